This design comes from an exercise in tuning for small area and a short achievable clock period on the open sky130 flow, not from production work.
Where RTL was checked, it was by simulation tests only, not by an equivalence proof against the original.
The runs stand in the order in which they began. Some may have run side by side, so a run need not build on the results above it, and the first need not be the original design.
The series may have gaps, and a smaller design here may also do less where the tests do not look.
The RTL of runs 2 and 3 was laid out without a check of its function.
Power is estimated from default activity; no workload was simulated.

--- flow/constraint.sdc ---
create_clock -name core_clock -period 12.0 [get_ports {clk}]
set_input_delay 2.4000 -clock core_clock [delete_from_list [all_inputs] [get_ports {clk}]]
set_output_delay 2.4000 -clock core_clock [all_outputs]
set_load 0.01 [all_outputs]
--- flow/design.v ---
module core (
   input wire clk,
   input wire rst,
   input wire en,
   input [3:0] pLength,
   input [239:0] prog,
   input [3:0] wready,
   input rreadyL,
   input rreadyR,
   input rreadyU,
   input rreadyD,
   input signed [10:0] left,
   input signed [10:0] right,
   input signed [10:0] up,
   input signed [10:0] down,
   output reg signed [10:0] out,
   output reg [3:0] write,
   output reg readL,
   output reg readR,
   output reg readU,
   output reg readD,
   output logic [3:0] pc,
   output reg signed [10:0] acc,
   output reg signed [10:0] bak
   );
   reg [2:0] last;
   reg [3:0] lastwrite;
   reg [3:0] pcReg;
   wire [15:0] instr = prog[16*pc +: 16];
   always_comb
      if(((write | lastwrite) & wready) != 0)
         if(pcReg == pLength-1)
            pc = 0;
         else
            pc = pcReg+1;
      else
         pc = pcReg;
   always_ff @(posedge clk or posedge rst) begin
      if (rst) begin
         pcReg <= 0;
         acc <= 0;
         bak <= 0;
         last <= 3'd0;
         lastwrite <= 0;
         out <= 0;
         write <= 0;
         readL <= 0;
         readR <= 0;
         readU <= 0;
         readD <= 0;
      end
      else if(en && (pLength != 0)) begin
         readL <= 0;
         readR <= 0;
         readU <= 0;
         readD <= 0;
         if(((write | lastwrite) != 0) && (((write | lastwrite) & wready) == 0)) begin
            if(write != 0) begin
               if(instr[13:11] == 3'd2) begin
                  case(write)
                     4'b0001: last <= 3'd4;
                     4'b0010: last <= 3'd5;
                     4'b0100: last <= 3'd6;
                     4'b1000: last <= 3'd7;
                  endcase
               end
               lastwrite <= write;
               write <= 0;
            end
            else begin
               if(instr[13:11] == 3'd2) begin
                  case(lastwrite)
                     4'b0001: write <= 4'b0010;
                     4'b0010: write <= 4'b1000;
                     4'b0100: write <= 4'b0001;
                     4'b1000: write <= 4'b0100;
                  endcase
               end
               else begin
                  write <= lastwrite;
               end
               lastwrite <= 0;
            end
         end
         else begin
            write <= 0;
            lastwrite <= 0;
            if(pc == pLength-1)
               pcReg <= 0;
            else
               pcReg <= pc+1;
            if(!instr[14]) begin  
               if(signed'(instr[10:0]) > 11'sd999) begin
                  if(instr[10:0] == 11'd1000) begin
                     if(instr[13:11] == 3'd1)
                        acc <= 0;
                     else if((instr[13:11] != 3'd0) && ((instr[13:11] != 3'd3) || (last != 3'd0))) begin
                        out <= 0;
                        pcReg <= pc;
                        if(instr[13:11] == 3'd2)
                           write[2] <= 1;  
                        else if(instr[13:11] == 3'd3)
                           write[last[1:0]] <= 1;
                        else
                           write[instr[12:11]] <= 1;
                     end
                  end
                  else if(instr[10:0] == 11'd1001) begin  
                     if((instr[13:11] != 3'd1) && (instr[13:11] != 3'd0) && ((instr[13:11] != 3'd3) || (last != 3'd0))) begin
                        out <= acc;
                        pcReg <= pc;
                        if(instr[13:11] == 3'd2)
                           write[2] <= 1;  
                        else if(instr[13:11] == 3'd3)
                           write[last[1:0]] <= 1;
                        else
                           write[instr[12:11]] <= 1;
                     end
                  end
                  else if((instr[10:0] == 11'd1004) || ((instr[10:0] == 11'd1002) && rreadyL) || ((instr[10:0] == 11'd1003) && (last == 3'd4))) begin  
                     if(rreadyL) begin
                        readL <= 1;
                        if(instr[10:0] == 11'd1002)
                            last <= 3'd4;
                        if(instr[13:11] == 3'd1)
                           acc <= left;
                        else if((instr[13:11] != 3'd0) && ((instr[13:11] != 3'd3) || (last != 3'd0))) begin
                           out <= left;
                           pcReg <= pc;
                           if(instr[13:11] == 3'd2)
                              write[2] <= 1;  
                           else if(instr[13:11] == 3'd3)
                              write[last[1:0]] <= 1;
                           else
                              write[instr[12:11]] <= 1;
                        end
                     end
                     else begin
                        pcReg <= pc;
                     end
                  end
                  else if((instr[10:0] == 11'd1005) || ((instr[10:0] == 11'd1002) && rreadyR) || ((instr[10:0] == 11'd1003) && (last == 3'd5))) begin  
                     if(rreadyR) begin
                        readR <= 1;
                        if(instr[10:0] == 11'd1002)
                            last <= 3'd5;
                        if(instr[13:11] == 3'd1)
                           acc <= right;
                        else if((instr[13:11] != 3'd0) && ((instr[13:11] != 3'd3) || (last != 3'd0))) begin
                           out <= right;
                           pcReg <= pc;
                           if(instr[13:11] == 3'd2)
                              write[2] <= 1;  
                           else if(instr[13:11] == 3'd3)
                              write[last[1:0]] <= 1;
                           else
                              write[instr[12:11]] <= 1;
                        end
                     end
                     else begin
                        pcReg <= pc;
                     end
                  end
                  else if((instr[10:0] == 11'd1006) || ((instr[10:0] == 11'd1002) && rreadyU) || ((instr[10:0] == 11'd1003) && (last == 3'd6))) begin  
                     if(rreadyU) begin
                        readU <= 1;
                        if(instr[10:0] == 11'd1002)
                            last <= 3'd6;
                        if(instr[13:11] == 3'd1)
                           acc <= up;
                        else if((instr[13:11] != 3'd0) && ((instr[13:11] != 3'd3) || (last != 3'd0))) begin
                           out <= up;
                           pcReg <= pc;
                           if(instr[13:11] == 3'd2)
                              write[2] <= 1;  
                           else if(instr[13:11] == 3'd3)
                              write[last[1:0]] <= 1;
                           else
                              write[instr[12:11]] <= 1;
                        end
                     end
                     else begin
                        pcReg <= pc;
                     end
                  end
                  else if((instr[10:0] == 11'd1007) || (instr[10:0] == 11'd1002) || ((instr[10:0] == 11'd1003) && (last == 3'd7))) begin  
                     if(rreadyD) begin
                        readD <= 1;
                        if(instr[10:0] == 11'd1002)
                            last <= 3'd7;
                        if(instr[13:11] == 3'd1)
                           acc <= down;
                        else if((instr[13:11] != 3'd0) && ((instr[13:11] != 3'd3) || (last != 3'd0))) begin
                           out <= down;
                           pcReg <= pc;
                           if(instr[13:11] == 3'd2)
                              write[2] <= 1;  
                           else if(instr[13:11] == 3'd3)
                              write[last[1:0]] <= 1;
                           else
                              write[instr[12:11]] <= 1;
                        end
                     end
                     else begin
                        pcReg <= pc;
                     end
                  end
               end
               else begin  
                  if(instr[13:11] == 3'd1)
                        acc <= signed'(instr[10:0]);
                     else if((instr[13:11] != 3'd0) && ((instr[13:11] != 3'd3) || (last != 3'd0))) begin
                        out <= signed'(instr[10:0]);
                        pcReg <= pc;
                        if(instr[13:11] == 3'd2)
                           write[2] <= 1;  
                        else if(instr[13:11] == 3'd3)
                           write[last[1:0]] <= 1;
                        else
                           write[instr[12:11]] <= 1;
                     end
               end
            end
            else begin
               case(instr[13:11])
                  3'b100:  
                     if(signed'(instr[10:0]) > 11'sd999) begin
                        if(instr[10:0] == 11'd1001 ) begin  
                           if((acc + acc) > 12'sd999) acc <= 11'sd999;
                           else if((acc + acc) < -12'sd999) acc <= -11'sd999;
                           else acc <= acc + acc;
                        end
                        else if((instr[10:0] == 11'd1004) || ((instr[10:0] == 11'd1002) && rreadyL) || ((instr[10:0] == 11'd1003) && (last == 3'd4))) begin  
                           if(rreadyL) begin
                              readL <= 1;
                              if((acc + left) > 12'sd999) acc <= 11'sd999;
                              else if((acc + left) < -12'sd999) acc <= -11'sd999;
                              else acc <= acc + left;
                              if(instr[10:0] == 11'd1002)
                                  last <= 3'd4;
                           end
                           else begin
                              pcReg <= pc;
                           end
                        end
                        else if((instr[10:0] == 11'd1005) || ((instr[10:0] == 11'd1002) && rreadyR) || ((instr[10:0] == 11'd1003) && (last == 3'd5))) begin  
                           if(rreadyR) begin
                              readR <= 1;
                              if((acc + right) > 12'sd999) acc <= 11'sd999;
                              else if((acc + right) < -12'sd999) acc <= -11'sd999;
                              else acc <= acc + right;
                              if(instr[10:0] == 11'd1002)
                                  last <= 3'd5;
                           end
                           else begin
                              pcReg <= pc;
                           end
                        end
                        else if((instr[10:0] == 11'd1006) || ((instr[10:0] == 11'd1002) && rreadyU) || ((instr[10:0] == 11'd1003) && (last == 3'd6))) begin  
                           if(rreadyU) begin
                              readU <= 1;
                              if((acc + up) > 12'sd999) acc <= 11'sd999;
                              else if((acc + up) < -12'sd999) acc <= -11'sd999;
                              else acc <= acc + up;
                              if(instr[10:0] == 11'd1002)
                                  last <= 3'd6;
                           end
                           else begin
                              pcReg <= pc;
                           end
                        end
                        else if((instr[10:0] == 11'd1007) || (instr[10:0] == 11'd1002) || ((instr[10:0] == 11'd1003) && (last == 3'd7))) begin  
                           if(rreadyD) begin
                              readD <= 1;
                              if((acc + down) > 12'sd999) acc <= 11'sd999;
                              else if((acc + down) < -12'sd999) acc <= -11'sd999;
                              else acc <= acc + down;
                              if(instr[10:0] == 11'd1002)
                                  last <= 3'd7;
                           end
                           else begin
                              pcReg <= pc;
                           end
                        end
                     end
                     else begin
                        if(acc + signed'(instr[10:0]) > 12'sd999) acc <= 11'sd999;
                        else if(acc + signed'(instr[10:0]) < -12'sd999) acc <= -11'sd999;
                        else acc <= acc + signed'(instr[10:0]);
                     end
                  3'b101:  
                     if(signed'(instr[10:0]) > 11'sd999) begin
                        if(instr[10:0] == 11'd1001 ) begin  
                           acc <= 0;
                        end
                        else if((instr[10:0] == 11'd1004) || ((instr[10:0] == 11'd1002) && rreadyL) || ((instr[10:0] == 11'd1003) && (last == 3'd4))) begin  
                           if(rreadyL) begin
                              readL <= 1;
                              if((acc - left) > 12'sd999) acc <= 11'sd999;
                              else if((acc - left) < -12'sd999) acc <= -11'sd999;
                              else acc <= acc - left;
                              if(instr[10:0] == 11'd1002)
                                  last <= 3'd4;
                           end
                           else begin
                              pcReg <= pc;
                           end
                        end
                        else if((instr[10:0] == 11'd1005) || ((instr[10:0] == 11'd1002) && rreadyR) || ((instr[10:0] == 11'd1003) && (last == 3'd5))) begin  
                           if(rreadyR) begin
                              readR <= 1;
                              if((acc - right) > 12'sd999) acc <= 11'sd999;
                              else if((acc - right) < -12'sd999) acc <= -11'sd999;
                              else acc <= acc - right;
                              if(instr[10:0] == 11'd1002)
                                  last <= 3'd5;
                           end
                           else begin
                              pcReg <= pc;
                           end
                        end
                        else if((instr[10:0] == 11'd1006) || ((instr[10:0] == 11'd1002) && rreadyU) || ((instr[10:0] == 11'd1003) && (last == 3'd6))) begin  
                           if(rreadyU) begin
                              readU <= 1;
                              if((acc - up) > 12'sd999) acc <= 11'sd999;
                              else if((acc - up) < -12'sd999) acc <= -11'sd999;
                              else acc <= acc - up;
                              if(instr[10:0] == 11'd1002)
                                  last <= 3'd6;
                           end
                           else begin
                              pcReg <= pc;
                           end
                        end
                        else if((instr[10:0] == 11'd1007) || (instr[10:0] == 11'd1002) || ((instr[10:0] == 11'd1003) && (last == 3'd7))) begin  
                           if(rreadyD) begin
                              readD <= 1;
                              if((acc - down) > 12'sd999) acc <= 11'sd999;
                              else if((acc - down) < -12'sd999) acc <= -11'sd999;
                              else acc <= acc - down;
                              if(instr[10:0] == 11'd1002)
                                  last <= 3'd7;
                           end
                           else begin
                              pcReg <= pc;
                           end
                        end
                     end
                     else begin
                        if(acc - signed'(instr[10:0]) > 12'sd999) acc <= 11'sd999;
                        else if(acc - signed'(instr[10:0]) < -12'sd999) acc <= -11'sd999;
                        else acc <= acc - signed'(instr[10:0]);
                     end
                  3'b110:  
                     if(signed'(instr[10:0]) > 11'sd999) begin
                        if(instr[10:0] == 11'd1000 ) begin  
                           pcReg <= 0;
                        end
                        else if(instr[10:0] == 11'd1001 ) begin  
                           if((signed'(5'(pc)) + acc) > signed'(5'(pLength-1))) pcReg <= pLength-1;
                           else if((signed'(5'(pc)) + acc) < 5'sd0) pcReg <= 0;
                           else pcReg <= signed'(5'(pc)) + acc;
                        end
                        else if((instr[10:0] == 11'd1004) || ((instr[10:0] == 11'd1002) && rreadyL) || ((instr[10:0] == 11'd1003) && (last == 3'd4))) begin  
                           if(rreadyL) begin
                              readL <= 1;
                              if((signed'(5'(pc)) + left) > signed'(5'(pLength-1))) pcReg <= pLength-1;
                              else if((signed'(5'(pc)) + left) < 5'sd0) pcReg <= 0;
                              else pcReg <= signed'(5'(pc)) + left;
                              if(instr[10:0] == 11'd1002)
                                  last <= 3'd4;
                           end
                           else begin
                              pcReg <= pc;
                           end
                        end
                        else if((instr[10:0] == 11'd1005) || ((instr[10:0] == 11'd1002) && rreadyR) || ((instr[10:0] == 11'd1003) && (last == 3'd5))) begin  
                           if(rreadyR) begin
                              readR <= 1;
                              if((signed'(5'(pc)) + right) > signed'(5'(pLength-1))) pcReg <= pLength-1;
                              else if((signed'(5'(pc)) + right) < 5'sd0) pcReg <= 0;
                              else pcReg <= signed'(5'(pc)) + right;
                              if(instr[10:0] == 11'd1002)
                                  last <= 3'd5;
                           end
                           else begin
                              pcReg <= pc;
                           end
                        end
                        else if((instr[10:0] == 11'd1006) || ((instr[10:0] == 11'd1002) && rreadyU) || ((instr[10:0] == 11'd1003) && (last == 3'd6))) begin  
                           if(rreadyU) begin
                              readU <= 1;
                              if((signed'(5'(pc)) + up) > signed'(5'(pLength-1))) pcReg <= pLength-1;
                              else if((signed'(5'(pc)) + up) < 5'sd0) pcReg <= 0;
                              else pcReg <= signed'(5'(pc)) + up;
                              if(instr[10:0] == 11'd1002)
                                  last <= 3'd6;
                           end
                           else begin
                              pcReg <= pc;
                           end
                        end
                        else if((instr[10:0] == 11'd1007) || (instr[10:0] == 11'd1002) || ((instr[10:0] == 11'd1003) && (last == 3'd7))) begin  
                           if(rreadyD) begin
                              readD <= 1;
                              if((signed'(5'(pc)) + down) > signed'(5'(pLength-1))) pcReg <= pLength-1;
                              else if((signed'(5'(pc)) + down) < 5'sd0) pcReg <= 0;
                              else pcReg <= signed'(5'(pc)) + down;
                              if(instr[10:0] == 11'd1002)
                                  last <= 3'd7;
                           end
                           else begin
                              pcReg <= pc;
                           end
                        end
                     end
                     else begin
                        if(signed'(5'(pc)) + signed'(instr[10:0]) > signed'(5'(pLength-1))) pcReg <= pLength-1;
                        else if(signed'(5'(pc)) + signed'(instr[10:0]) < 5'sd0) pcReg <= 0;
                        else pcReg <= signed'(5'(pc)) + signed'(instr[10:0]);
                     end
                  3'b111:
                     case(instr[10:4])
                        7'b1111010:  
                           pcReg <= instr[3:0];
                        7'b1111011:  
                           if(acc == 11'sb0) pcReg <= instr[3:0];
                        7'b1111100:  
                           if(acc != 11'sb0) pcReg <= instr[3:0];
                        7'b1111101:  
                           if(acc > 11'sb0) pcReg <= instr[3:0];
                        7'b1111110:  
                           if(acc < 11'sb0) pcReg <= instr[3:0];
                        7'b1111111:
                           case(instr[3:0])
                              4'b1100:  
                                 begin
                                    acc <= bak;
                                    bak <= acc;
                                 end
                              4'b1101:  
                                 bak <= acc;
                              4'b1110:  
                                acc <= -acc;
                              4'b1111:  
                                 ;
                           endcase
                     endcase
               endcase
            end
         end
      end
   end
endmodule
module stack (
   input wire clk,
   input wire rst,
   input wire en,
   input [3:0] wready,
   input rreadyL,
   input rreadyR,
   input rreadyU,
   input rreadyD,
   input signed [10:0] left,
   input signed [10:0] right,
   input signed [10:0] up,
   input signed [10:0] down,
   output reg signed [10:0] out,
   output reg [3:0] write,
   output reg readL,
   output reg readR,
   output reg readU,
   output reg readD
);
   reg [10:0] stack [0:14];
   reg [3:0] depth;
   reg [3:0] lastwrite;
   always_ff @(posedge clk or posedge rst) begin
      if (rst) begin
         out <= 0;
         write <= 0;
         readL <= 0;
         readR <= 0;
         readU <= 0;
         readD <= 0;
         depth <= 0;
         lastwrite <= 4'b0100;  
      end
      else if(en) begin
         readL <= 0;
         readR <= 0;
         readU <= 0;
         readD <= 0;
         if(depth != 0 && write == 0) begin
            if((wready & lastwrite) != 0) begin
               if(depth != 1)
                  out <= stack[depth-2];
               lastwrite <= 4'b0100;  
               depth <= depth-1;
            end 
            else begin
               case(lastwrite)
                  4'b0001: write <= 4'b0010;
                  4'b0010: write <= 4'b1000;
                  4'b0100: write <= 4'b0001;
                  4'b1000: write <= 4'b0100;
               endcase
               if(depth != 15) begin
                  if(rreadyL) begin
                     readL <= 1;
                     out <= left;
                     stack[depth] <= left;
                     depth <= depth + 1;
                  end
                  else if(rreadyR) begin
                     readR <= 1;
                     out <= right;
                     stack[depth] <= right;
                     depth <= depth + 1;
                  end
                  else if(rreadyU) begin
                     readU <= 1;
                     out <= up;
                     stack[depth] <= up;
                     depth <= depth + 1;
                  end
                  else if(rreadyD) begin
                     readD <= 1;
                     out <= down;
                     stack[depth] <= down;
                     depth <= depth + 1;
                  end
               end
            end
         end
         else begin
            if(write != 0) begin
               lastwrite <= write;
               write <= 0;
            end
            if(depth != 15) begin
               if(rreadyL) begin
                  readL <= 1;
                  out <= left;
                  stack[depth] <= left;
                  depth <= depth + 1;
               end
               else if(rreadyR) begin
                  readR <= 1;
                  out <= right;
                  stack[depth] <= right;
                  depth <= depth + 1;
               end
               else if(rreadyU) begin
                  readU <= 1;
                  out <= up;
                  stack[depth] <= up;
                  depth <= depth + 1;
               end
               else if(rreadyD) begin
                  readD <= 1;
                  out <= down;
                  stack[depth] <= down;
                  depth <= depth + 1;
               end
            end
         end
      end
   end
endmodule
module node (
   input stack,
   input wire clk,
   input wire rst,
   input [3:0] pLength,
   input [239:0] prog,
   input [3:0] wready,
   input rreadyL,
   input rreadyR,
   input rreadyU,
   input rreadyD,
   input signed [10:0] left,
   input signed [10:0] right,
   input signed [10:0] up,
   input signed [10:0] down,
   output logic signed [10:0] out,
   output logic [3:0] write,
   output logic readL,
   output logic readR,
   output logic readU,
   output logic readD,
   output logic [3:0] pc,
   output logic signed [10:0] acc,
   output logic signed [10:0] bak
);
   reg signed [10:0] outC;
   reg [3:0] writeC;
   reg readLC;
   reg readRC;
   reg readUC;
   reg readDC;
   reg [3:0] pcC;
   reg signed [10:0] accC;
   reg signed [10:0] bakC;
   core core0(.clk(clk), .rst(rst), .en(!stack), .pLength(pLength), .prog(prog), .wready(wready),
      .rreadyL(rreadyL), .rreadyR(rreadyR), .rreadyU(rreadyU), .rreadyD(rreadyD),
      .left(left), .right(right), .up(up), .down(down),
      .out(outC), .write(writeC), .readL(readLC), .readR(readRC), .readU(readUC),
      .readD(readDC), .pc(pcC), .acc(accC), .bak(bakC)
   );
   reg signed [10:0] outS;
   reg [3:0] writeS;
   reg readLS;
   reg readRS;
   reg readUS;
   reg readDS;
   stack stack0(.clk(clk), .rst(rst), .en(stack), .wready(wready),
      .rreadyL(rreadyL), .rreadyR(rreadyR), .rreadyU(rreadyU), .rreadyD(rreadyD),
      .left(left), .right(right), .up(up), .down(down),
      .out(outS), .write(writeS), .readL(readLS), .readR(readRS), .readU(readUS),
      .readD(readDS)
   );
   always_comb begin
      if(!stack) begin
         out = outC;
         write = writeC;
         readL = readLC;
         readR = readRC;
         readU = readUC;
         readD = readDC;
         pc = pcC;
         acc = accC;
         bak = bakC;
      end
      else begin
         out = outS;
         write = writeS;
         readL = readLS;
         readR = readRS;
         readU = readUS;
         readD = readDS;
         pc = 4'b0;
         acc = 11'b0;
         bak = 11'b0;
      end
   end
endmodule
module row
(
   input wire clk,
   input wire rst,
   input [15:0] pLength,
   input [959:0] prog,
   input [43:0] up,
   input [43:0] down,
   input [3:0] rreadyU,
   input [3:0] rreadyD,
   input [3:0] wreadyU,
   input [3:0] wreadyD,
   input [3:0] stack,
   output [3:0] writeU,
   output [3:0] writeD,
   output [43:0] out,
   output [3:0] readU,
   output [3:0] readD,
   output [43:0] acc
);
   wire [7:0] wreg;
   wire [7:0] rreg;
   assign rreg[0] = 1'b0;
   assign rreg[7] = 1'b0;
   node node0(.clk(clk), .rst(rst), .pLength(pLength[3:0]), .prog(prog[239:0]), .acc(acc[10:0]), .stack(stack[0]),
      .write({writeD[0], writeU[0], wreg[1:0]}), .wready({wreadyD[0], wreadyU[0], rreg[1:0]}), .out(out[10:0]),
      .rreadyR(wreg[2]), .readR(rreg[2]), .right(out[21:11]),
      .rreadyL(1'b0), .readL(), .left(11'd0),
      .rreadyU(rreadyU[0]), .readU(readU[0]), .up(up[10:0]),
      .rreadyD(rreadyD[0]), .readD(readD[0]), .down(down[10:0]),
      .pc(), .bak()
   );
   node node1(.clk(clk), .rst(rst), .pLength(pLength[7:4]), .prog(prog[479:240]), .acc(acc[21:11]), .stack(stack[1]),
      .write({writeD[1], writeU[1], wreg[3:2]}), .wready({wreadyD[1], wreadyU[1], rreg[3:2]}), .out(out[21:11]),
      .rreadyL(wreg[1]), .readL(rreg[1]), .left(out[10:0]),
      .rreadyR(wreg[4]), .readR(rreg[4]), .right(out[32:22]),
      .rreadyU(rreadyU[1]), .readU(readU[1]), .up(up[21:11]),
      .rreadyD(rreadyD[1]), .readD(readD[1]), .down(down[21:11]),
      .pc(), .bak()
   );
   node node2(.clk(clk), .rst(rst), .pLength(pLength[11:8]), .prog(prog[719:480]), .acc(acc[32:22]), .stack(stack[2]),
      .write({writeD[2], writeU[2], wreg[5:4]}), .wready({wreadyD[2], wreadyU[2], rreg[5:4]}), .out(out[32:22]),
      .rreadyL(wreg[3]), .readL(rreg[3]), .left(out[21:11]),
      .rreadyR(wreg[6]), .readR(rreg[6]), .right(out[43:33]),
      .rreadyU(rreadyU[2]), .readU(readU[2]), .up(up[32:22]),
      .rreadyD(rreadyD[2]), .readD(readD[2]), .down(down[32:22]),
      .pc(), .bak()
   );
   node node3(.clk(clk), .rst(rst), .pLength(pLength[15:12]), .prog(prog[959:720]), .acc(acc[43:33]), .stack(stack[3]),
      .write({writeD[3], writeU[3], wreg[7:6]}), .wready({wreadyD[3], wreadyU[3], rreg[7:6]}), .out(out[43:33]),
      .rreadyL(wreg[5]), .readL(rreg[5]), .left(out[32:22]),
      .rreadyR(1'b0), .readR(), .right(11'd0),
      .rreadyU(rreadyU[3]), .readU(readU[3]), .up(up[43:33]),
      .rreadyD(rreadyD[3]), .readD(readD[3]), .down(down[43:33]),
      .pc(), .bak()
   );
endmodule
--- flow/run.sh ---
#!/bin/bash
# synth_recipe.tcl (not shown) runs the flow's synth.tcl, then flattens the netlist and writes it again
# the make line also repeats each setting of config.mk as NAME=value (left out here)
make -C /OpenROAD-flow-scripts/flow DESIGN_CONFIG=/design/flow/config.mk WORK_HOME=/design/flow/orfs CLKGATE_MAP_FILE= SYNTH_SCRIPT=/design/flow/synth_recipe.tcl finish
--- flow/config.mk ---
export PLATFORM = sky130hd
export DESIGN_NAME = row
export DESIGN_NICKNAME = row
export VERILOG_FILES = /design/flow/design.v
export SDC_FILE = /design/flow/constraint.sdc
export NUM_CORES = 4
export LEC_CHECK = 0
export CAP_MARGIN = 20
export CORE_MARGIN = 2
export CORE_UTILIZATION = 35
export SLEW_MARGIN = 20
==> impl_metrics.tcl, run 1 <==
set metrics [dict create \
    postCtsSetupBuffers 0 \
    crit_arrival_ns 10.91 \
    syn-cell-area_sq_mm 0.102 \
    synth_most_common_cell "nand2_1" \
    rows 197 \
    synth_edf_count 660 \
    die_h_microns 543 \
    yosys-top-cells-count "nand2_1 (1122), a21oi_1 (962), nor2_1 (926)" \
    yosys_warnings 4 \
    totalNegativeSetupSlack_ns 0 \
    crit_slowest_cell "or4_1" \
    grt_first_pass_wirelength_microns 704000 \
    slew_violations 0 \
    critPathKind "in -> reg" \
    die_area_sq_mm 0.295 \
    slew_headroom 0.194 \
    gp_congestion 1.03 \
    synth_cells 12200 \
    worst_ep_required_time_ns 12.60 \
    routedWlPerCell_microns 28.8 \
    finalCriticalPeriod_ns 10.31 \
    gr-usage-all-layers 0.321 \
    start_util 0.352 \
    yosys.area.top_type "edfxtp_1" \
    coreArea_sq_mm 0.289 \
    layout-drive-gt1-share 0.0795 \
    synth_top_cell_area_share 0.195 \
    synth_cell_types 129 \
    async_reset_ff_frac 0.321 \
    status "finished clean" \
    ctsHoldBuffers 0 \
    drc 0 \
    ant_nets 0 \
    antenna_found_initial 50 \
    grt_overflow 0 \
    worstMarginPinSlew_ns 1.21 \
    fillers 29000 \
    yosys-top-cells-area "edfxtp_1 (19%), ha_1 (10%), dfrtp_1 (7.6%), a21oi_1 (4.7%), nand2_1 (4.1%)" \
    via_per_inst 6.22 \
    htree_levels 3 \
    cts_buffer_depth 3 \
    hpwl_microns 382000 \
    dr.pass1.iters 7 \
    post_cts_resize_count 0 \
    r2r_slack_ns 3.38 \
    cp_max_fo 11 \
    io_pins 1190 \
    slowest_delay_ns 0.84 \
    clkTransAtPathRegs_ns 0.07 \
    ys.flop_type "edfxtp_1" \
    avgSynthCellArea_sq_um 8.31 \
    maxCapViolCount 0 \
    final_nets 15200 \
    end_kind "flip-flop" \
    die_x_microns 543 \
    cts_made_buffers 107 \
    postLayoutSetupSlackWorst_ns 1.69 \
    ys_seq_area_frac 0.272 \
    grt_max_degree 157 \
    worstSkewPairLatency_ns 0.77 \
    hold_class "reg -> reg" \
    vias 107000 \
    area_growth_pct 20.5 \
    hold_violations 0 \
    cts_tree "done" \
    drtIter0Drc 12900 \
    ys_ff_latch 972 \
    ctsRootBufferMaster "clkbuf_16" \
    grt_pass1_vias 99600 \
    place_ws_ns 1.19 \
    period_share 0.859 \
    cp-start-kind "input port" \
    port_buffers 1129 \
    fin_skew_ns 0.0546 \
    syn_nets 14200 \
    routed_wl_microns 497000 \
    numClockSinks 972 \
    max_freq_mhz 97.0 \
    grt_setup_unrepaired "no" \
    setup_viol 0 \
]
metrics by stage:
step	instances	hold slack (ns)	util	instance area, sq um
6_report	17200	0.471	0.424	122000
3_3_place_gp	17000	0.454	0.411	119000
2_1_floorplan	12200	0.435	-	102000
4_1_cts	17200	0.472	0.424	122000
3_5_place_dp	17000	0.457	0.411	119000
5_1_grt	17200	0.498	0.424	122000
kinds of logic (layout without fill, tap and decap cells):
logic type / count (synthesis) / count (layout) / synth area share
flip-flops: 972 / 972 / 0.272
other: 0 / 21 / 0
adder cells (fa/ha/maj): 927 / 927 / 0.118
AND/OR/NAND/NOR: 3741 / 3741 / 0.177
XOR/XNOR: 537 / 537 / 0.0471
buffers and inverters: 1341 / 2448 / 0.0527
multiplexers: 413 / 413 / 0.0437
AO/OA/AOI/OAI: 4306 / 4306 / 0.290
final cells by class:
class	instances	area, sq um	share of cell area
antenna	21	52.6	0.000429
inverter	684	2570	0.0210
sequential	972	27600	0.226
timing repair buffer	1563	14500	0.119
clock inverter	70	754	0.00616
multi-input combinational	9924	69300	0.565
clock buffer	131	2840	0.0232
tap	3880	4850	0.0396
registers in the layout, summed over array words and instances, names as in the netlist, 11 cells and up:
| signal | cells |
|---|---|
| node0.core0.bak | 11 |
| node3.core0.acc | 11 |
| node2.core0.acc | 11 |
| node0.stack0.out | 11 |
| node3.core0.out | 11 |
| node2.stack0.stack | 165 |
| node1.core0.acc | 11 |
| node3.stack0.out | 11 |
| node1.core0.bak | 11 |
| node2.stack0.out | 11 |
| node0.core0.acc | 11 |
| node2.core0.out | 11 |
| node3.core0.bak | 11 |
| node2.core0.bak | 11 |
| node1.stack0.stack | 165 |
| node0.stack0.stack | 165 |
| node1.core0.out | 11 |
| node1.stack0.out | 11 |
| node3.stack0.stack | 165 |
| node0.core0.out | 11 |
worst max-delay path, delay by kind of cell:
kind | cells | cell delay (ns)
AOI/OAI and AO/OA | 14 | 3.12
and+or+nand+nor | 7 | 2.59
buffers and inverters | 6 | 2.03
adders and majority gates | 2 | 0.57
xor gates and xnor gates | 1 | 0.15
layout by cell type, fill, tap and decap left out, types with 58 or more instances in the layout:
| cell type | synthesis | layout |
|---|---|---|
| o21a_1 | 202 | 202 |
| ha_1 | 839 | 839 |
| a21boi_0 | 64 | 64 |
| nand3_1 | 314 | 314 |
| xor2_1 | 106 | 106 |
| nand2b_1 | 138 | 138 |
| nor2b_1 | 161 | 161 |
| o31ai_1 | 87 | 86 |
| nor4_1 | 111 | 109 |
| buf_4 | 38 | 426 |
| a22oi_1 | 285 | 285 |
| o22ai_1 | 94 | 94 |
| o221ai_1 | 105 | 105 |
| a221oi_1 | 142 | 142 |
| nor3_1 | 264 | 256 |
| mux2_2 | 167 | 167 |
| o21ai_0 | 803 | 796 |
| o211ai_1 | 174 | 174 |
| dfrtp_1 | 308 | 307 |
| clkdlybuf4s50_1 | 0 | 1123 |
| and3_1 | 128 | 128 |
| a211oi_1 | 143 | 143 |
| fa_1 | 58 | 58 |
| inv_1 | 655 | 652 |
| o21bai_1 | 66 | 66 |
| mux2i_1 | 234 | 210 |
| a21o_1 | 144 | 144 |
| and2_1 | 78 | 78 |
| clkbuf_16 | 0 | 108 |
| a31oi_1 | 154 | 151 |
| nor2_1 | 926 | 913 |
| or3_1 | 69 | 69 |
| edfxtp_1 | 660 | 660 |
| nand2_1 | 1122 | 1122 |
| a22o_1 | 105 | 105 |
| xnor2_1 | 423 | 419 |
| a21oi_1 | 962 | 956 |
| nand4_1 | 162 | 162 |
worst paths after layout:
kind,endpoint,from,depth (start not counted)
min reg2reg,node0.core0.readU,node0.core0.readU,2
max in group asynchronous,node0.core0.acc[4],rst,5
max reg2reg,node1.core0.acc[4],node2.core0.readL,28
max,node0.core0.acc[2],pLength[0],30
min,node0.core0.readU,node0.core0.readU,2
min in group asynchronous,node1.stack0.out[6],rst,3
metal layers:
layer | track usage | up-vias | share of wire
li1 | - | 48500 | -
met1 | 0.433 | 51900 | 0.42
met2 | 0.490 | 5783 | 0.43
met3 | 0.0739 | 1023 | 0.10
met4 | 0.132 | 38 | 0.048
met5 | 0.000493 | - | 0.00049
Power of run 1 is not shown: the default activity estimate is doubtful for this run.
==> run 2, diff against run 1 <==
==> flow/design.v (replaced) <==
module stack (
   input wire clk,
   input [13:0] we,
   input [10:0] d,
   input [3:0] depth,
   output [10:0] q      
);
   reg [10:0] mem [0:13];
   always_ff @(posedge clk) begin
      for (int i = 0; i < 14; i++)
         if (we[i]) mem[i] <= d;
   end
   assign q = mem[depth - 4'd2];
endmodule
module node (
   input wire clk,
   input wire rst,
   input wire stack,
   input [3:0] pLength,
   input [239:0] prog,
   input [3:0] wready,
   input [3:0] rready,
   input [10:0] left,
   input [10:0] right,
   input [10:0] up,
   input [10:0] down,
   output reg [10:0] out,
   output reg [3:0] write,
   output reg [3:0] read,
   output reg [10:0] acc
);
   reg [3:0] lw;
   reg [3:0] pc;         
   reg [10:0] bak;
   reg [2:0] last;       
   reg anyDst;           
   reg [3:0] depth;
   wire [10:0] memTop;
   wire [13:0] memWe;
   wire [1:0] anyDir = rready[0] ? 2'd0 : rready[1] ? 2'd1 : rready[2] ? 2'd2 : 2'd3;
   wire [15:0] instr = prog[16*pc +: 16];
   wire [2:0] dst = instr[13:11];
   wire [10:0] src = instr[10:0];
   wire [2:0] code = src[2:0];
   wire special = !src[10] && (&src[9:5]) && src[3];
   wire [1:0] sdir = code[2] ? code[1:0] : (code[0] ? last[1:0] : anyDir);
   wire [1:0] psel = stack ? anyDir : sdir;
   reg [10:0] pv;
   always_comb
      case (psel)
         2'd0: pv = left;
         2'd1: pv = right;
         2'd2: pv = up;
         2'd3: pv = down;
      endcase
   wire prdy = rready[psel];
   wire coreEn = !stack && (pLength != 4'd0);
   wire isMov = !instr[14];
   wire isAdd = instr[14:11] == 4'b1100;
   wire isSub = instr[14:11] == 4'b1101;
   wire isJro = instr[14:11] == 4'b1110;
   wire isMisc = instr[14:11] == 4'b1111;
   wire usesSrc = !isMisc;
   wire waiting = (write | lw) != 4'd0;
   wire ack = ((write | lw) & wready) != 4'd0;
   wire srcNone = special && code == 3'd3 && !last[2];
   wire srcPort = special && (code[2] || code[1]) && !srcNone;
   wire stall = usesSrc && srcPort && !prdy;
   reg [10:0] v;
   always_comb
      if (!special) v = src;
      else if (code == 3'd0) v = 11'd0;
      else if (code == 3'd1) v = acc;
      else v = pv;
   wire [11:0] opB = {v[10], v} ^ {12{isSub}};
   wire [11:0] sum = {acc[10], acc} + opB + {11'd0, isSub};
   wire over = !sum[11] && sum[10:0] > 11'd999;
   wire under = sum[11] && sum[10:0] < 11'd1049;
   wire [10:0] sat = over ? 11'd999 : under ? -11'sd999 : sum[10:0];
   wire [10:0] neg = -acc;
   wire [3:0] pLast = pLength - 4'd1;
   wire [4:0] t = {1'b0, pc} + {1'b0, v[3:0]};
   reg [3:0] jro;
   always_comb
      if (!v[10]) begin
         if (v[9:4] != 6'd0 || t > {1'b0, pLast}) jro = pLast;
         else jro = t[3:0];
      end
      else begin
         if (v[9:4] != 6'h3f || !t[4]) jro = 4'd0;
         else jro = t[3:0];
      end
   wire [3:0] inc = (pc == pLast) ? 4'd0 : pc + 4'd1;
   wire accZero = acc == 11'd0;
   reg jmpTaken;
   always_comb
      case (instr[6:4])
         3'b010: jmpTaken = 1'b1;
         3'b011: jmpTaken = accZero;
         3'b100: jmpTaken = !accZero;
         3'b101: jmpTaken = !acc[10] && !accZero;
         3'b110: jmpTaken = acc[10];
         default: jmpTaken = 1'b0;
      endcase
   wire movWrite = isMov && dst != 3'd1 && dst != 3'd0 && (dst != 3'd3 || last[2]);
   wire [1:0] wdir = dst[2] ? dst[1:0] : (dst[0] ? last[1:0] : 2'd2);
   reg [10:0] accC, bakC, outC;
   reg [3:0] pcC, writeC, lwC, readC;
   reg [2:0] lastC;
   reg anyDstC;
   always_comb begin
      accC = acc; bakC = bak; outC = out; pcC = pc; writeC = write; lwC = lw;
      readC = 4'd0; lastC = last; anyDstC = anyDst;
      if (waiting && !ack) begin
         if (write != 4'd0) begin
            if (anyDst) lastC = {1'b1, write[3] ? 2'd3 : write[2] ? 2'd2 : write[1] ? 2'd1 : 2'd0};
            lwC = write;
            writeC = 4'd0;
         end
         else begin
            writeC = anyDst ? {lw[1], lw[3], lw[0], lw[2]} : lw;
            lwC = 4'd0;
         end
      end
      else begin
         writeC = 4'd0;
         lwC = 4'd0;
         pcC = inc;
         anyDstC = dst == 3'd2;
         if (stall)
            pcC = pc;
         else if (!(usesSrc && srcNone)) begin
            if (usesSrc && srcPort) begin
               readC[sdir] = 1'b1;
               if (code == 3'd2) lastC = {1'b1, sdir};
            end
            if (isMov) begin
               if (dst == 3'd1) accC = v;
               else if (movWrite) begin
                  outC = v;
                  writeC[wdir] = 1'b1;
               end
            end
            else if (isAdd || isSub) accC = sat;
            else if (isJro) pcC = (special && code == 3'd0) ? 4'd0 : jro;
            else if (instr[6:4] == 3'b111) begin
               case (instr[1:0])
                  2'b00: begin accC = bak; bakC = acc; end
                  2'b01: bakC = acc;
                  2'b10: accC = neg;
                  2'b11: ;
               endcase
            end
            else if (jmpTaken) pcC = instr[3:0];
         end
      end
   end
   wire [3:0] stackLw = {lw[3], lw[2] | (lw == 4'd0), lw[1], lw[0]};
   wire pop = depth != 4'd0 && write == 4'd0 && (wready & stackLw) != 4'd0;
   wire push = depth != 4'd15 && rready != 4'd0 && !pop;
   reg [10:0] outS;
   reg [3:0] writeS, lwS, readS, depthS;
   always_comb begin
      outS = out; writeS = write; lwS = lw; readS = 4'd0; depthS = depth;
      if (depth != 4'd0 && write == 4'd0) begin
         if (pop) begin
            if (depth != 4'd1) outS = memTop;
            lwS = 4'd0;
            depthS = depth - 4'd1;
         end
         else
            writeS = {stackLw[1], stackLw[3], stackLw[0], stackLw[2]};
      end
      else if (write != 4'd0) begin
         lwS = write;
         writeS = 4'd0;
      end
      if (push) begin
         readS[anyDir] = 1'b1;
         outS = pv;
         depthS = depth + 4'd1;
      end
   end
   stack mem0(.clk(clk), .we(memWe), .d(out), .q(memTop), .depth(depth));
   assign memWe = (stack && push) ? (14'd1 << (depth - 4'd1)) & {14{depth != 4'd0}} : 14'd0;
   always_ff @(posedge clk or posedge rst) begin
      if (rst) begin
         out <= 11'd0;
         write <= 4'd0;
         read <= 4'd0;
         lw <= 4'd0;
         acc <= 11'd0;
         bak <= 11'd0;
         pc <= 4'd0;
         last <= 3'd0;
         anyDst <= 1'b0;
         depth <= 4'd0;
      end
      else if (stack) begin
         out <= outS;
         write <= writeS;
         read <= readS;
         lw <= lwS;
         depth <= depthS;
      end
      else if (coreEn) begin
         out <= outC;
         write <= writeC;
         read <= readC;
         lw <= lwC;
         acc <= accC;
         bak <= bakC;
         pc <= pcC;
         last <= lastC;
         anyDst <= anyDstC;
      end
   end
endmodule
module row
(
   input wire clk,
   input wire rst,
   input [15:0] pLength,
   input [959:0] prog,
   input [43:0] up,
   input [43:0] down,
   input [3:0] rreadyU,
   input [3:0] rreadyD,
   input [3:0] wreadyU,
   input [3:0] wreadyD,
   input [3:0] stack,
   output [3:0] writeU,
   output [3:0] writeD,
   output [43:0] out,
   output [3:0] readU,
   output [3:0] readD,
   output [43:0] acc
);
   wire [3:0] wr [0:3];
   wire [3:0] rd [0:3];
   genvar n;
   generate
      for (n = 0; n < 4; n++) begin : g
         wire rreadyL = (n == 0) ? 1'b0 : wr[(n == 0) ? 0 : n-1][1];
         wire rreadyR = (n == 3) ? 1'b0 : wr[(n == 3) ? 3 : n+1][0];
         wire wreadyL = (n == 0) ? 1'b0 : rd[(n == 0) ? 0 : n-1][1];
         wire wreadyR = (n == 3) ? 1'b0 : rd[(n == 3) ? 3 : n+1][0];
         wire [10:0] left = (n == 0) ? 11'd0 : out[11*((n == 0) ? 0 : n-1) +: 11];
         wire [10:0] right = (n == 3) ? 11'd0 : out[11*((n == 3) ? 3 : n+1) +: 11];
         node nd(.clk(clk), .rst(rst), .stack(stack[n]), .pLength(pLength[4*n +: 4]),
            .prog(prog[240*n +: 240]),
            .wready({wreadyD[n], wreadyU[n], wreadyR, wreadyL}),
            .rready({rreadyD[n], rreadyU[n], rreadyR, rreadyL}),
            .left(left), .right(right), .up(up[11*n +: 11]), .down(down[11*n +: 11]),
            .out(out[11*n +: 11]), .write(wr[n]), .read(rd[n]), .acc(acc[11*n +: 11]));
         assign writeU[n] = wr[n][2];
         assign writeD[n] = wr[n][3];
         assign readU[n] = rd[n][2];
         assign readD[n] = rd[n][3];
      end
   endgenerate
endmodule
--- a/flow/config.mk
+++ b/flow/config.mk
@@ -5,7 +5,7 @@
 export SDC_FILE = /design/flow/constraint.sdc
 export NUM_CORES = 4
 export LEC_CHECK = 0
-export CAP_MARGIN = 20
+export CAP_MARGIN = 30
 export CORE_MARGIN = 2
-export CORE_UTILIZATION = 35
+export CORE_UTILIZATION = 50
 export SLEW_MARGIN = 20
==> impl_metrics.tcl, run 2 <==
set metrics [dict create \
    status "finished clean" \
    rows 120 \
    ctsHoldBuffers 0 \
    end_kind "flip-flop" \
    period_share 0.785 \
    grt_first_pass_wirelength_microns 348000 \
    postCtsSetupBuffers 0 \
    worstMarginPinSlew_ns 1.08 \
    numClockSinks 842 \
    synth_cells 4918 \
    gp_congestion 1.08 \
    max_freq_mhz 106 \
    synth_most_common_cell "edfxtp_1" \
    grt_pass1_vias 47400 \
    ys_ff_latch 842 \
    layout_commonest_cell "clkdlybuf4s50_1" \
    clkTransAtPathRegs_ns 0.06 \
    drtIter0Drc 6484 \
    path_buf_inv 1 \
    ys.flop_type "edfxtp_1" \
    die_area_sq_mm 0.110 \
    ctsRootBufferMaster "clkbuf_16" \
    syn_nets 6139 \
    slew_violations 0 \
    io_pins 1190 \
    hold_class "reg -> reg" \
    async_reset_ff_frac 0.268 \
    worst_ep_required_time_ns 12.62 \
    critPathKind "in -> reg" \
    yosys-top-cells-count "edfxtp_1 (616), nand2_1 (404), nor2_1 (373)" \
    crit_arrival_ns 10.04 \
    routed_wl_microns 248000 \
    top_register "g.nd.mem0.mem" \
    start_util 0.502 \
    r2r_cells 26 \
    yosys-top-cells-area "edfxtp_1 (35%), dfrtp_1 (11%), mux4_2 (7.0%), mux2i_1 (3.4%), ha_1 (3.0%)" \
    slowest_delay_ns 0.69 \
    die_x_microns 331 \
    postLayoutCellArea_sq_mm 0.0694 \
    crit_family "compound AO/OA/AOI/OAI gates" \
    dr.pass1.iters 7 \
    grt_setup_unrepaired "no" \
    synth_cell_types 118 \
    port_buffers 1129 \
    ant_nets 0 \
    grt_overflow 0 \
    via_per_inst 6.66 \
    postLayoutSetupSlackWorst_ns 2.58 \
    gr-usage-all-layers 0.441 \
    drc 0 \
    maxCapViolCount 0 \
    totalNegativeSetupSlack_ns 0 \
    layout-drive-gt1-share 0.107 \
    synth_top_cell_area_share 0.345 \
    yosys_warnings 4 \
    worstSkewPairLatency_ns 0.70 \
    antenna_found_initial 60 \
    area_growth_pct 29.6 \
    cts_buffer_depth 3 \
    hpwl_microns 196000 \
    syn-cell-area_sq_mm 0.0535 \
    largest_reg_flops 616 \
    routedWlPerCell_microns 33.1 \
    synth_edf_count 616 \
    crit_slowest_cell "a21oi_1" \
    cts_made_buffers 88 \
    cts_tree "done" \
    yosys.area.top_type "edfxtp_1" \
    htree_levels 3 \
    slew_headroom 0.259 \
    avgSynthCellArea_sq_um 10.9 \
    grt_max_degree 114 \
    finalCriticalPeriod_ns 9.42 \
    coreArea_sq_mm 0.107 \
    cp_max_fo 16 \
    die_h_microns 331 \
    setup_viol 0 \
    hold_violations 0 \
    dpl_cell_area_sq_mm 0.0662 \
    vias 50000 \
    final_nets 7200 \
    cp-start-kind "input port" \
    ys_seq_area_frac 0.451 \
    place_ws_ns 2.13 \
    post_cts_resize_count 0 \
    cp.depth 26 \
    crit_top_cell "a21oi_1" \
    fin_skew_ns 0.0532 \
    layout_common_cells "clkdlybuf4s50_1 (1129), edfxtp_1 (616), nand2_1 (404)" \
    min_path_cells 2 \
]
-- run 2: cell types whose count changed in the layout (fill, tap and decap cells not counted), moves of 303 or more --
cell	before	now
nand2_1	1122	404
ha_1	839	127
a21oi_1	956	282
o21ai_0	796	231
nor2_1	913	372
inv_1	652	140
xnor2_1	419	108
buf_4	426	123
-- run 2: worst paths after layout --
path | startpoint | to | slack [ns]
setup / recovery | prog[416] | g[1].nd.acc[9] | 2.58
hold / removal | g[0].nd.bak[1] | g[0].nd.bak[1] | 0.49
setup reg to reg | g[1].nd.pc[1] | g[1].nd.acc[9] | 3.47
hold reg to reg | g[0].nd.bak[1] | g[0].nd.bak[1] | 0.49
max in group asynchronous | rst | g[3].nd.pc[1] | 8.11
min in group asynchronous | rst | g[2].nd.bak[3] | 2.29
-- run 2: kinds of logic after synthesis --
family,after synthesis,share of synthesized area
AO/OA/AOI/OAI,1409,0.185
XOR/XNOR,179,0.0293
adder cells (fa/ha/maj),137,0.0330
buffers and inverters,436,0.0356
flip-flops,842,0.451
multiplexers,488,0.137
AND/OR/NAND/NOR,1427,0.129
-- run 2: stage by stage --
stage / std cells / hold WS [ns] / utilization
final: 7510 / 0.488 / 0.651
after floorplan: 4918 / 0.444 / -
after global placement: 7277 / 0.462 / 0.621
after global routing: 7499 / 0.515 / 0.651
after CTS: 7447 / 0.485 / 0.649
after detailed placement: 7282 / 0.471 / 0.621
-- run 2: area by class of cell --
type	count	area, sq um
Fill cell	8593	37200
Multi-Input combinational cell	3640	27500
Sequential cell	842	24200
Timing Repair Buffer	1258	12300
Clock buffer	117	2400
Tap cell	1403	1760
Clock inverter	48	574
Inverter	149	567
Antenna cell	53	133
-- run 2: routing by layer --
| layer | routed length (microns) | up-vias | global-route usage |
|---|---|---|---|
| met2 | 111000 | 3203 | 0.675 |
| met5 | 102 | - | 0 |
| li1 | - | 21400 | - |
| met3 | 25800 | 705 | 0.106 |
| met4 | 25800 | 14 | 0.387 |
| met1 | 86000 | 24700 | 0.521 |
-- run 2: worst reg2reg max path: cells and delay by family, from the launching register on --
kind / cells / cell delay [ns]
XOR/XNOR: 2 / 0.39
flip-flops: 1 / 0.74
buffers and inverters: 1 / 0.62
adder cells (fa/ha/maj): 1 / 0.32
multiplexers: 3 / 1.24
AO/OA/AOI/OAI: 15 / 4.81
AND/OR/NAND/NOR: 4 / 0.36
Power of run 2 is not shown: the default activity estimate is doubtful for this run.
==> run 3, diff against run 2 <==
--- a/flow/config.mk
+++ b/flow/config.mk
@@ -8,4 +8,5 @@
 export CAP_MARGIN = 30
 export CORE_MARGIN = 2
 export CORE_UTILIZATION = 50
+export SETUP_SLACK_MARGIN = 4
 export SLEW_MARGIN = 20
==> impl_metrics.tcl, run 3 <==
set metrics [dict create \
    cp_max_fo 7 \
    crit_slowest_cell "mux4_2" \
    status "finished clean" \
    syn_nets 6139 \
    clkTransAtPathRegs_ns 0.06 \
    layout_common_cells "clkdlybuf4s50_1 (1118), edfxtp_1 (616), nand2_1 (399)" \
    yosys.area_share.simple 0.129 \
    grt_overflow 0 \
    grt_first_pass_wirelength_microns 346000 \
    postLayoutCellArea_sq_mm 0.0705 \
    io_pins 1190 \
    antenna_found_initial 59 \
    layout_commonest_cell "clkdlybuf4s50_1" \
    dpl_cell_area_sq_mm 0.0662 \
    worstSkewPairLatency_ns 0.69 \
    hold_violations 0 \
    die_area_sq_mm 0.110 \
    routed_wl_microns 247000 \
    numClockSinks 842 \
    gp_congestion 1.03 \
    synth_most_common_cell "edfxtp_1" \
    coreArea_sq_mm 0.107 \
    drc 0 \
    hpwl_microns 192000 \
    synth_cell_types 118 \
    fin_skew_ns 0.0235 \
    start_util 0.502 \
    vias 49900 \
    via_per_inst 6.60 \
    synthMuxAreaShare 0.137 \
    synth_adder_area_share 0.0330 \
    top_register "g.nd.mem0.mem" \
    ant_nets 0 \
    largest_reg_flops 616 \
    synth_top_family_by_area "compound AO/OA/AOI/OAI gates" \
    place_ws_ns 2.27 \
    htree_levels 3 \
    slew_violations 0 \
    synth_compound_area_frac 0.185 \
    maxCapViolCount 0 \
    synth_edf_count 616 \
    end_kind "flip-flop" \
    hold_class "reg -> reg" \
    avgSynthCellArea_sq_um 10.9 \
    cts_buffer_depth 3 \
    grt_pass1_vias 47700 \
    synthXorXnorAreaFrac 0.0293 \
    crit_family "compound AO/OA/AOI/OAI gates" \
    synth_top_cell_area_share 0.345 \
    synth_cells 4918 \
    yosys.area.top_type "edfxtp_1" \
    slew_headroom 0.270 \
    ys_ff_latch 842 \
    die_x_microns 331 \
    period_share 0.653 \
    rows 120 \
    ctsRootBufferMaster "clkbuf_16" \
    routedWlPerCell_microns 32.7 \
    grt_max_degree 131 \
    totalNegativeSetupSlack_ns 0 \
    yosys_warnings 4 \
    ys.flop_type "edfxtp_1" \
    yosys-top-cells-area "edfxtp_1 (35%), dfrtp_1 (11%), mux4_2 (7.0%), mux2i_1 (3.4%), ha_1 (3.0%)" \
    setup_viol 0 \
    final_nets 7249 \
    postLayoutSetupSlackWorst_ns 4.16 \
    die_h_microns 331 \
    r2r_slack_ns 4.47 \
    gr-usage-all-layers 0.436 \
    worstMarginPinSlew_ns 1.09 \
    cts_made_buffers 88 \
    utilization 0.662 \
    dr.pass1.iters 6 \
    port_buffers 1129 \
    critPathKind "in -> reg" \
    slowest_delay_ns 0.63 \
    area_growth_pct 31.7 \
    yosys-top-cells-count "edfxtp_1 (616), nand2_1 (404), nor2_1 (373)" \
    ys_seq_area_frac 0.451 \
    crit_arrival_ns 8.45 \
    worst_ep_required_time_ns 12.61 \
    path_buf_inv 2 \
    drtIter0Drc 6677 \
    syn-cell-area_sq_mm 0.0535 \
    cp-start-kind "input port" \
    crit_top_cell "a21oi_2" \
    finalCriticalPeriod_ns 7.84 \
    layout-drive-gt1-share 0.132 \
    grt_setup_unrepaired "no" \
    cts_tree "done" \
    async_reset_ff_frac 0.268 \
    max_freq_mhz 128 \
]
run 3: path summary, 6_finish.rpt:
check                               startpoint         endpoint  depth (start not counted)
worst min-delay path            g[1].nd.bak[0]   g[1].nd.bak[0]                          2
min in group asynchronous                  rst  g[2].nd.read[2]                          2
worst max register to register   g[3].nd.pc[0]   g[3].nd.acc[4]                         26
worst min register to register  g[1].nd.bak[0]   g[1].nd.bak[0]                          2
worst max-delay path                 prog[465]   g[1].nd.acc[9]                         26
max in group asynchronous                  rst   g[1].nd.bak[7]                          5
run 3: final cells by class:
cell class	count	area, sq um
diodes	61	153
clock buffers	106	2320
clock inverters	55	543
fillers	8626	36100
inverters	149	569
multi-input cells	3641	28300
flip-flops and latches	842	24200
well taps	1403	1760
repair buffers	1306	12700
run 3: per-layer routing:
layer / vias to the layer above / wire length, microns / track usage
met5: - / 106 / 0.00478
met4: 16 / 25100 / 0.386
met3: 667 / 25600 / 0.106
met2: 3191 / 111000 / 0.669
met1: 24600 / 85300 / 0.512
li1: 21500 / - / -
run 3: cells by family after synthesis:
logic type,Yosys count
compound gates,1409
xor+xnor,179
fa+ha+maj,137
buf+inv,436
flops,842
mux,488
simple gates,1427
run 3: worst register-to-register path, delay by kind of cell, from the launching register on:
kind / cells / cell delay, ns
AND/OR/NAND/NOR: 11 / 2.81
AO/OA/AOI/OAI: 11 / 2.24
buffers and inverters: 3 / 1.18
flip-flops: 1 / 0.78
adder cells (fa/ha/maj): 1 / 0.43
run 3: per-stage QoR:
step / std cells / hold WS, ns
2_1_floorplan: 4918 / 0.444
3_3_place_gp: 7270 / 0.463
3_5_place_dp: 7273 / 0.474
4_1_cts: 7457 / 0.488
5_1_grt: 7561 / 0.505
6_report: 7563 / 0.489
run 3: what timing repair did:
action / in CTS / in global routing
pin swaps: 9 / 26
hold buffers: 0 / 0
resized for setup: 57 / 121
setup buffers: 23 / 35
setup endpoints to repair: 49 / 53
cloned: 0 / 1
Power of run 3 is not shown: the default activity estimate is doubtful for this run.
==> run 4, diff against run 3 <==
--- a/flow/design.v
+++ b/flow/design.v
@@ -37,24 +37,31 @@
    reg [3:0] depth;
    wire [10:0] memTop;
    wire [13:0] memWe;
+   reg isStack, coreEn;
+   reg [3:0] pLast;
+   always_ff @(posedge clk) begin
+      isStack <= stack;
+      coreEn <= !stack && (pLength != 4'd0);
+      pLast <= pLength - 4'd1;
+   end
    wire [1:0] anyDir = rready[0] ? 2'd0 : rready[1] ? 2'd1 : rready[2] ? 2'd2 : 2'd3;
-   wire [15:0] instr = prog[16*pc +: 16];
+   reg [14:0] instr;
+   wire [3:0] pcNext;
+   always_ff @(posedge clk)
+      instr <= prog[16*pcNext +: 15];
    wire [2:0] dst = instr[13:11];
    wire [10:0] src = instr[10:0];
    wire [2:0] code = src[2:0];
    wire special = !src[10] && (&src[9:5]) && src[3];
-   wire [1:0] sdir = code[2] ? code[1:0] : (code[0] ? last[1:0] : anyDir);
-   wire [1:0] psel = stack ? anyDir : sdir;
-   reg [10:0] pv;
-   always_comb
-      case (psel)
-         2'd0: pv = left;
-         2'd1: pv = right;
-         2'd2: pv = up;
-         2'd3: pv = down;
-      endcase
-   wire prdy = rready[psel];
-   wire coreEn = !stack && (pLength != 4'd0);
+   wire anyMode = isStack || code == 3'd2;
+   wire [1:0] fixedDir = code[2] ? code[1:0] : last[1:0];
+   wire takeL = anyMode ? rready[0] : fixedDir == 2'd0;
+   wire takeR = anyMode ? !rready[0] && rready[1] : fixedDir == 2'd1;
+   wire takeLR = takeL || takeR;
+   wire takeU = anyMode ? rready[2] : fixedDir == 2'd2;
+   wire [10:0] pv = takeLR ? (takeL ? left : right) : (takeU ? up : down);
+   wire prdy = takeLR ? (takeL ? rready[0] : rready[1]) : (takeU ? rready[2] : rready[3]);
+   wire [1:0] sdir = takeLR ? {1'b0, !takeL} : {1'b1, !takeU};
    wire isMov = !instr[14];
    wire isAdd = instr[14:11] == 4'b1100;
    wire isSub = instr[14:11] == 4'b1101;
@@ -66,30 +73,27 @@
    wire srcNone = special && code == 3'd3 && !last[2];
    wire srcPort = special && (code[2] || code[1]) && !srcNone;
    wire stall = usesSrc && srcPort && !prdy;
-   reg [10:0] v;
+   reg [10:0] spv;
    always_comb
-      if (!special) v = src;
-      else if (code == 3'd0) v = 11'd0;
-      else if (code == 3'd1) v = acc;
-      else v = pv;
-   wire [11:0] opB = {v[10], v} ^ {12{isSub}};
-   wire [11:0] sum = {acc[10], acc} + opB + {11'd0, isSub};
+      if (code == 3'd0) spv = 11'd0;
+      else if (code == 3'd1) spv = acc;
+      else spv = pv;
+   wire [10:0] v = special ? spv : src;
+   wire [11:0] sum = {acc[10], acc} + ({v[10], v} ^ {12{isSub}}) + {11'd0, isSub};
    wire over = !sum[11] && sum[10:0] > 11'd999;
    wire under = sum[11] && sum[10:0] < 11'd1049;
    wire [10:0] sat = over ? 11'd999 : under ? -11'sd999 : sum[10:0];
    wire [10:0] neg = -acc;
-   wire [3:0] pLast = pLength - 4'd1;
-   wire [4:0] t = {1'b0, pc} + {1'b0, v[3:0]};
-   reg [3:0] jro;
-   always_comb
-      if (!v[10]) begin
-         if (v[9:4] != 6'd0 || t > {1'b0, pLast}) jro = pLast;
-         else jro = t[3:0];
-      end
-      else begin
-         if (v[9:4] != 6'h3f || !t[4]) jro = 4'd0;
-         else jro = t[3:0];
-      end
+   wire [3:0] room = pLast - pc;        
+   function automatic [3:0] jroTo(input [10:0] x);
+      reg [3:0] t;
+      begin
+         t = pc + x[3:0];
+         if (!x[10]) jroTo = (x[9:4] == 6'd0 && x[3:0] <= room) ? t : pLast;
+         else jroTo = (x[9:4] == 6'h3f && x[3:0] > ~pc) ? t : 4'd0;
+      end
+   endfunction
+   wire [3:0] jro = (special && code == 3'd0) ? 4'd0 : jroTo(v);
    wire [3:0] inc = (pc == pLast) ? 4'd0 : pc + 4'd1;
    wire accZero = acc == 11'd0;
    reg jmpTaken;
@@ -142,7 +146,7 @@
                end
             end
             else if (isAdd || isSub) accC = sat;
-            else if (isJro) pcC = (special && code == 3'd0) ? 4'd0 : jro;
+            else if (isJro) pcC = jro;
             else if (instr[6:4] == 3'b111) begin
                case (instr[1:0])
                   2'b00: begin accC = bak; bakC = acc; end
@@ -155,6 +159,7 @@
          end
       end
    end
+   assign pcNext = rst ? 4'd0 : pcC;
    wire [3:0] stackLw = {lw[3], lw[2] | (lw == 4'd0), lw[1], lw[0]};
    wire pop = depth != 4'd0 && write == 4'd0 && (wready & stackLw) != 4'd0;
    wire push = depth != 4'd15 && rready != 4'd0 && !pop;
@@ -182,7 +187,7 @@
       end
    end
    stack mem0(.clk(clk), .we(memWe), .d(out), .q(memTop), .depth(depth));
-   assign memWe = (stack && push) ? (14'd1 << (depth - 4'd1)) & {14{depth != 4'd0}} : 14'd0;
+   assign memWe = (isStack && push) ? (14'd1 << (depth - 4'd1)) & {14{depth != 4'd0}} : 14'd0;
    always_ff @(posedge clk or posedge rst) begin
       if (rst) begin
          out <= 11'd0;
@@ -196,7 +201,7 @@
          anyDst <= 1'b0;
          depth <= 4'd0;
       end
-      else if (stack) begin
+      else if (isStack) begin
          out <= outS;
          write <= writeS;
          read <= readS;
==> flow/flow/run.sh (new file) <==
#!/bin/bash
# Standard layout, with the port buffers that placement inserts on every
# input and output made of the platform's smallest buffer (buf_1) instead of
# the delay cell buffer_ports picks by default.
set -euo pipefail
export BUFFER_PORTS_ARGS="-buffer_cell sky130_fd_sc_hd__buf_1"
bash standard.sh finish > standard.log 2>&1
==> flow/standard.sh (new file) <==
#!/bin/bash
# synth_recipe.tcl (not shown) runs the flow's synth.tcl, then flattens the netlist and writes it again
# the make line also repeats each setting of config.mk as NAME=value (left out here)
make -C /OpenROAD-flow-scripts/flow DESIGN_CONFIG=/design/flow/config.mk WORK_HOME=/design/flow/orfs CLKGATE_MAP_FILE= SYNTH_SCRIPT=/design/flow/synth_recipe.tcl "${@:-finish}"
--- a/flow/config.mk
+++ b/flow/config.mk
@@ -7,6 +7,6 @@
 export LEC_CHECK = 0
 export CAP_MARGIN = 30
 export CORE_MARGIN = 2
-export CORE_UTILIZATION = 50
-export SETUP_SLACK_MARGIN = 4
+export CORE_UTILIZATION = 55
+export SETUP_SLACK_MARGIN = 5
 export SLEW_MARGIN = 20
removed: flow/run.sh
==> impl_metrics.tcl, run 4 <==
set metrics [dict create \
    status "aborted with a tool error" \
    stop_stage "I/O pin placement" \
    tool.error "[ERROR PPL-0024] Number of IO pins (1190) exceeds maximum number of available positions (1174). Increase the die perimeter from 1301.96um to 1618.40um." \
    die_h_microns 325 \
    yosys.area.top_type "edfxtp_1" \
    yosys_warnings 4 \
    avgSynthCellArea_sq_um 10.0 \
    synth_cells 5668 \
    syn_nets 6904 \
    yosys-top-cells-count "edfxtp_1 (616), nand2_1 (480), o21ai_0 (427)" \
    rows 117 \
    ys_seq_area_frac 0.454 \
    die_x_microns 325 \
    start_util 0.556 \
    async_reset_ff_frac 0.244 \
    synth_edf_count 616 \
    ys.flop_type "edfxtp_1" \
    yosys-top-cells-area "edfxtp_1 (33%), dfrtp_1 (9.9%), o21ai_0 (3.8%), nand2_1 (3.2%), ha_1 (3.0%)" \
    synth_cell_types 130 \
    synth_top_cell_area_share 0.325 \
    syn-cell-area_sq_mm 0.0568 \
    synth_most_common_cell "edfxtp_1" \
    ys_ff_latch 926 \
]
-- run 4: cell types whose count changed after synthesis, sizes merged, moves of 32 or more --
cell	before	now
o21ai	259	454
mux4	178	28
dfxtp	0	84
nand2	405	482
clkbuf	193	263
o211ai	37	105
or3	21	66
nand4	43	81
nor3	74	112
a211oi	38	75
a32o	3	37
nor2b	53	85
-- run 4: cells by family after synthesis --
family / after synthesis / synth area share
AOI/OAI and AO/OA: 1833 / 0.228
muxes: 310 / 0.0634
and+or+nand+nor: 1774 / 0.157
DFF: 926 / 0.454
xor gates and xnor gates: 148 / 0.0228
buffers and inverters: 524 / 0.0385
adders and majority gates: 153 / 0.0351
==> run 5, diff against run 4 <==
--- a/flow/design.v
+++ b/flow/design.v
@@ -1,16 +1,22 @@
 module stack (
    input wire clk,
-   input [13:0] we,
+   input [11:0] we,
    input [10:0] d,
+   input [10:0] e12,
+   input [10:0] e13,
    input [3:0] depth,
-   output [10:0] q      
+   output reg [10:0] q      
 );
-   reg [10:0] mem [0:13];
+   reg [10:0] mem [0:11];
    always_ff @(posedge clk) begin
-      for (int i = 0; i < 14; i++)
+      for (int i = 0; i < 12; i++)
          if (we[i]) mem[i] <= d;
    end
-   assign q = mem[depth - 4'd2];
+   wire [3:0] i = depth - 4'd2;
+   always_comb
+      if (i == 4'd12) q = e12;
+      else if (i == 4'd13) q = e13;
+      else q = mem[i];
 endmodule
 module node (
    input wire clk,
@@ -27,11 +33,11 @@
    output reg [10:0] out,
    output reg [3:0] write,
    output reg [3:0] read,
-   output reg [10:0] acc
+   output [10:0] acc
 );
    reg [3:0] lw;
    reg [3:0] pc;         
-   reg [10:0] bak;
+   reg [10:0] accR, bakR;    
    reg [2:0] last;       
    reg anyDst;           
    reg [3:0] depth;
@@ -44,6 +50,7 @@
       coreEn <= !stack && (pLength != 4'd0);
       pLast <= pLength - 4'd1;
    end
+   assign acc = isStack ? 11'd0 : accR;
    wire [1:0] anyDir = rready[0] ? 2'd0 : rready[1] ? 2'd1 : rready[2] ? 2'd2 : 2'd3;
    reg [14:0] instr;
    wire [3:0] pcNext;
@@ -76,14 +83,14 @@
    reg [10:0] spv;
    always_comb
       if (code == 3'd0) spv = 11'd0;
-      else if (code == 3'd1) spv = acc;
+      else if (code == 3'd1) spv = accR;
       else spv = pv;
    wire [10:0] v = special ? spv : src;
-   wire [11:0] sum = {acc[10], acc} + ({v[10], v} ^ {12{isSub}}) + {11'd0, isSub};
+   wire [11:0] sum = {accR[10], accR} + ({v[10], v} ^ {12{isSub}}) + {11'd0, isSub};
    wire over = !sum[11] && sum[10:0] > 11'd999;
    wire under = sum[11] && sum[10:0] < 11'd1049;
    wire [10:0] sat = over ? 11'd999 : under ? -11'sd999 : sum[10:0];
-   wire [10:0] neg = -acc;
+   wire [10:0] neg = -accR;
    wire [3:0] room = pLast - pc;        
    function automatic [3:0] jroTo(input [10:0] x);
       reg [3:0] t;
@@ -95,15 +102,15 @@
    endfunction
    wire [3:0] jro = (special && code == 3'd0) ? 4'd0 : jroTo(v);
    wire [3:0] inc = (pc == pLast) ? 4'd0 : pc + 4'd1;
-   wire accZero = acc == 11'd0;
+   wire accZero = accR == 11'd0;
    reg jmpTaken;
    always_comb
       case (instr[6:4])
          3'b010: jmpTaken = 1'b1;
          3'b011: jmpTaken = accZero;
          3'b100: jmpTaken = !accZero;
-         3'b101: jmpTaken = !acc[10] && !accZero;
-         3'b110: jmpTaken = acc[10];
+         3'b101: jmpTaken = !accR[10] && !accZero;
+         3'b110: jmpTaken = accR[10];
          default: jmpTaken = 1'b0;
       endcase
    wire movWrite = isMov && dst != 3'd1 && dst != 3'd0 && (dst != 3'd3 || last[2]);
@@ -113,7 +120,7 @@
    reg [2:0] lastC;
    reg anyDstC;
    always_comb begin
-      accC = acc; bakC = bak; outC = out; pcC = pc; writeC = write; lwC = lw;
+      accC = accR; bakC = bakR; outC = out; pcC = pc; writeC = write; lwC = lw;
       readC = 4'd0; lastC = last; anyDstC = anyDst;
       if (waiting && !ack) begin
          if (write != 4'd0) begin
@@ -149,8 +156,8 @@
             else if (isJro) pcC = jro;
             else if (instr[6:4] == 3'b111) begin
                case (instr[1:0])
-                  2'b00: begin accC = bak; bakC = acc; end
-                  2'b01: bakC = acc;
+                  2'b00: begin accC = bakR; bakC = accR; end
+                  2'b01: bakC = accR;
                   2'b10: accC = neg;
                   2'b11: ;
                endcase
@@ -186,7 +193,7 @@
          depthS = depth + 4'd1;
       end
    end
-   stack mem0(.clk(clk), .we(memWe), .d(out), .q(memTop), .depth(depth));
+   stack mem0(.clk(clk), .we(memWe[11:0]), .d(out), .e12(accR), .e13(bakR), .q(memTop), .depth(depth));
    assign memWe = (isStack && push) ? (14'd1 << (depth - 4'd1)) & {14{depth != 4'd0}} : 14'd0;
    always_ff @(posedge clk or posedge rst) begin
       if (rst) begin
@@ -194,8 +201,8 @@
          write <= 4'd0;
          read <= 4'd0;
          lw <= 4'd0;
-         acc <= 11'd0;
-         bak <= 11'd0;
+         accR <= 11'd0;
+         bakR <= 11'd0;
          pc <= 4'd0;
          last <= 3'd0;
          anyDst <= 1'b0;
@@ -207,14 +214,16 @@
          read <= readS;
          lw <= lwS;
          depth <= depthS;
+         if (memWe[12]) accR <= out;
+         if (memWe[13]) bakR <= out;
       end
       else if (coreEn) begin
          out <= outC;
          write <= writeC;
          read <= readC;
          lw <= lwC;
-         acc <= accC;
-         bak <= bakC;
+         accR <= accC;
+         bakR <= bakC;
          pc <= pcC;
          last <= lastC;
          anyDst <= anyDstC;
==> flow/flow/run.sh (replaced) <==
#!/bin/bash
# The standard layout (standard.sh), with two changes to how it is made:
# - the buffer that placement puts on every input and output port is the
#   platform's smallest buffer (buf_1) instead of the delay cell that
#   buffer_ports picks by default;
# - synthesis leaves adders as plain gates for abc (no full/half adder
#   cells), so abc can time the carry logic with the rest.
# make's full output goes to standard.log; ORFS keeps each step's log in
# orfs/logs.
set -euo pipefail
export BUFFER_PORTS_ARGS="-buffer_cell sky130_fd_sc_hd__buf_1"
export ADDER_MAP_FILE=
bash standard.sh finish > standard.log 2>&1
--- a/flow/config.mk
+++ b/flow/config.mk
@@ -6,7 +6,7 @@
 export NUM_CORES = 4
 export LEC_CHECK = 0
 export CAP_MARGIN = 30
-export CORE_MARGIN = 2
-export CORE_UTILIZATION = 55
+export CORE_AREA = 2 2 338 338
+export DIE_AREA = 0 0 340 340
 export SETUP_SLACK_MARGIN = 5
 export SLEW_MARGIN = 20
==> impl_metrics.tcl, run 5 <==
set metrics [dict create \
    status "finished clean" \
    finalCriticalPeriod_ns 7.01 \
    ys_seq_area_frac 0.427 \
    postLayoutSetupSlackWorst_ns 4.99 \
    finalNonFillerCells 8604 \
    yosys-top-cells-count "nand2_1 (595), edfxtp_1 (528), nor2_1 (490)" \
    syn_nets 7084 \
    hpwl_microns 203000 \
    avgSynthCellArea_sq_um 9.06 \
    layout-drive-gt1-share 0.104 \
    fin_skew_ns 0.0360 \
    routedWlPerCell_microns 30.9 \
    die_area_sq_mm 0.116 \
    die_h_microns 340 \
    gr-usage-all-layers 0.437 \
    end_kind "flip-flop" \
    cp-start-kind "input port" \
    drc 0 \
    layout_commonest_cell "buf_1" \
    port_buffers 1129 \
    grt_first_pass_wirelength_microns 370000 \
    antenna_found_initial 46 \
    die_x_microns 340 \
    async_reset_ff_frac 0.270 \
    maxCapViolCount 0 \
    io_pins 1190 \
    synth_edf_count 528 \
    cp_max_fo 29 \
    placedCellCount 8361 \
    totalNegativeSetupSlack_ns 0 \
    worstMarginPinSlew_ns 1.08 \
    critPathKind "in -> reg" \
    vias 57400 \
    cts_tree "done" \
    routed_wl_microns 266000 \
    dr.pass1.iters 8 \
    top_register "g.nd.mem0.mem" \
    max_freq_mhz 143 \
    slew_violations 0 \
    area_growth_pct 19.2 \
    grt_overflow 0 \
    final_nets 8089 \
    yosys.area.top_type "edfxtp_1" \
    syn-cell-area_sq_mm 0.0544 \
    cts_buffer_depth 3 \
    clkTransAtPathRegs_ns 0.07 \
    cts_made_buffers 90 \
    ant_nets 0 \
    synth_most_common_cell "nand2_1" \
    ctsRootBufferMaster "clkbuf_16" \
    synth_top_cell_area_share 0.292 \
    yosys-top-cells-area "edfxtp_1 (29%), dfrtp_1 (10%), mux2i_1 (4.7%), a21oi_1 (4.4%), nand2_1 (4.1%)" \
    start_util 0.484 \
    grt_pass1_vias 52200 \
    worstSkewPairLatency_ns 0.71 \
    crit_arrival_ns 7.58 \
    hold_class "reg -> reg" \
    place_ws_ns 3.24 \
    coreArea_sq_mm 0.112 \
    grt_max_degree 64 \
    rows 123 \
    reg_top3 "g.nd.mem0.mem (528), g.nd.instr (60)" \
    ys.flop_type "edfxtp_1" \
    synth_cells 5998 \
    ys_ff_latch 838 \
    via_per_inst 6.67 \
    synth_cell_types 106 \
    period_share 0.585 \
    grt_setup_unrepaired "yes" \
    worst_ep_required_time_ns 12.57 \
    setup_viol 0 \
    largest_reg_flops 528 \
    slew_headroom 0.271 \
    numClockSinks 838 \
    htree_levels 3 \
    drtIter0Drc 7698 \
    yosys_warnings 4 \
    hold_violations 0 \
    gp_congestion 1.04 \
    layout_common_cells "buf_1 (1127), nand2_1 (581), edfxtp_1 (528)" \
]
run 5: changes by cell type after synthesis, moves of 88 or more:
cell,before,now
nand2_1,480,595
a22oi_1,99,192
xnor2_1,85,178
clkbuf_1,263,406
a21oi_1,253,478
edfxtp_1,616,528
nor2_1,371,490
ha_1,138,0
run 5: timing repair:
item / 4_1_cts / 5_1_grt
gates resized for setup: 78 / 118
endpoints found under the setup margin: 89 / 95
hold buffers: 0 / 0
gates cloned: 1 / 3
pin swaps: 7 / 14
buffers inserted: 7 / 22
run 5: through the flow:
| stage | utilization | cell area [sq um] | hold WS (ns) |
|---|---|---|---|
| 2_1_floorplan | - | 54400 | 0.439 |
| 4_1_cts | 0.569 | 63800 | 0.485 |
| 3_3_place_gp | 0.537 | 60300 | 0.466 |
| 5_1_grt | 0.577 | 64700 | 0.504 |
| 6_report | 0.577 | 64800 | 0.484 |
| 3_5_place_dp | 0.539 | 60500 | 0.468 |
run 5: final timing paths:
check	startpoint	end	slack, ns	cells after the start
min in group asynchronous	rst	g[1].nd.pc[0]	2.44	4
worst max-delay path	rreadyU[0]	g[0].nd.instr[12]	4.99	20
worst min-delay path	g[0].nd.last[2]	g[0].nd.last[2]	0.48	1
worst min register to register	g[0].nd.last[2]	g[0].nd.last[2]	0.48	1
worst max register to register	g[2].nd.instr[1]	g[2].nd.instr[6]	5.17	20
max in group asynchronous	rst	g[2].nd.bakR[9]	8.22	5
run 5: logic make-up (layout without fill, tap and decap cells):
| group | count (synthesis) | after routing | share of synthesized area |
|---|---|---|---|
| buffers and inverters | 592 | 1672 | 0.0422 |
| AND/OR/NAND/NOR | 1898 | 1900 | 0.165 |
| multiplexers | 314 | 315 | 0.0591 |
| other | 0 | 23 | 0 |
| adder cells (fa/ha/maj) | 23 | 23 | 0.00428 |
| flip-flops | 838 | 838 | 0.427 |
| AO/OA/AOI/OAI | 2112 | 2112 | 0.267 |
| XOR/XNOR | 221 | 221 | 0.0361 |
run 5: area by class of cell:
class	count	area, sq um
well taps	1500	1880
clock inverters	51	518
repair buffers	1391	6370
multi-input cells	4571	29900
fillers	10200	47400
diodes	23	57.6
clock buffers	119	2450
inverters	111	428
flip-flops and latches	838	23200
run 5: metal layers:
metal,track usage,wire (microns),part of all wire
met5,0,247,0.00093
met4,0.226,16400,0.062
met3,0.141,35100,0.13
met2,0.635,112000,0.42
met1,0.582,102000,0.38
run 5: critical path, cell delays in order:
cell	delay (ns)
buf_1	0.20
inv_1	0.10
o22ai_2	0.28
clkbuf_4	0.31
mux2i_1	0.35
o21ai_0	0.27
a221o_1	0.41
nand2_4	0.20
nand4_1	0.12
a2111oi_1	0.37
a21boi_2	0.20
mux2i_1	0.37
a31oi_4	0.16
nor3_4	0.43
buf_6	0.35
nor2_1	0.19
buf_6	0.19
a222oi_1	0.27
nor2_1	0.11
a211o_1	0.29
Power of run 5 is not shown: the default activity estimate is doubtful for this run.
==> run 6, diff against run 5 <==
--- a/flow/design.v
+++ b/flow/design.v
@@ -62,13 +62,15 @@
    wire special = !src[10] && (&src[9:5]) && src[3];
    wire anyMode = isStack || code == 3'd2;
    wire [1:0] fixedDir = code[2] ? code[1:0] : last[1:0];
-   wire takeL = anyMode ? rready[0] : fixedDir == 2'd0;
-   wire takeR = anyMode ? !rready[0] && rready[1] : fixedDir == 2'd1;
-   wire takeLR = takeL || takeR;
-   wire takeU = anyMode ? rready[2] : fixedDir == 2'd2;
-   wire [10:0] pv = takeLR ? (takeL ? left : right) : (takeU ? up : down);
-   wire prdy = takeLR ? (takeL ? rready[0] : rready[1]) : (takeU ? rready[2] : rready[3]);
-   wire [1:0] sdir = takeLR ? {1'b0, !takeL} : {1'b1, !takeU};
+   wire [3:0] take;
+   assign take[0] = anyMode ? rready[0] : fixedDir == 2'd0;
+   assign take[1] = anyMode ? !rready[0] && rready[1] : fixedDir == 2'd1;
+   assign take[2] = anyMode ? !rready[0] && !rready[1] && rready[2] : fixedDir == 2'd2;
+   assign take[3] = anyMode ? !rready[0] && !rready[1] && !rready[2] : fixedDir == 2'd3;
+   wire [10:0] pv = ({11{take[0]}} & left) | ({11{take[1]}} & right) |
+                    ({11{take[2]}} & up) | ({11{take[3]}} & down);
+   wire prdy = (take & rready) != 4'd0;
+   wire [1:0] sdir = anyMode ? anyDir : fixedDir;
    wire isMov = !instr[14];
    wire isAdd = instr[14:11] == 4'b1100;
    wire isSub = instr[14:11] == 4'b1101;
@@ -80,17 +82,18 @@
    wire srcNone = special && code == 3'd3 && !last[2];
    wire srcPort = special && (code[2] || code[1]) && !srcNone;
    wire stall = usesSrc && srcPort && !prdy;
-   reg [10:0] spv;
-   always_comb
-      if (code == 3'd0) spv = 11'd0;
-      else if (code == 3'd1) spv = accR;
-      else spv = pv;
-   wire [10:0] v = special ? spv : src;
-   wire [11:0] sum = {accR[10], accR} + ({v[10], v} ^ {12{isSub}}) + {11'd0, isSub};
+   wire usePv = special && code[2:1] != 2'd0;
+   wire isNeg = isMisc && instr[6:4] == 3'b111 && instr[1:0] == 2'b10;
+   wire [10:0] vOther = (isNeg || (special && code[0])) ? accR : special ? 11'd0 : src;
+   wire [10:0] v = ({11{usePv && take[0]}} & left) | ({11{usePv && take[1]}} & right) |
+                   ({11{usePv && take[2]}} & up) | ({11{usePv && take[3]}} & down) |
+                   ({11{!usePv}} & vOther);
+   wire sb = isSub || isNeg;
+   wire [10:0] opA = isNeg ? 11'd0 : accR;
+   wire [11:0] sum = {opA[10], opA} + ({v[10], v} ^ {12{sb}}) + {11'd0, sb};
    wire over = !sum[11] && sum[10:0] > 11'd999;
    wire under = sum[11] && sum[10:0] < 11'd1049;
    wire [10:0] sat = over ? 11'd999 : under ? -11'sd999 : sum[10:0];
-   wire [10:0] neg = -accR;
    wire [3:0] room = pLast - pc;        
    function automatic [3:0] jroTo(input [10:0] x);
       reg [3:0] t;
@@ -158,7 +161,7 @@
                case (instr[1:0])
                   2'b00: begin accC = bakR; bakC = accR; end
                   2'b01: bakC = accR;
-                  2'b10: accC = neg;
+                  2'b10: accC = sat;
                   2'b11: ;
                endcase
             end
==> flow/flow/run.sh (replaced) <==
#!/bin/bash
# The standard layout (standard.sh), with three changes to how it is made:
# - the buffer that placement puts on every input and output port is the
#   platform's smallest buffer (buf_1) instead of the delay cell that
#   buffer_ports picks by default;
# - synthesis leaves adders as plain gates for abc (no full/half adder
#   cells), so abc can time the carry logic with the rest;
# - timing repair aims at a setup margin of 7 ns.
# make's full output goes to standard.log; ORFS keeps each step's log in
# orfs/logs.
set -euo pipefail
export BUFFER_PORTS_ARGS="-buffer_cell sky130_fd_sc_hd__buf_1"
export ADDER_MAP_FILE=
export SETUP_SLACK_MARGIN=7
bash standard.sh finish > standard.log 2>&1
--- a/flow/config.mk
+++ b/flow/config.mk
@@ -5,8 +5,9 @@
 export SDC_FILE = /design/flow/constraint.sdc
 export NUM_CORES = 4
 export LEC_CHECK = 0
+export ABC_AREA = 1
 export CAP_MARGIN = 30
 export CORE_AREA = 2 2 338 338
+export CTS_BUF_LIST = sky130_fd_sc_hd__clkbuf_4 sky130_fd_sc_hd__clkbuf_8
 export DIE_AREA = 0 0 340 340
-export SETUP_SLACK_MARGIN = 5
 export SLEW_MARGIN = 20
==> impl_metrics.tcl, run 6 <==
set metrics [dict create \
    htree_levels 4 \
    synth_edf_count 528 \
    clkTransAtPathRegs_ns 0.07 \
    dpl_cell_area_sq_mm 0.0640 \
    reg_top3 "g.nd.mem0.mem (528), g.nd.instr (60)" \
    finalCriticalPeriod_ns 5.03 \
    layout-drive-gt1-share 0.120 \
    syn-cell-area_sq_mm 0.0586 \
    yosys-top-cells-count "nand2_1 (1981), nand3_1 (1484), inv_1 (1108)" \
    synth_top_cell_area_share 0.270 \
    crit_family "simple AND/OR/NAND/NOR gates" \
    hpwl_microns 228000 \
    yosys.area.top_type "edfxtp_1" \
    drc 0 \
    slew_headroom 0.238 \
    gp_congestion 1.13 \
    yosys-top-cells-area "edfxtp_1 (27%), nand2_1 (13%), nand3_1 (13%), dfrtp_1 (9.6%), inv_1 (7.1%)" \
    cts_made_buffers 145 \
    grt_first_pass_wirelength_microns 415000 \
    totalNegativeSetupSlack_ns 0 \
    grt_overflow 0 \
    synth_most_common_cell "nand2_1" \
    reg2reg_from "g[3].nd.instr[13]" \
    vias 69500 \
    maxCapViolCount 0 \
    syn_nets 9360 \
    port_buffers 1129 \
    die_x_microns 340 \
    crit_top_cell "nand2_1" \
    crit_slowest_cell "a211oi_4" \
    postLayoutSetupSlackWorst_ns 6.97 \
    cp-start-kind "input port" \
    utilization 0.647 \
    fin_skew_ns 0.0834 \
    synth_cells 8274 \
    ys_ff_latch 838 \
    slowest_delay_ns 0.35 \
    crit_arrival_ns 5.77 \
    met2_wirelength_microns 121000 \
    hold_violations 0 \
    layout_common_cells "nand2_1 (1857), nand3_1 (1353), buf_1 (1125)" \
    ctsRootBufferMaster "clkbuf_8" \
    grt_setup_unrepaired "yes" \
    worstMarginPinSlew_ns 1.14 \
    period_share 0.419 \
    status "finished clean" \
    max_freq_mhz 199 \
    gr-usage-all-layers 0.493 \
    grt_max_degree 91 \
    cts_tree "done" \
    end_kind "flip-flop" \
    start_util 0.523 \
    holdCritStartpoint "g[0].nd.last[0]" \
    cts_buffer_depth 3 \
    ys_seq_area_frac 0.396 \
    slew_violations 0 \
    top_register "g.nd.mem0.mem" \
    area_growth_pct 23.8 \
    yosys_warnings 4 \
    met3_wirelength_microns 51300 \
    routed.top_layer "met5" \
    coreArea_sq_mm 0.112 \
    final_nets 10600 \
    ant_nets 0 \
    avgSynthCellArea_sq_um 7.09 \
    setup.worst_path.start "rreadyU[2]" \
    die_area_sq_mm 0.116 \
    synth_cell_types 79 \
    via_per_inst 6.22 \
    async_reset_ff_frac 0.270 \
    largest_reg_flops 528 \
    path_buf_inv 6 \
    cp_max_fo 7 \
    postLayoutCellArea_sq_mm 0.0726 \
    setup_viol 0 \
    routed_wl_microns 307000 \
    routedWlPerCell_microns 27.5 \
    place_ws_ns 4.26 \
    layout_commonest_cell "nand2_1" \
    drtIter0Drc 10300 \
    hold_class "reg -> reg" \
    die_h_microns 340 \
    ys.flop_type "edfxtp_1" \
    dr.pass1.iters 9 \
    numClockSinks 838 \
    worst_ep_required_time_ns 12.74 \
    critPathKind "in -> reg" \
    io_pins 1190 \
    grt_pass1_vias 60700 \
    antenna_found_initial 66 \
    worstSkewPairLatency_ns 0.91 \
    rows 123 \
    wirelength_met1_microns 107000 \
]
## run 6: cells by family after synthesis
family,Yosys count,synth area share
AND/OR/NAND/NOR,4702,0.366
buffers and inverters,1560,0.109
AO/OA/AOI/OAI,1103,0.118
flip-flops,838,0.396
XOR/XNOR,45,0.00672
multiplexers,26,0.00480
## run 6: tightest hold or removal path, delay by kind of cell (launching register included)
family          cells  cell delay (ns)
simple gates        1             0.05
flops               1             0.35
compound gates      1             0.06
## run 6: final timing paths
path	end	slack, ns	cells after the start
max	g[2].nd.instr[0]	6.97	26
min	g[0].nd.last[0]	0.49	2
max reg2reg	g[3].nd.instr[9]	7.12	24
min reg2reg	g[0].nd.last[0]	0.49	2
max in group asynchronous	g[0].nd.depth[2]	7.46	6
min in group asynchronous	g[2].nd.lw[2]	1.96	3
## run 6: final cells by class
type	count	area (sq um)
clock inverters	65	748
clock buffers	203	2470
diodes	44	110
repair buffers	1465	8130
flip-flops and latches	838	23200
well taps	1500	1880
inverters	1148	4410
multi-input cells	5901	31600
fillers	10100	39600
## run 6: per-stage QoR
stage / cells / hold WS (ns)
global route: 11100 / 0.524
finish: 11200 / 0.492
global placement: 10600 / 0.472
CTS: 11000 / 0.490
detailed placement: 10600 / 0.473
floorplan: 8274 / 0.453
## run 6: repair_timing
action                                  CTS  global route
setup buffers                            57            73
hold buffers                              0             0
endpoints found under the setup margin  199           167
gates resized for setup                 291           334
pin swaps                                40           133
gates cloned                             34            23
## run 6: metal layers
layer,vias to the layer above,track usage
met5,-,0.00572
met4,52,0.323
met3,1141,0.220
met2,5517,0.683
met1,32300,0.618
li1,30500,-
Power of run 6 is not shown: the default activity estimate is doubtful for this run.
==> run 7, diff against run 6 <==
--- a/flow/design.v
+++ b/flow/design.v
@@ -12,11 +12,11 @@
       for (int i = 0; i < 12; i++)
          if (we[i]) mem[i] <= d;
    end
-   wire [3:0] i = depth - 4'd2;
-   always_comb
-      if (i == 4'd12) q = e12;
-      else if (i == 4'd13) q = e13;
-      else q = mem[i];
+   always_comb begin
+      q = ({11{depth == 4'd14}} & e12) | ({11{depth == 4'd15}} & e13);
+      for (int k = 0; k < 12; k++)
+         q = q | (mem[k] & {11{depth == k + 2}});
+   end
 endmodule
 module node (
    input wire clk,
@@ -40,7 +40,7 @@
    reg [10:0] accR, bakR;    
    reg [2:0] last;       
    reg anyDst;           
-   reg [3:0] depth;
+   wire [3:0] depth = pc;    
    wire [10:0] memTop;
    wire [13:0] memWe;
    reg isStack, coreEn;
@@ -54,8 +54,19 @@
    wire [1:0] anyDir = rready[0] ? 2'd0 : rready[1] ? 2'd1 : rready[2] ? 2'd2 : 2'd3;
    reg [14:0] instr;
    wire [3:0] pcNext;
+   wire [14:0] pcHot;
+   reg [14:0] fetched;
+   genvar w;
+   for (w = 0; w < 15; w++) begin : hot
+      assign pcHot[w] = pcNext == w;
+   end
+   always_comb begin
+      fetched = 15'd0;
+      for (int k = 0; k < 15; k++)
+         fetched = fetched | (prog[16*k +: 15] & {15{pcHot[k]}});
+   end
    always_ff @(posedge clk)
-      instr <= prog[16*pcNext +: 15];
+      instr <= fetched;
    wire [2:0] dst = instr[13:11];
    wire [10:0] src = instr[10:0];
    wire [2:0] code = src[2:0];
@@ -197,7 +208,7 @@
       end
    end
    stack mem0(.clk(clk), .we(memWe[11:0]), .d(out), .e12(accR), .e13(bakR), .q(memTop), .depth(depth));
-   assign memWe = (isStack && push) ? (14'd1 << (depth - 4'd1)) & {14{depth != 4'd0}} : 14'd0;
+   assign memWe = isStack ? (14'd1 << (depth - 4'd1)) & {14{depth != 4'd0}} : 14'd0;
    always_ff @(posedge clk or posedge rst) begin
       if (rst) begin
          out <= 11'd0;
@@ -209,14 +220,13 @@
          pc <= 4'd0;
          last <= 3'd0;
          anyDst <= 1'b0;
-         depth <= 4'd0;
       end
       else if (isStack) begin
          out <= outS;
          write <= writeS;
          read <= readS;
          lw <= lwS;
-         depth <= depthS;
+         pc <= depthS;
          if (memWe[12]) accR <= out;
          if (memWe[13]) bakR <= out;
       end
==> impl_metrics.tcl, run 7 <==
set metrics [dict create \
    die_area_sq_mm 0.116 \
    die_h_microns 340 \
    crit_slowest_cell "nand4_1" \
    grt_max_degree 105 \
    vias 64300 \
    top_register "g.nd.mem0.mem" \
    comb_power_share 0.652 \
    hold_class "reg -> reg" \
    cp_max_fo 13 \
    max_freq_mhz 195 \
    maxCapViolCount 0 \
    leakagePower_nw 28.2 \
    pwr_density_cell_mw_per_mm2 326 \
    drtIter0Drc 10200 \
    via_per_inst 6.17 \
    cp-start-kind "input port" \
    hold_violations 0 \
    htree_levels 4 \
    holdCritStartpoint "g[1].nd.last[2]" \
    min_path_cells 2 \
    ys_seq_area_frac 0.421 \
    end_kind "flip-flop" \
    gr-usage-all-layers 0.498 \
    worst_ep_required_time_ns 12.74 \
    yosys-top-cells-area "edfxtp_1 (29%), nand2_1 (16%), nand3_1 (11%), dfrtp_1 (9.7%), nor2_1 (5.1%)" \
    hpwl_microns 240000 \
    synth_top_cell_area_share 0.293 \
    die_x_microns 340 \
    slew_headroom 0.210 \
    ys.flop_type "edfxtp_1" \
    grt_first_pass_wirelength_microns 411000 \
    rows 123 \
    grt_setup_unrepaired "yes" \
    yosys-top-cells-count "nand2_1 (2261), nand3_1 (1158), nor2_1 (728)" \
    synth_edf_count 528 \
    cts_made_buffers 139 \
    syn-cell-area_sq_mm 0.0541 \
    avgSynthCellArea_sq_um 7.23 \
    grt_overflow 0 \
    crit_arrival_ns 5.86 \
    p_clk_frac 0.125 \
    syn_nets 8569 \
    cts_tree "done" \
    slowest_delay_ns 0.42 \
    critPathKind "in -> reg" \
    area_growth_pct 22.7 \
    p_switching_w 0.0121 \
    coreArea_sq_mm 0.112 \
    holdWs_ns 0.488 \
    fin_skew_ns 0.0526 \
    drc 0 \
    reg_top3 "g.nd.mem0.mem (528), g.nd.instr (60)" \
    reg2reg_from "g[3].nd.instr[5]" \
    layout_common_cells "nand2_1 (2151), buf_1 (1111), nand3_1 (1095)" \
    setup_viol 0 \
    peakVddDrop_mv 0.160 \
    routed_wl_microns 304000 \
    ctsHoldBuffers 0 \
    synth_cell_types 79 \
    synth_cells 7483 \
    crit_chain "buf_1 > nand3_1 > nand3_1 > nand2_1 > nand2_1 > nand4_1 > nor2_2 > nand2_1 > nand2_1 > nand2_1 > inv_2 > nand3_1 > nand2_1 > nand2_1 > nand2_2 > nand2_1 > inv_2 > nor2_4 > buf_4 > nand3_1 > nand4_1 > nor2_1 > nand3_1" \
    layout_commonest_cell "nand2_1" \
    r2r_cells 25 \
    final_nets 9849 \
    setup.worst_path.start "up[41]" \
    netSwitchingFraction 0.559 \
    yosys.area.top_type "edfxtp_1" \
    worstSkewPairLatency_ns 0.86 \
    clkTransAtPathRegs_ns 0.06 \
    largest_reg_flops 528 \
    status "finished clean" \
    yosys_warnings 4 \
    period_share 0.427 \
    slew_violations 0 \
    async_reset_ff_frac 0.255 \
    ys_ff_latch 822 \
    ant_nets 0 \
    io_pins 1190 \
    routedWlPerCell_microns 29.2 \
    ctsRootBufferMaster "clkbuf_8" \
    placedCellCount 9914 \
    synth_most_common_cell "nand2_1" \
    port_buffers 1129 \
    grt_pass1_vias 56800 \
    r2r_slack_ns 7.04 \
    crit_top_cell "nand2_1" \
    power_frac_seq 0.223 \
    finalCriticalPeriod_ns 5.12 \
    numClockSinks 822 \
    cts_buffer_depth 3 \
    start_util 0.482 \
    layout-drive-gt1-share 0.123 \
    totalNegativeSetupSlack_ns 0 \
    gp_congestion 1.13 \
    dr.pass1.iters 8 \
    worstMarginPinSlew_ns 1.19 \
    finalNonFillerCells 10400 \
    antenna_found_initial 74 \
    power.internal_w 0.00954 \
]
run 7: cell count changes after synthesis, sizes merged, moves of 39 or more:
cell	delta
nand4	+98
nand3	-321
nand3b	-259
a21oi	-70
inv	-443
a221oi	+39
clkbuf	-72
nor2	+116
nand2	+296
run 7: path summary, 6_finish.rpt:
path / end
max: g[3].nd.instr[4]
min: g[1].nd.last[2]
max reg2reg: g[3].nd.instr[4]
min reg2reg: g[1].nd.last[2]
max in group asynchronous: g[2].nd.last[2]
min in group asynchronous: g[0].nd.out[7]
run 7: what timing repair did:
item	in CTS	in global routing
setup buffers	78	84
cloned	11	11
pin swaps	34	114
setup endpoints to repair	71	99
resized for setup	164	313
run 7: cell families (layout without fill, tap and decap cells):
family	after synthesis	after routing	share of synthesized area
and+or+nand+nor	4623	4633	0.378
buffers and inverters	1023	2405	0.0805
AOI/OAI and AO/OA	964	964	0.111
DFF	822	822	0.421
xor gates and xnor gates	39	39	0.00645
muxes	12	12	0.00234
other	0	45	0
run 7: final cells by class:
class	instances	area, sq um
inverters	710	2740
repair inverters	4	30.0
clock buffers	195	2450
clock inverters	58	458
repair buffers	1438	7410
diodes	45	113
multi-input cells	5648	28500
well taps	1500	1880
flip-flops and latches	822	22800
fillers	10700	45800
run 7: per-stage QoR:
step / worst slack [ns] / utilization / power [W] / cell area, sq um
after detailed placement: 4.76 / 0.531 / 0.0166 / 59600
after floorplan: 7.08 / - / 0.0124 / 54100
after CTS: 6.96 / 0.571 / 0.0201 / 64100
after global placement: 4.77 / 0.529 / 0.0164 / 59300
after global routing: 6.83 / 0.591 / 0.0225 / 66300
final: 6.88 / 0.592 / 0.0216 / 66400
run 7: critical path: cells and delay by family:
| kind | cells | cell delay, ns |
|---|---|---|
| simple gates | 19 | 2.55 |
| buf+inv | 4 | 0.91 |
run 7: power groups by stage:
stage | combinational, W | sequential [W] | clock [W]
6_report | 0.0141 | 0.00483 | 0.00270
5_1_grt | 0.0149 | 0.00485 | 0.00279
4_1_cts | 0.0126 | 0.00477 | 0.00267
3_5_place_dp | 0.0117 | 0.00483 | 0
3_3_place_gp | 0.0116 | 0.00480 | 0
2_1_floorplan | 0.00786 | 0.00450 | 0
run 7: metal layers:
layer	GRT usage	share of wire	up-vias	wire [microns]
met5	0	0.0011	-	322
met2	0.683	0.39	5106	119000
met4	0.318	0.081	48	24700
met3	0.249	0.18	989	53800
li1	-	-	28000	-
met1	0.618	0.35	30100	106000

## what the ideal ports hide
Ports are ideal in the flow. The routed layouts listed here were re-timed in OpenROAD.
Step 1, drivers: a clkbuf_16 drives clk and a buf_2 each remaining input, both assumed.
Step 2 times the ports against the registers' clock, not the clock port: input delays grow and output delays shrink by t, the midpoint of the rising clock arrivals with the driver on.
Three values: ideal, step 1, step 2; two values: the first two.
run	t (ns)	setup slack, ns	worst setup path at the end	latest minus earliest clock arrival (ns)
run 1	0.834	1.691 / 1.711 / 0.878	input to register	0.057 / 0.057
run 2	0.753	2.582 / 2.645 / 1.892	input to register	0.054 / 0.054
run 3	0.767	4.162 / 3.974 / 3.207	input to register	0.023 / 0.024
run 5	0.775	4.986 / 4.956 / 4.181	input to register	0.036 / 0.036
run 6	0.939	6.968 / 6.855 / 5.917	input to register	0.085 / 0.085
run 7	0.929	6.881 / 6.808 / 5.879	input to register	0.055 / 0.054
After both steps setup and hold are still met in every run listed. For run 6, which loses most, drivers alone change the setup slack by -0.113 ns; drivers and shift together by -1.051 ns.
